This is an optimization exercise on Yosys and OpenROAD, whose aim is small area, not a production implementation. RTL that was checked went through simulation tests only; none was proved equivalent to the original. Order is by start time. A run may have started before the one above it ended, and the first run may already hold edits. Not every run is shown, and edits may drop behaviour that the tests do not exercise. No functional check of the RTL was part of runs 2 to 5. Power and IR drop assume default switching activity.

--- config.mk ---
export PLATFORM = sky130hd
export DESIGN_NAME = Little_star_music_main
export DESIGN_NICKNAME = Little_star_music_main
export VERILOG_FILES = /design/flow/design.v
export SDC_FILE = /design/flow/constraint.sdc
export NUM_CORES = 4
export LEC_CHECK = 0
export CAP_MARGIN = 20
export CORE_MARGIN = 2
export CORE_UTILIZATION = 40
export SLEW_MARGIN = 20
--- constraint.sdc ---
create_clock -name core_clock -period 10.0 [get_ports {clk}]
set_input_delay 2.0000 -clock core_clock [delete_from_list [all_inputs] [get_ports {clk}]]
set_output_delay 2.0000 -clock core_clock [all_outputs]
set_load 0.01 [all_outputs]
--- design.v ---
`timescale 1ns / 1ps
module Div_n_Frequency_main(
    input  clk,
    input  rst,
    output reg  o_clk
    );
    reg[27:0] counter;
    parameter DIVISOR = 28'd20000000; 
    always @(posedge clk) begin
    if (rst) begin
        counter <= 28'd0;
        o_clk <= 1'b0;
    end
    else begin
    counter <= counter + 28'd1;
     if(counter==(DIVISOR-1))
        counter <= 28'd0;
    o_clk <= (counter<DIVISOR/2)?1'b1:1'b0;
    end
    end
endmodule
`timescale 1ns / 1ps
module Div_n_Frequency_C4 ( 
    input  clk,
    input  rst,
    output reg  o_clk
    );
    reg[27:0] counter;
    parameter DIVISOR = 28'd382225;
    always @(posedge clk) begin
    if (rst) begin
        counter <= 28'd0;
        o_clk <= 1'b0;
    end
    else begin
    counter <= counter + 28'd1;
     if(counter==(DIVISOR-1))
        counter <= 28'd0;
    o_clk <= (counter<DIVISOR/2)?1'b1:1'b0;
    end
    end
endmodule
module Div_n_Frequency_D4 ( 
    input  clk,
    input  rst,
    output reg  o_clk
    );
    reg[27:0] counter;
    parameter DIVISOR = 28'd340524;
    always @(posedge clk) begin
    if (rst) begin
        counter <= 28'd0;
        o_clk <= 1'b0;
    end
    else begin
    counter <= counter + 28'd1;
     if(counter==(DIVISOR-1))
        counter <= 28'd0;
    o_clk <= (counter<DIVISOR/2)?1'b1:1'b0;
    end
    end
endmodule
module Div_n_Frequency_E4 (
    input  clk,
    input  rst,
    output reg  o_clk
    );
    reg[27:0] counter;
    parameter DIVISOR = 28'd303372;
    always @(posedge clk) begin
    if (rst) begin
        counter <= 28'd0;
        o_clk <= 1'b0;
    end
    else begin
    counter <= counter + 28'd1;
     if(counter==(DIVISOR-1))
        counter <= 28'd0;
    o_clk <= (counter<DIVISOR/2)?1'b1:1'b0;
    end
    end
endmodule
module Div_n_Frequency_F4 (
    input  clk,
    input  rst,
    output reg  o_clk
    );
    reg[27:0] counter;
    parameter DIVISOR = 28'd286345;
    always @(posedge clk) begin
    if (rst) begin
        counter <= 28'd0;
        o_clk <= 1'b0;
    end
    else begin
    counter <= counter + 28'd1;
     if(counter==(DIVISOR-1))
        counter <= 28'd0;
    o_clk <= (counter<DIVISOR/2)?1'b1:1'b0;
    end
    end
endmodule
module Div_n_Frequency_G4 (
    input  clk,
    input  rst,
    output reg  o_clk
    );
    reg[27:0] counter;
    parameter DIVISOR = 28'd255106;
    always @(posedge clk) begin
    if (rst) begin
        counter <= 28'd0;
        o_clk <= 1'b0;
    end
    else begin
    counter <= counter + 28'd1;
     if(counter==(DIVISOR-1))
        counter <= 28'd0;
    o_clk <= (counter<DIVISOR/2)?1'b1:1'b0;
    end
    end
endmodule
module Div_n_Frequency_A4 (
    input  clk,
    input  rst,
    output reg  o_clk
    );
    reg[27:0] counter;
    parameter DIVISOR = 28'd227272;
    always @(posedge clk) begin
    if (rst) begin
        counter <= 28'd0;
        o_clk <= 1'b0;
    end
    else begin
    counter <= counter + 28'd1;
     if(counter==(DIVISOR-1))
        counter <= 28'd0;
    o_clk <= (counter<DIVISOR/2)?1'b1:1'b0;
    end
    end
endmodule
module Div_n_Frequency_B4 (
    input  clk,
    input  rst,
    output reg  o_clk
    );
    reg[27:0] counter;
    parameter DIVISOR = 28'd202475;
    always @(posedge clk) begin
    if (rst) begin
        counter <= 28'd0;
        o_clk <= 1'b0;
    end
    else begin
    counter <= counter + 28'd1;
     if(counter==(DIVISOR-1))
        counter <= 28'd0;
    o_clk <= (counter<DIVISOR/2)?1'b1:1'b0;
    end
    end
endmodule
module Div_n_Frequency_C5 (
    input  clk,
    input  rst,
    output reg  o_clk
    );
    reg[27:0] counter;
    parameter DIVISOR = 28'd191112;
    always @(posedge clk) begin
    if (rst) begin
        counter <= 28'd0;
        o_clk <= 1'b0;
    end
    else begin
    counter <= counter + 28'd1;
     if(counter==(DIVISOR-1))
        counter <= 28'd0;
    o_clk <= (counter<DIVISOR/2)?1'b1:1'b0;
    end
    end
endmodule
`timescale 1ns / 1ps
module Div_n_Frequency_play(
    input  clk,
    input  rst,
    output reg  o_clk
    );
    reg[27:0] counter;
    parameter DIVISOR = 28'd16;
    always @(posedge clk) begin
    if (rst) begin
        counter <= 28'd0;
        o_clk <= 1'b0;
    end
    else begin
    counter <= counter + 28'd1;
     if(counter==(DIVISOR-1))
        counter <= 28'd0;
    o_clk <= (counter<DIVISOR/2)?1'b1:1'b0;
    end
    end
endmodule
`timescale 1ns / 1ps
module Little_star_music_main(
    input clk ,
    input rst ,
    output reg music_play
    );
    wire main_clk ;
    wire play_clk ;
    wire [8:1] music_code ;
    reg main_clk_q ;
    reg play_clk_q ;
    wire main_tick = main_clk & ~main_clk_q ;
    wire play_tick = play_clk & ~play_clk_q ;
    reg [2:0] count_stop ;  
    reg [5:0] count_music_index ;  
    reg [3:0] music_arr_q ;  
    reg [3:0] get_code ;
    always @(*) begin
        case (count_music_index)
            6'd41 : music_arr_q = 4'd1 ; 6'd40 : music_arr_q = 4'd1 ; 6'd39 : music_arr_q = 4'd5 ; 6'd38 : music_arr_q = 4'd5 ;
            6'd37 : music_arr_q = 4'd6 ; 6'd36 : music_arr_q = 4'd6 ; 6'd35 : music_arr_q = 4'd5 ;
            6'd34 : music_arr_q = 4'd4 ; 6'd33 : music_arr_q = 4'd4 ; 6'd32 : music_arr_q = 4'd3 ; 6'd31 : music_arr_q = 4'd3 ;
            6'd30 : music_arr_q = 4'd2 ; 6'd29 : music_arr_q = 4'd2 ; 6'd28 : music_arr_q = 4'd1 ;
            6'd27 : music_arr_q = 4'd5 ; 6'd26 : music_arr_q = 4'd5 ; 6'd25 : music_arr_q = 4'd4 ; 6'd24 : music_arr_q = 4'd4 ;
            6'd23 : music_arr_q = 4'd3 ; 6'd22 : music_arr_q = 4'd3 ; 6'd21 : music_arr_q = 4'd2 ;
            6'd20 : music_arr_q = 4'd5 ; 6'd19 : music_arr_q = 4'd5 ; 6'd18 : music_arr_q = 4'd4 ; 6'd17 : music_arr_q = 4'd4 ;
            6'd16 : music_arr_q = 4'd3 ; 6'd15 : music_arr_q = 4'd3 ; 6'd14 : music_arr_q = 4'd2 ;
            6'd13 : music_arr_q = 4'd1 ; 6'd12 : music_arr_q = 4'd1 ; 6'd11 : music_arr_q = 4'd5 ; 6'd10 : music_arr_q = 4'd5 ;
            6'd9  : music_arr_q = 4'd6 ; 6'd8  : music_arr_q = 4'd6 ; 6'd7  : music_arr_q = 4'd5 ;
            6'd6  : music_arr_q = 4'd4 ; 6'd5  : music_arr_q = 4'd4 ; 6'd4  : music_arr_q = 4'd3 ; 6'd3  : music_arr_q = 4'd3 ;
            6'd2  : music_arr_q = 4'd2 ; 6'd1  : music_arr_q = 4'd2 ; 6'd0  : music_arr_q = 4'd1 ;
            default : music_arr_q = 4'd0 ;
        endcase
    end
    Div_n_Frequency_main #(.DIVISOR(28'd250000)) MAIN_clk(.clk(clk),.rst(rst),.o_clk(main_clk));
    Div_n_Frequency_play PLAY_clk(.clk(clk),.rst(rst),.o_clk(play_clk));
    Div_n_Frequency_C4 C4( .clk(clk), .rst(rst), .o_clk(music_code[1]));
    Div_n_Frequency_D4 D4( .clk(clk), .rst(rst), .o_clk(music_code[2]));
    Div_n_Frequency_E4 E4( .clk(clk), .rst(rst), .o_clk(music_code[3]));
    Div_n_Frequency_F4 F4( .clk(clk), .rst(rst), .o_clk(music_code[4]));
    Div_n_Frequency_G4 G4( .clk(clk), .rst(rst), .o_clk(music_code[5]));
    Div_n_Frequency_A4 A4( .clk(clk), .rst(rst), .o_clk(music_code[6]));
    Div_n_Frequency_B4 B4( .clk(clk), .rst(rst), .o_clk(music_code[7]));
    Div_n_Frequency_C5 C5( .clk(clk), .rst(rst), .o_clk(music_code[8]));
    always @(posedge clk) begin
        if (rst) begin
            main_clk_q <= 1'b0 ;
            play_clk_q <= 1'b0 ;
        end
        else begin
            main_clk_q <= main_clk ;
            play_clk_q <= play_clk ;
        end
    end
    always @(posedge clk) begin
        if (rst) begin
            count_stop <= 3'd0 ;
            count_music_index <= 6'd41 ;
            get_code <= 4'd15 ;
        end
        else if (main_tick) begin
            count_stop <= count_stop + 1'd1 ;
            if (count_stop == 1 ) begin
                count_stop <= 3'd0 ;
                get_code <= 4'd15;
            end
            else begin
                count_music_index <= count_music_index - 1'd1 ;
                if (count_music_index == 0 )begin
                    get_code <= music_arr_q ;
                    count_music_index <= 6'd41 ;
                end
                else get_code <= music_arr_q ;
            end
        end
    end
    always @(posedge clk) begin
        if (rst) begin
            music_play <= 1'b0 ;
        end
        else if (play_tick) begin
            case(get_code)
                4'd15 : music_play <= 1'b0 ;
                4'd1 : music_play <= music_code[1] ;
                4'd2 : music_play <= music_code[2] ;
                4'd3 : music_play <= music_code[3] ;
                4'd4 : music_play <= music_code[4] ;
                4'd5 : music_play <= music_code[5] ;
                4'd6 : music_play <= music_code[6] ;
                4'd7 : music_play <= music_code[7] ;
                4'd8 : music_play <= music_code[8] ;
                default : music_play <= 1'b0 ;
            endcase
        end
    end
endmodule
--- run.sh ---
#!/bin/bash
# synth_recipe.tcl (not shown) runs the flow's synth.tcl, then flattens the netlist and writes it again
# the make line also repeats each setting of config.mk as NAME=value (left out here)
make -C /OpenROAD-flow-scripts/flow DESIGN_CONFIG=/design/flow/config.mk WORK_HOME=/design/flow/orfs CLKGATE_MAP_FILE= SYNTH_SCRIPT=/design/flow/synth_recipe.tcl finish
==> metrics.md, run 1 <==
| Metric | Value |
|---|---|
| FF-to-FF Start | MAIN_clk.o_clk$_SDFF_PP0_ |
| Clock latency on the worst-skew pair | 0.52 ns |
| Die H | 192 µm |
| Final Hold Vio Count | 0 |
| Final GP Congestion | 0.815 |
| R2r setup slk | 7.02 ns |
| CP endpoint kind | flop |
| Max-cap violations | 0 |
| Vias post-DR | 10941 |
| Final clock skew | 0.0278 ns |
| Post-DRT Antenna Nets | 0 |
| Hold slack | 0.431 ns |
| Most frequent cells in the layout | 353 x nor2_1, 309 x dfxtp_1, 135 x xor2_1 |
| Synthesized area per cell | 8.47 µm² |
| Critical path arrival | 4.75 ns |
| Final Max Slew Viols | 0 |
| DP HPWL | 17.8 mm |
| Largest net degree at the start of global routing | 34 |
| Final worst-path cycle share | 0.432 |
| Antenna cells | 0 |
| Tmin final | 4.32 ns |
| Post-layout power | 2.61 mW |
| WP data required | 10.42 ns |
| Yosys reg bits | 309 |
| Worst Max-Slew Pin Slew | 0.991 ns |
| Wire per inst | 12.5 µm |
| Fmax | 0.231 GHz |
| Nets@finish | 1696 |
| Most common cell after layout, fill and taps aside | nor2_1 |
| H-tree depth | 2 |
| First-pass GRT wire length | 47.8 mm |
| Reg2reg path depth | 8 |
| Hold-fix buffers at CTS | 0 |
| Post-cts gate resize count | 0 |
| Post-CTS Setup Inserts | 0 |
| Setup Crit Path Kind | in -> reg |
| Min-delay src | music_arr_q[2]$_DFF_P_ |
| Sum Neg Setup Slack | 0 ns |
| Ports | 3 |
| Antenna violations before repair | 0 |
| Port Buffers | 2 |
| RSZ-0062 raised after global routing | no |
| Clk buf depth | 3 |
| Clock Tree Root | clkbuf_16 |
| Endpoint of the worst hold path | get_code[2]$_SDFFE_PP1N_ |
| Synthesis-to-finish area growth | 10.8% |
| Register area share after synthesis | 0.436 |
| PD cells | 166 nW/µm² |
| Vias per inst | 5.09 |
| Fillers | 3405 |
| Synth async-reset ratio | 0 |
| Leakage power | 5.57 nW |
| Drt first pass iters | 5 |
| Reg2reg end | music_arr_q[2]$_DFF_P_ |
| Mapped cell area | 14200 µm² |
| Syn_nets | 1699 |
| # DRC | 0 |
| Final setup vio count | 0 |
| Die area | 37000 µm² |
| Clock sink count | 309 |
| Worst Hold Depth | 2 |
| Worst Path Max Fanout | 33 |
| Die Width | 192 µm |
| Initial DRC count | 461 |
| Vias in the first global route | 10317 |
| Synth Flop Type | dfxtp_1 |
| VDD IR max | 0.000104 V |
| Post-Route WL | 26.9 mm |
| Layout cell share with drive strength beyond 1 | 0.0478 |
| Status | no timing/DRC/antenna violations |
| Post-DP Area | 14600 µm² |
| Startpoint Class | primary input |
| GRT overflow | 0 |
| Mapped Cells | 1674 |
| EDFF count, synth | 0 |
| Fin area | 15700 µm² |
| Yosys warns | 11 |
| Inserted Clock Buffers | 34 |
| Core Box Area | 34700 µm² |
| Hold Crit Class | reg -> reg |
| Rel. slew slack | 0.339 |
| Yosys cell types | 77 |
| CTS tree | done |
| CTS clock-pin slew for the worst setup and hold paths | 0.06 ns |
| Fin util | 0.453 |
| Initial core utilization | 0.408 |
| Gr usage total | 0.149 |
| Row count | 68 |
## stage by stage
step,std cells,setup slack [ns]
final,2148,5.68
after global routing,2148,5.45
after CTS,2148,5.78
after detailed placement,2090,5.26
after global placement,2090,5.33
after floorplan,1674,6.45
## cell type report
class | instances | area (µm²) | share of cell area
inverters | 53 | 199 | 0.0127
repair buffers | 5 | 37.5 | 0.00239
clock buffers | 47 | 981 | 0.0624
flip-flops and latches | 309 | 6190 | 0.394
clock inverters | 11 | 136 | 0.00868
well taps | 455 | 569 | 0.0362
multi-input cells | 1268 | 7610 | 0.484
## logic make-up (layout without fill, tap and decap cells)
group,Yosys count,after routing,share of synthesized area
xor+xnor,251,251,0.155
simple gates,883,883,0.305
flops,309,309,0.436
compound gates,108,108,0.0521
mux,3,3,0.00300
fa+ha+maj,23,23,0.0203
buf+inv,97,116,0.0280
## registers in the layout, summed over array words and instances (netlist names), 3 cells and up
register	flops
MAIN_clk.counter	28
count_music_index	6
C4.counter	28
G4.counter	28
D4.counter	28
PLAY_clk.counter	28
F4.counter	28
music_arr_q	3
E4.counter	28
count_stop	3
get_code	4
C5.counter	28
A4.counter	28
B4.counter	28
## synthesized netlist by cell type (3+ instances only)
master,count,share of area
nor2b_1,8,0.0035
nand4b_1,5,0.0031
a211oi_1,3,0.0016
o21ai_0,28,0.0099
nand3_1,122,0.043
o22ai_1,4,0.0018
xor2_1,135,0.083
nor4bb_1,4,0.0028
nor4b_1,9,0.0056
buf_2,10,0.0035
a31oi_1,4,0.0018
nand2b_1,4,0.0018
nor4_1,43,0.019
or2_2,6,0.0026
a41o_1,3,0.0021
ha_1,23,0.020
buf_1,3,0.00079
or4_1,7,0.0037
dfxtp_1,309,0.44
and4_1,17,0.011
nor3_1,39,0.014
nand4_1,57,0.025
and3_1,46,0.020
nand2_1,115,0.030
a21o_1,3,0.0016
xnor2_1,116,0.072
inv_1,51,0.014
or3_1,17,0.0075
and2_1,11,0.0049
clkbuf_1,27,0.0071
nor3_2,3,0.0021
nor2_1,353,0.093
o31ai_1,4,0.0021
a21oi_1,30,0.011
nand3b_1,3,0.0016
## report_power, final
part	internal, mW	total [mW]	switching, mW
Clock	0.762	1.25	0.492
Sequential	1.25	1.27	0.0183
Combinational	0.0333	0.0899	0.0565
Total	2.05	2.61	0.567
## metal layers
| layer | part of all wire | routed length, µm | track usage | vias up |
|---|---|---|---|---|
| met5 | 0 | 0 | 0 | - |
| li1 | - | - | - | 5713 |
| met4 | 0.019 | 505 | 0.0382 | 0 |
| met3 | 0.029 | 788 | 0.0256 | 44 |
| met1 | 0.50 | 13500 | 0.205 | 5077 |
| met2 | 0.45 | 12100 | 0.243 | 107 |
## worst max-delay path by stage
stage / slack (ns) / depth (start not counted) / endpoint / start
2_1_floorplan: 6.45 / 7 / music_arr_q[1]$_DFF_P_ / rst
3_3_place_gp: 5.33 / 8 / music_arr_q[1]$_DFF_P_ / rst
3_5_place_dp: 5.26 / 9 / music_arr_q[2]$_DFF_P_ / rst
5_1_grt: 5.45 / 9 / music_arr_q[2]$_DFF_P_ / rst
4_1_cts: 5.78 / 9 / music_arr_q[2]$_DFF_P_ / rst
6_report: 5.68 / 9 / music_arr_q[2]$_DFF_P_ / rst
## critical path: stages
cell and delay, ns:
buf_2 0.08, buf_4 0.39, clkinv_1 0.62, a32oi_1 0.77, ha_1 0.28, inv_1 0.07
a211oi_1 0.26, a21oi_1 0.07, o22ai_1 0.18
==> run 2: changes to the inputs <==
==> design.v (replaced) <==
module Little_star_music_main(
    input clk ,
    input rst ,
    output reg music_play
    );
    reg rst_q ;
    always @(posedge clk) rst_q <= rst ;
    wire rr = rst | rst_q ;
    reg [17:0] y_C4 ;
    reg p_C4 ;
    wire [17:0] x_C4 = y_C4 ^ 18'h24ccc ;
    wire [17:0] sh_C4 = {~y_C4[16], y_C4[15], ~y_C4[14], ~y_C4[13], y_C4[12], ~y_C4[11], y_C4[10], ~y_C4[9], y_C4[8], ~y_C4[7], y_C4[6], ~y_C4[5], y_C4[4], ~y_C4[3], y_C4[2], ~y_C4[1], y_C4[0], x_C4[17] ^ x_C4[10]} ;
    wire rt_C4 = rr | (((x_C4 ^ 18'h155dd) & 18'h3dbff) == 18'h0) ;
    always @(posedge clk) begin
        p_C4 <= ~rst & (p_C4 ^ rt_C4) ;
        if (rt_C4) y_C4 <= (sh_C4 & 18'h12aaa) | ((p_C4 ? 18'h27333 : 18'h23333) & 18'h2d555) ;
        else y_C4 <= sh_C4 ;
    end
    reg [17:0] y_D4 ;
    reg p_D4 ;
    wire [17:0] x_D4 = y_D4 ^ 18'h332cc ;
    wire [17:0] sh_D4 = {y_D4[16], ~y_D4[15], y_D4[14], ~y_D4[13], y_D4[12], ~y_D4[11], y_D4[10], ~y_D4[9], ~y_D4[8], ~y_D4[7], y_D4[6], ~y_D4[5], y_D4[4], ~y_D4[3], y_D4[2], ~y_D4[1], y_D4[0], x_D4[17] ^ x_D4[10]} ;
    wire rt_D4 = rr | (((x_D4 ^ 18'h762) & 18'h1bff7) == 18'h0) ;
    always @(posedge clk) begin
        p_D4 <= ~rst & (p_D4 ^ rt_D4) ;
        if (rt_D4) y_D4 <= (sh_D4 & 18'h2a8aa) | ((p_D4 ? 18'h33f0c : 18'h33f0c) & 18'h15755) ;
        else y_D4 <= sh_D4 ;
    end
    reg [17:0] y_E4 ;
    reg p_E4 ;
    wire [17:0] x_E4 = y_E4 ^ 18'h2666c ;
    wire [17:0] sh_E4 = {~y_E4[16], y_E4[15], ~y_E4[14], y_E4[13], ~y_E4[12], y_E4[11], ~y_E4[10], y_E4[9], ~y_E4[8], y_E4[7], ~y_E4[6], y_E4[5], ~y_E4[4], ~y_E4[3], y_E4[2], ~y_E4[1], y_E4[0], x_E4[17] ^ x_E4[10]} ;
    wire rt_E4 = rr | (((x_E4 ^ 18'h22f16) & 18'h3ef7b) == 18'h0) ;
    always @(posedge clk) begin
        p_E4 <= ~rst & (p_E4 ^ rt_E4) ;
        if (rt_E4) y_E4 <= (sh_E4 & 18'h1554a) | ((p_E4 ? 18'h21870 : 18'h21870) & 18'h2aab5) ;
        else y_E4 <= sh_E4 ;
    end
    reg [17:0] y_F4 ;
    reg p_F4 ;
    wire [17:0] x_F4 = y_F4 ^ 18'hc92c ;
    wire [17:0] sh_F4 = {y_F4[16], ~y_F4[15], y_F4[14], ~y_F4[13], y_F4[12], ~y_F4[11], ~y_F4[10], y_F4[9], ~y_F4[8], ~y_F4[7], y_F4[6], ~y_F4[5], ~y_F4[4], ~y_F4[3], y_F4[2], ~y_F4[1], y_F4[0], x_F4[17] ^ x_F4[6]} ;
    wire rt_F4 = rr | (((x_F4 ^ 18'h22ac5) & 18'h3afdf) == 18'h0) ;
    always @(posedge clk) begin
        p_F4 <= ~rst & (p_F4 ^ rt_F4) ;
        if (rt_F4) y_F4 <= (sh_F4 & 18'h2a48a) | ((p_F4 ? 18'hced3 : 18'hc6d3) & 18'h15b75) ;
        else y_F4 <= sh_F4 ;
    end
    reg [16:0] y_G4 ;
    reg p_G4 ;
    wire [16:0] x_G4 = y_G4 ^ 17'h6664 ;
    wire [16:0] sh_G4 = {y_G4[15], ~y_G4[14], y_G4[13], ~y_G4[12], y_G4[11], ~y_G4[10], y_G4[9], ~y_G4[8], y_G4[7], ~y_G4[6], y_G4[5], ~y_G4[4], y_G4[3], ~y_G4[2], ~y_G4[1], y_G4[0], x_G4[16] ^ x_G4[2]} ;
    wire rt_G4 = rr | (((x_G4 ^ 17'h187b7) & 17'h1dfef) == 17'h0) ;
    always @(posedge clk) begin
        p_G4 <= ~rst & (p_G4 ^ rt_G4) ;
        if (rt_G4) y_G4 <= (sh_G4 & 17'h15552) | ((p_G4 ? 17'h1e187 : 17'h1e187) & 17'haaad) ;
        else y_G4 <= sh_G4 ;
    end
    reg [16:0] y_A4 ;
    reg p_A4 ;
    wire [16:0] x_A4 = y_A4 ^ 17'h6ccc ;
    wire [16:0] sh_A4 = {y_A4[15], ~y_A4[14], y_A4[13], ~y_A4[12], ~y_A4[11], y_A4[10], ~y_A4[9], y_A4[8], ~y_A4[7], y_A4[6], ~y_A4[5], y_A4[4], ~y_A4[3], y_A4[2], ~y_A4[1], y_A4[0], x_A4[16] ^ x_A4[5]} ;
    wire rt_A4 = rr | (((x_A4 ^ 17'h119b8) & 17'h17eff) == 17'h0) ;
    always @(posedge clk) begin
        p_A4 <= ~rst & (p_A4 ^ rt_A4) ;
        if (rt_A4) y_A4 <= (sh_A4 & 17'h14aaa) | ((p_A4 ? 17'h6ffc : 17'h6ffc) & 17'hb555) ;
        else y_A4 <= sh_A4 ;
    end
    reg [17:0] y_s ;
    wire [17:0] x_s = y_s ^ 18'h2aaaa ;
    wire term_s = ((x_s ^ 18'hb07) & 18'h3dfff) == 18'h0 ;
    reg rest ;
    reg [5:0] idx ;
    always @(posedge clk) begin
        if (rst) begin
            y_s <= 18'h2bf29 ;
            rest <= 1'b1 ;
            idx <= 6'd0 ;
        end
        else if (term_s) begin
            y_s <= 18'h3bb39 ;
            rest <= ~rest ;
            if (!rest) idx <= (idx == 6'd41) ? 6'd0 : idx + 6'd1 ;
        end
        else y_s <= {~y_s[16:0], x_s[17] ^ x_s[10]} ;
    end
    reg tone ;
    always @(*) begin
        case (idx)
            6'd0 : tone = p_C4 ;
            6'd1 : tone = p_C4 ;
            6'd2 : tone = p_G4 ;
            6'd3 : tone = p_G4 ;
            6'd4 : tone = p_A4 ;
            6'd5 : tone = p_A4 ;
            6'd6 : tone = p_G4 ;
            6'd7 : tone = p_F4 ;
            6'd8 : tone = p_F4 ;
            6'd9 : tone = p_E4 ;
            6'd10 : tone = p_E4 ;
            6'd11 : tone = p_D4 ;
            6'd12 : tone = p_D4 ;
            6'd13 : tone = p_C4 ;
            6'd14 : tone = p_G4 ;
            6'd15 : tone = p_G4 ;
            6'd16 : tone = p_F4 ;
            6'd17 : tone = p_F4 ;
            6'd18 : tone = p_E4 ;
            6'd19 : tone = p_E4 ;
            6'd20 : tone = p_D4 ;
            6'd21 : tone = p_G4 ;
            6'd22 : tone = p_G4 ;
            6'd23 : tone = p_F4 ;
            6'd24 : tone = p_F4 ;
            6'd25 : tone = p_E4 ;
            6'd26 : tone = p_E4 ;
            6'd27 : tone = p_D4 ;
            6'd28 : tone = p_C4 ;
            6'd29 : tone = p_C4 ;
            6'd30 : tone = p_G4 ;
            6'd31 : tone = p_G4 ;
            6'd32 : tone = p_A4 ;
            6'd33 : tone = p_A4 ;
            6'd34 : tone = p_G4 ;
            6'd35 : tone = p_F4 ;
            6'd36 : tone = p_F4 ;
            6'd37 : tone = p_E4 ;
            6'd38 : tone = p_E4 ;
            6'd39 : tone = p_D4 ;
            6'd40 : tone = p_D4 ;
            6'd41 : tone = p_C4 ;
            default : tone = 1'b0 ;
        endcase
    end
    reg [3:0] ph ;
    always @(posedge clk) begin
        if (rst) ph <= 4'd0 ;
        else ph <= ph + 4'd1 ;
        if (rst) music_play <= 1'b0 ;
        else if (ph == 4'd1) music_play <= ~rest & tone ;
    end
endmodule
==> run 2 against run 1 <==
  * Cell count decreased by 74%
  * Combinational power decreased by 64%
  * Critical path depth decreased by 3
  * Global-route usage decreased by 1.4 points
  * Routed wire length decreased by 73%
  * Worst setup slack improved by 0.70 ns
  * Sequential power decreased by 52%
  * Largest cell class is now registers
  * Synthesized cell count decreased by 76%
  * Flip-flop and latch count decreased by 166
  * Largest power group is now clock
  * Worst hold slack got worse by 0.10 ns
  * First-iteration DRC count decreased by 74%
==> metrics.md, run 2 <==
| Metric | Value |
|---|---|
| Port Buffers | 2 |
| Share of the synthesized area in the top cell type | 0.653 |
| Yosys top cell by area | dfxtp_1 |
| Fmax | 0.276 GHz |
| First-pass GRT wire length | 12.2 mm |
| Startpoint Class | primary input |
| Yosys reg bits | 143 |
| Most frequent cells in the layout | 143 x dfxtp_1, 59 x nor2_1, 52 x nand2_1 |
| Clock power share | 0.500 |
| Post-Route WL | 7.19 mm |
| Yosys warns | 1 |
| RSZ-0062 raised after global routing | no |
| Clock Tree Root | clkbuf_8 |
| Gr usage total | 0.136 |
| Mapped Cells | 404 |
| Syn_nets | 412 |
| Fin area | 5160 µm² |
| Worst Path Max Fanout | 32 |
| Register area share after synthesis | 0.653 |
| PD cells | 247 nW/µm² |
| Synthesis-to-finish area growth | 17.6% |
| Tmin final | 3.63 ns |
| Die H | 109 µm |
| # DRC | 0 |
| Final Max Slew Viols | 0 |
| DP HPWL | 4.73 mm |
| VDD IR max | 0.000104 V |
| Vias post-DR | 2769 |
| Initial core utilization | 0.408 |
| Post-DRT Antenna Nets | 0 |
| Inserted Clock Buffers | 17 |
| Top post-synthesis cells by count | 143 x dfxtp_1, 59 x nor2_1, 52 x nand2_1 |
| Critical path arrival | 4.05 ns |
| Max-cap violations | 0 |
| Synth async-reset ratio | 0 |
| Pre-CTS WS | 5.84 ns |
| CP endpoint kind | flop |
| Hold-fix buffers at CTS | 0 |
| Nets@finish | 424 |
| Clk buf depth | 2 |
| Switching power | 0.261 mW |
| WP data required | 10.42 ns |
| Vias in the first global route | 2666 |
| Post-CTS Setup Inserts | 0 |
| CTS clock-pin slew for the worst setup and hold paths | 0.06 ns |
| Power share of the combinational group | 0.025 |
| Switching share of power | 0.205 |
| Final GP Congestion | 0.760 |
| Antenna cells | 0 |
| Synth area leaders | dfxtp_1 65%, nor2_1 5.1%, nand2_1 4.5%, nand4b_1 2.2%, xnor2_1 2.0% |
| Hold slack | 0.327 ns |
| Setup Crit Path Kind | in -> reg |
| Worst Max-Slew Pin Slew | 0.826 ns |
| Fillers | 991 |
| Clock latency on the worst-skew pair | 0.50 ns |
| Sum Neg Setup Slack | 0 ns |
| Post-DP Area | 4550 µm² |
| Wire per inst | 12.6 µm |
| Row count | 38 |
| Reg2reg path depth | 5 |
| H-tree depth | 4 |
| Post-cts gate resize count | 0 |
| CTS tree | done |
| Most common cell after layout, fill and taps aside | dfxtp_1 |
| Vias per inst | 4.87 |
| Die area | 11800 µm² |
| Sequential Power Share | 0.475 |
| Yosys cell types | 54 |
| Initial DRC count | 119 |
| Clock sink count | 143 |
| Drt first pass iters | 4 |
| Layout cell share with drive strength beyond 1 | 0.0932 |
| Core Box Area | 10700 µm² |
| Antenna violations before repair | 0 |
| Final Hold Vio Count | 0 |
| Leakage power | 1.93 nW |
| Mapped cell area | 4380 µm² |
| Largest net degree at the start of global routing | 33 |
| Synthesized area per cell | 10.9 µm² |
| EDFF count, synth | 0 |
| Reg area | 2860 µm² |
| Worst Slack Setup Final | 6.37 ns |
| Final worst-path cycle share | 0.363 |
| Ports | 3 |
| Synth Flop Type | dfxtp_1 |
| Multi-input gate area | 1450 µm² |
| Worst Hold Depth | 0 |
| GRT overflow | 0 |
| Pint | 1.01 mW |
| Status | no timing/DRC/antenna violations |
| Die Width | 109 µm |
| Rel. slew slack | 0.447 |
| Top-count cell post-synth | dfxtp_1 |
| Final setup vio count | 0 |
| Final clock skew | 0.00833 ns |
| Hold Crit Class | reg -> reg |
## run 2: cells by family after synthesis
logic type | Yosys count | synth area share
AND/OR/NAND/NOR | 182 | 0.218
AO/OA/AOI/OAI | 38 | 0.0608
buffers and inverters | 18 | 0.0160
flip-flops | 143 | 0.653
XOR/XNOR | 14 | 0.0280
multiplexers | 3 | 0.00713
adder cells (fa/ha/maj) | 6 | 0.0171
## run 2: final timing paths
path	start	slack (ns)	end
min reg2reg	y_E4[2]$_SDFF_PN0_	0.33	y_E4[3]$_DFF_P_
max reg2reg	y_s[12]$_SDFF_PP1_	8.04	idx[2]$_SDFFE_PP0P_
min	y_E4[2]$_SDFF_PN0_	0.33	y_E4[3]$_DFF_P_
max	rst	6.37	p_F4$_DFF_P_
## run 2: layout make-up
class	count	area share
repair buffers	3	0.00534
inverters	8	0.00582
multi-input cells	243	0.281
flip-flops and latches	143	0.555
well taps	140	0.0340
clock inverters	13	0.0364
clock buffers	19	0.0818
## run 2: worst max-delay path, stage by stage
cell             delay [ns]
clkdlybuf4s50_1        0.40
buf_4                  0.23
nor2_1                 0.66
o31ai_1                0.38
nand2_1                0.17
nor3b_1                0.19
## run 2: power by group through the flow
stage / combinational, mW / sequential [mW] / clock [mW]
finish: 0.0322 / 0.605 / 0.636
global route: 0.0374 / 0.607 / 0.677
CTS: 0.0327 / 0.605 / 0.649
detailed placement: 0.0323 / 0.617 / 0
global placement: 0.0316 / 0.617 / 0
floorplan: 0.0260 / 0.613 / 0
## run 2: routing by layer
metal	track usage	vias up	share of wire	routed length, µm
met5	0	-	0	0
met4	0.0778	0	0.018	127
li1	-	1424	-	-
met2	0.200	35	0.44	3140
met3	0.0466	12	0.027	196
met1	0.173	1298	0.52	3730
## run 2: through the flow
stage / util / cells / power (mW)
floorplan: - / 404 / 0.639
global placement: 0.423 / 537 / 0.648
detailed placement: 0.423 / 537 / 0.649
CTS: 0.480 / 569 / 1.29
global route: 0.480 / 569 / 1.32
finish: 0.480 / 569 / 1.27
==> run 3: changes to the inputs <==
--- a/config.mk
+++ b/config.mk
@@ -10,2 +10,5 @@
 export CORE_UTILIZATION = 40
+export CTS_BUF_LIST = sky130_fd_sc_hd__clkbuf_4
+export CTS_CLUSTER_DIAMETER = 100
+export CTS_CLUSTER_SIZE = 40
 export SLEW_MARGIN = 20
==> run 3 against run 2 <==
  * Worst hold slack better by 0.013 ns
  * Still clean
  * Global-route usage down 0.47 points
  * Utilization down 2.6 points
  * Sequential share of layout area up 3.2 points
  * Largest cell class unchanged
  * Flip-flop and latch count unchanged
  * Clock skew up 0.0083 ns
  * Sequential power about the same
  * Power down 18%
  * Non-clock buffer count unchanged
  * Clock-buffer cell count unchanged
  * Synthesized cell count unchanged
  * Critical endpoint unchanged
==> metrics.md, run 3 <==
| Metric | Value |
|---|---|
| Status | no timing/DRC/antenna violations |
| Yosys reg bits | 143 |
| Synth area leaders | dfxtp_1 65%, nor2_1 5.1%, nand2_1 4.5%, nand4b_1 2.2%, xnor2_1 2.0% |
| Vias post-DR | 2768 |
| Fmax | 0.277 GHz |
| Crit path from | rst |
| Fillers | 1018 |
| Synthesized area per cell | 10.9 µm² |
| Fin util | 0.454 |
| Die H | 109 µm |
| Met1 usage | 0.166 |
| Gr usage total | 0.131 |
| Post-CTS Setup Inserts | 0 |
| Most common cell after layout, fill and taps aside | dfxtp_1 |
| Syn_nets | 412 |
| # DRC | 0 |
| Vias in the first global route | 2615 |
| Largest net degree at the start of global routing | 33 |
| CTS tree | done |
| EDFF count, synth | 0 |
| Clk buf depth | 2 |
| Setup Crit Path Kind | in -> reg |
| Synth Flop Type | dfxtp_1 |
| Top post-synthesis cells by count | 143 x dfxtp_1, 59 x nor2_1, 52 x nand2_1 |
| Min-delay src | y_F4[12]$_SDFF_PN0_ |
| DP HPWL | 4.73 mm |
| Critical path arrival | 4.04 ns |
| Hold slack | 0.340 ns |
| Startpoint Class | primary input |
| Worst Hold Depth | 0 |
| Mapped cell area | 4380 µm² |
| WP data required | 10.43 ns |
| Row count | 38 |
| Clock Tree Root | clkbuf_4 |
| Layout cell share with drive strength beyond 1 | 0.0979 |
| Endpoint of the worst hold path | y_F4[13]$_DFF_P_ |
| Die Width | 109 µm |
| Mapped Cells | 404 |
| Ports | 3 |
| Top-count cell post-synth | dfxtp_1 |
| Core Box Area | 10700 µm² |
| Die area | 11800 µm² |
| Clock sink count | 143 |
| Max-cap violations | 0 |
| FF-to-FF Start | y_s[12]$_SDFF_PP1_ |
| Inserted Clock Buffers | 17 |
| Leakage power | 1.81 nW |
| Post-DRT Antenna Nets | 0 |
| Yosys top cell by area | dfxtp_1 |
| Vias per inst | 4.86 |
| Final clock skew | 0.0166 ns |
| Clock latency on the worst-skew pair | 0.51 ns |
| Nets@finish | 424 |
| Worst Path Max Fanout | 32 |
| Final setup vio count | 0 |
| Slowest cell on crit path | nor2_1 |
| Initial core utilization | 0.408 |
| Port Buffers | 2 |
| Initial DRC count | 146 |
| Post-Route WL | 6.93 mm |
| Drt first pass iters | 4 |
| Most frequent cells in the layout | 143 x dfxtp_1, 59 x nor2_1, 52 x nand2_1 |
| Fin area | 4880 µm² |
| CTS clock-pin slew for the worst setup and hold paths | 0.11 ns |
| Final GP Congestion | 0.760 |
| Post-DP Area | 4550 µm² |
| Wire per inst | 12.2 µm |
| Antenna violations before repair | 0 |
| Sum Neg Setup Slack | 0 ns |
| Register area share after synthesis | 0.653 |
| Final Hold Vio Count | 0 |
| R2r setup slk | 8.03 ns |
| Critical path cell sequence | clkdlybuf4s50_1 -> buf_4 -> nor2_1 -> o31ai_1 -> nand2_1 -> nor3b_1 |
| GRT overflow | 0 |
| Rel. slew slack | 0.449 |
| GR Util met3 | 0.0556 |
| Dpl cells | 537 |
| Post-cts gate resize count | 0 |
| CP endpoint kind | flop |
| Hold Crit Class | reg -> reg |
| Yosys warns | 1 |
| Yosys cell types | 54 |
| Antenna cells | 0 |
| Synthesis-to-finish area growth | 11.2% |
| Non-Filler Instances | 569 |
| Reg2reg end | idx[2]$_SDFFE_PP0P_ |
| Final Max Slew Viols | 0 |
| VDD IR max | 0.0000741 V |
| H-tree depth | 4 |
| Max incr delay on CP | 0.66 ns |
| M2 GR Usage | 0.194 |
| First-pass GRT wire length | 11.8 mm |
| Final worst-path cycle share | 0.361 |
| Synth async-reset ratio | 0 |
| Hold-fix buffers at CTS | 0 |
| Gr busiest metal | met2 |
| Share of the synthesized area in the top cell type | 0.653 |
| RSZ-0062 raised after global routing | no |
| PD cells | 213 nW/µm² |
| Tmin final | 3.61 ns |
| Reg2reg path depth | 5 |
| Worst Max-Slew Pin Slew | 0.824 ns |
[run 3: per-stage QoR]
stage          power [mW]  setup WS, ns
5_1_grt              1.08          6.25
2_1_floorplan       0.639          7.04
3_5_place_dp        0.649          5.84
6_report             1.04          6.39
3_3_place_gp        0.648          5.97
4_1_cts              1.05          6.39
[run 3: cells by family (layout without fill, tap and decap cells)]
group,Yosys count,count (layout),synth area share
AO/OA/AOI/OAI,38,38,0.0608
XOR/XNOR,14,14,0.0280
adder cells (fa/ha/maj),6,6,0.0171
buffers and inverters,18,43,0.0160
flip-flops,143,143,0.653
multiplexers,3,3,0.00713
AND/OR/NAND/NOR,182,182,0.218
[run 3: final cells by class]
cell class | instances | area (µm²) | area share
Inverter | 8 | 30.0 | 0.00616
Clock buffer | 19 | 143 | 0.0292
Tap cell | 140 | 175 | 0.0359
Timing Repair Buffer | 3 | 27.5 | 0.00564
Sequential cell | 143 | 2860 | 0.587
Multi-Input combinational cell | 243 | 1450 | 0.298
Clock inverter | 13 | 188 | 0.0385
[run 3: where the power goes]
group	internal (mW)	leakage [nW]	switching, mW
Combinational	0.0147	0.467	0.0173
Clock	0.205	0.170	0.198
Sequential	0.591	1.17	0.0131
[run 3: worst max-delay path, delay by kind of cell]
family | cells | cell delay, ns
AOI/OAI and AO/OA | 1 | 0.38
buffers and inverters | 2 | 0.63
and+or+nand+nor | 3 | 1.02
[run 3: how the worst max path moves through the flow]
| stage | slack (ns) | end | depth (start not counted) |
|---|---|---|---|
| floorplan | 7.04 | p_G4$_DFF_P_ | 4 |
| global placement | 5.97 | p_F4$_DFF_P_ | 6 |
| detailed placement | 5.84 | p_F4$_DFF_P_ | 6 |
| CTS | 6.39 | p_F4$_DFF_P_ | 6 |
| global route | 6.25 | p_F4$_DFF_P_ | 6 |
| finish | 6.39 | p_F4$_DFF_P_ | 6 |
[run 3: routing by layer]
metal | vias up | share of wire
met4 | 0 | 0.015
met1 | 1294 | 0.52
met3 | 8 | 0.037
li1 | 1429 | -
met2 | 37 | 0.43
met5 | - | 0
==> run 4: changes to the inputs <==
==> flow/run.sh (new file) <==
#!/bin/bash
# Own layout flow: the standard flow, with clock tree synthesis told not
# to add dummy loads and to use small clock buffers. Each tool's output goes to
# the ORFS logs under orfs/logs; the make output goes to standard.log.
set -euo pipefail
export CTS_ARGS="-sink_clustering_enable -repair_clock_nets -dont_use_dummy_load -sink_clustering_size 20 -sink_clustering_max_diameter 100 -buf_list {sky130_fd_sc_hd__clkbuf_4 sky130_fd_sc_hd__clkbuf_8}"
bash standard.sh > standard.log 2>&1
==> standard.sh (new file) <==
#!/bin/bash
# synth_recipe.tcl (not shown) runs the flow's synth.tcl, then flattens the netlist and writes it again
# the make line also repeats each setting of config.mk as NAME=value (left out here)
make -C /OpenROAD-flow-scripts/flow DESIGN_CONFIG=/design/flow/config.mk WORK_HOME=/design/flow/orfs CLKGATE_MAP_FILE= SYNTH_SCRIPT=/design/flow/synth_recipe.tcl "${@:-finish}"
--- a/config.mk
+++ b/config.mk
@@ -10,5 +10,2 @@
 export CORE_UTILIZATION = 40
-export CTS_BUF_LIST = sky130_fd_sc_hd__clkbuf_4
-export CTS_CLUSTER_DIAMETER = 100
-export CTS_CLUSTER_SIZE = 40
 export SLEW_MARGIN = 20
removed: run.sh
==> run 4 against run 3 <==
  * Largest power group unchanged
  * Clock skew rose by 0.0058 ns
  * Combinational power barely moved
  * Critical endpoint unchanged
  * Synthesized cell count unchanged
  * Final area is 2.0% lower
==> metrics.md, run 4 <==
| Metric | Value |
|---|---|
| Port Buffers | 2 |
| Initial core utilization | 0.408 |
| H-tree depth | 4 |
| Post-DRT Antenna Nets | 0 |
| Row count | 38 |
| VDD IR max | 0.0000789 V |
| Clock sink count | 143 |
| Critical path capture point | p_F4$_DFF_P_ |
| # DRC | 0 |
| Synthesized area per cell | 10.9 µm² |
| Register area share after synthesis | 0.653 |
| CTS tree | done |
| Share of the synthesized area in the top cell type | 0.653 |
| PD cells | 200 nW/µm² |
| Nets@finish | 424 |
| GRT overflow | 0 |
| Reg area | 2860 µm² |
| Yosys reg bits | 143 |
| Clk buf depth | 2 |
| Wire per inst | 12.5 µm |
| Met3 WL | 246 µm |
| Clock latency on the worst-skew pair | 0.42 ns |
| Critical path arrival | 4.06 ns |
| Setup Crit Path Kind | in -> reg |
| Hold-fix buffers at CTS | 0 |
| Die H | 109 µm |
| Final Hold Vio Count | 0 |
| Rel. slew slack | 0.437 |
| Max incr delay on CP | 0.67 ns |
| Ports | 3 |
| Metal-1 WL | 3.58 mm |
| First-pass GRT wire length | 11.8 mm |
| Yosys top cell by area | dfxtp_1 |
| Leakage power | 1.76 nW |
| Metal2 WL | 2.96 mm |
| Antenna cells | 0 |
| CTS clock-pin slew for the worst setup and hold paths | 0.08 ns |
| Vias in the first global route | 2624 |
| Yosys warns | 1 |
| Post-Route WL | 6.91 mm |
| Core Box Area | 10700 µm² |
| Most common cell after layout, fill and taps aside | dfxtp_1 |
| Final GP Congestion | 0.760 |
| Crit path from | rst |
| R2r setup slk | 8.04 ns |
| Critical path cell sequence | clkdlybuf4s50_1 -> buf_4 -> nor2_1 -> o31ai_1 -> nand2_1 -> nor3b_1 |
| Vias post-DR | 2731 |
| Worst Path Max Fanout | 32 |
| Synth Flop Type | dfxtp_1 |
| Mapped cell area | 4380 µm² |
| Layout cell share with drive strength beyond 1 | 0.0652 |
| Reg2reg end | idx[2]$_SDFFE_PP0P_ |
| Fillers | 1022 |
| Initial DRC count | 100 |
| Inserted Clock Buffers | 17 |
| CP endpoint kind | flop |
| Tmin final | 3.75 ns |
| RSZ-0062 raised after global routing | no |
| Gr usage total | 0.131 |
| Yosys cell types | 54 |
| Syn_nets | 412 |
| Hold slack | 0.317 ns |
| DP HPWL | 4.73 mm |
| Synth area leaders | dfxtp_1 65%, nor2_1 5.1%, nand2_1 4.5%, nand4b_1 2.2%, xnor2_1 2.0% |
| WP data required | 10.32 ns |
| Antenna violations before repair | 0 |
| Vias per inst | 4.93 |
| Top post-synthesis cells by count | 143 x dfxtp_1, 59 x nor2_1, 52 x nand2_1 |
| Worst Max-Slew Pin Slew | 0.841 ns |
| Final Max Slew Viols | 0 |
| Clock Tree Root | clkbuf_8 |
| Largest net degree at the start of global routing | 33 |
| Mapped Cells | 404 |
| Max-cap violations | 0 |
| Slowest cell on crit path | nor2_1 |
| Synth async-reset ratio | 0 |
| Die Width | 109 µm |
| Highest Signal Layer | met4 |
| Reg2reg path depth | 5 |
| Synthesis-to-finish area growth | 9.05% |
| Final worst-path cycle share | 0.375 |
| Fmax | 0.267 GHz |
| Multi-input gate area | 1450 µm² |
| Top-count cell post-synth | dfxtp_1 |
| Post-CTS Setup Inserts | 0 |
| Die area | 11800 µm² |
| Status | no timing/DRC/antenna violations |
| Final setup vio count | 0 |
| Sum Neg Setup Slack | 0 ns |
| Startpoint Class | primary input |
| Post-cts gate resize count | 0 |
| EDFF count, synth | 0 |
| FF-to-FF Start | y_s[14]$_SDFF_PP0_ |
| Final clock skew | 0.0223 ns |
| Most frequent cells in the layout | 143 x dfxtp_1, 59 x nor2_1, 52 x nand2_1 |
| Hold Crit Class | reg -> reg |
| Drt first pass iters | 4 |
run 4: worst max-delay path: cells and delay by family:
family	cells	cell delay, ns
AO/OA/AOI/OAI	1	0.39
AND/OR/NAND/NOR	3	1.03
buffers and inverters	2	0.63
run 4: worst min-delay path by stage:
stage / startpoint / endpoint / slack [ns] / depth (start not counted)
2_1_floorplan: y_A4[15]$_SDFF_PN0_ / y_A4[16]$_DFF_P_ / 0.31 / 0
4_1_cts: y_F4[14]$_SDFF_PN1_ / y_F4[15]$_DFF_P_ / 0.32 / 0
3_3_place_gp: y_E4[7]$_SDFF_PN0_ / y_E4[8]$_DFF_P_ / 0.31 / 0
3_5_place_dp: y_E4[2]$_SDFF_PN0_ / y_E4[3]$_DFF_P_ / 0.31 / 0
5_1_grt: y_F4[14]$_SDFF_PN1_ / y_F4[15]$_DFF_P_ / 0.33 / 0
6_report: y_F4[14]$_SDFF_PN1_ / y_F4[15]$_DFF_P_ / 0.32 / 0
run 4: layout make-up:
class | count | area share
well taps | 140 | 0.0366
flip-flops and latches | 143 | 0.599
multi-input cells | 243 | 0.304
inverters | 8 | 0.00628
repair buffers | 3 | 0.00576
clock buffers | 17 | 0.0489
run 4: per-stage QoR:
stage	std cells	util	worst slack (ns)	instance area [µm²]	power, mW
2_1_floorplan	404	-	7.04	4380	0.639
6_report	554	0.445	6.25	4780	0.954
3_3_place_gp	537	0.423	5.97	4550	0.648
3_5_place_dp	537	0.423	5.84	4550	0.649
5_1_grt	554	0.445	6.12	4780	0.998
4_1_cts	554	0.445	6.27	4780	0.967
run 4: kinds of logic (layout without fill, tap and decap cells):
family          after synthesis  count (layout)  synth area share
xor+xnor                     14              14            0.0280
buf+inv                      18              28            0.0160
fa+ha+maj                     6               6            0.0171
simple gates                182             182             0.218
flops                       143             143             0.653
compound gates               38              38            0.0608
mux                           3               3           0.00713
run 4: power by group:
part           switching, mW  internal [mW]
registers             0.0132          0.591
logic                 0.0172         0.0147
clock network          0.168          0.150
run 4: per-layer routing:
| metal | up-vias | track usage |
|---|---|---|
| li1 | 1403 | - |
| met1 | 1273 | 0.165 |
| met2 | 45 | 0.193 |
| met3 | 10 | 0.0484 |
| met4 | 0 | 0.0714 |
| met5 | - | 0 |
==> run 5: changes to the inputs <==
==> flow/run.sh (replaced) <==
#!/bin/bash
# Own layout flow: the standard flow, with clock tree synthesis told not
# to add dummy loads and to use small clock buffers. Each tool's output goes to
# the ORFS logs under orfs/logs; the make output goes to standard.log.
set -euo pipefail
export CTS_ARGS="-sink_clustering_enable -repair_clock_nets -dont_use_dummy_load -sink_clustering_size 30 -sink_clustering_max_diameter 150 -buf_list {sky130_fd_sc_hd__clkbuf_2 sky130_fd_sc_hd__clkbuf_4}"
bash standard.sh > standard.log 2>&1
==> run 5 against run 4 <==
  * First-iteration DRC count increased by 17%
  * Sequential share of layout area increased by 1.4 points
  * Worst setup slack gained 0.089 ns
  * Synthesized cell count unchanged
  * Global-route usage about the same
  * Combinational power is essentially flat
  * Maximum frequency increased by 2.4%
  * Largest power group unchanged
==> metrics.md, run 5 <==
| Metric | Value |
|---|---|
| Yosys warns | 1 |
| Vias post-DR | 2718 |
| Layout cell share with drive strength beyond 1 | 0.0652 |
| Final clock skew | 0.0326 ns |
| Mux cell area share after synthesis | 0.00713 |
| Final Hold Vio Count | 0 |
| Pre-CTS WS | 5.84 ns |
| Synth area leaders | dfxtp_1 65%, nor2_1 5.1%, nand2_1 4.5%, nand4b_1 2.2%, xnor2_1 2.0% |
| PD cells | 186 nW/µm² |
| Antenna violations before repair | 0 |
| CP endpoint kind | flop |
| Nets@finish | 424 |
| Synth Flop Type | dfxtp_1 |
| Clk buf depth | 2 |
| Top post-synthesis cells by count | 143 x dfxtp_1, 59 x nor2_1, 52 x nand2_1 |
| Most frequent cells in the layout | 143 x dfxtp_1, 59 x nor2_1, 52 x nand2_1 |
| Die Width | 109 µm |
| Metal-1 WL | 3.58 mm |
| Hold slack | 0.319 ns |
| Status | no timing/DRC/antenna violations |
| Sequential Power Share | 0.694 |
| Simple-gate share of the synthesized area | 0.218 |
| Yosys top cell by area | dfxtp_1 |
| Worst Path Max Fanout | 32 |
| Max incr delay on CP | 0.66 ns |
| Adder-Cell Fraction of Synth Area | 0.0171 |
| Post-Route WL | 6.87 mm |
| Gr usage total | 0.130 |
| Mapped cell area | 4380 µm² |
| Worst Slack Setup Final | 6.34 ns |
| Met3 WL | 249 µm |
| VDD IR max | 0.0000592 V |
| Synth Area in XOR/XNOR | 0.0280 |
| Top-count cell post-synth | dfxtp_1 |
| Synth Area in Compound Gates | 0.0608 |
| GRT overflow | 0 |
| Final Max Slew Viols | 0 |
| Fin util | 0.435 |
| Yosys cell types | 54 |
| Highest Signal Layer | met4 |
| Critical path arrival | 4.04 ns |
| Most common cell after layout, fill and taps aside | dfxtp_1 |
| EDFF count, synth | 0 |
| Die H | 109 µm |
| Clock power share | 0.269 |
| Vias in the first global route | 2621 |
| Share of the synthesized area in the top cell type | 0.653 |
| Metal2 WL | 2.93 mm |
| Drt first pass iters | 4 |
| Initial DRC count | 117 |
| Inserted Clock Buffers | 17 |
| Synthesis-to-finish area growth | 6.62% |
| Antenna cells | 0 |
| Mapped Cells | 404 |
| Clock sink count | 143 |
| Clock Tree Root | clkbuf_4 |
| Tmin final | 3.66 ns |
| Sum Neg Setup Slack | 0 ns |
| DP HPWL | 4.73 mm |
| Ports | 3 |
| Vias per inst | 4.91 |
| Synthesized area per cell | 10.9 µm² |
| Fmax | 0.273 GHz |
| Row count | 38 |
| WP data required | 10.38 ns |
| Pint | 0.683 mW |
| Clock latency on the worst-skew pair | 0.50 ns |
| Initial core utilization | 0.408 |
| H-tree depth | 4 |
| Max-cap violations | 0 |
| Critical path cell sequence | clkdlybuf4s50_1 -> buf_4 -> nor2_1 -> o31ai_1 -> nand2_1 -> nor3b_1 |
| Switching share of power | 0.215 |
| Wire per inst | 12.4 µm |
| Syn_nets | 412 |
| Final setup vio count | 0 |
| Leakage power | 1.72 nW |
| Hold Crit Class | reg -> reg |
| Cell family with most CP delay | simple AND/OR/NAND/NOR gates |
| Switching power | 0.187 mW |
| First-pass GRT wire length | 11.8 mm |
| Largest family of logic cells by synthesized area | simple AND/OR/NAND/NOR gates |
| Final GP Congestion | 0.760 |
| CTS tree | done |
| Port Buffers | 2 |
| Slowest cell on crit path | nor2_1 |
| Synth async-reset ratio | 0 |
| RSZ-0062 raised after global routing | no |
| Yosys reg bits | 143 |
| Final worst-path cycle share | 0.366 |
| Post-CTS Setup Inserts | 0 |
| Largest net degree at the start of global routing | 33 |
| CP Buf/Inv Count | 2 |
| CTS clock-pin slew for the worst setup and hold paths | 0.11 ns |
| Register area share after synthesis | 0.653 |
| Power share of the combinational group | 0.037 |
| Core Box Area | 10700 µm² |
| Hold-fix buffers at CTS | 0 |
| Post-DRT Antenna Nets | 0 |
| Rel. slew slack | 0.450 |
| Startpoint Class | primary input |
| Post-cts gate resize count | 0 |
| Die area | 11800 µm² |
| Setup Crit Path Kind | in -> reg |
| Worst Max-Slew Pin Slew | 0.822 ns |
| # DRC | 0 |
## run 5: path summary, 6_finish.rpt
check	from	end	slack, ns	cells past startpoint
worst min-delay path	y_F4[14]$_SDFF_PN1_	y_F4[15]$_DFF_P_	0.32	0
worst max-delay path	rst	p_F4$_DFF_P_	6.34	6
worst max register to register	y_s[14]$_SDFF_PP0_	idx[3]$_SDFFE_PP0P_	8.01	5
worst min register to register	y_F4[14]$_SDFF_PN1_	y_F4[15]$_DFF_P_	0.32	0
## run 5: worst register-to-register path, delay by kind of cell (launching register included)
family / cells / cell delay [ns]
AOI/OAI and AO/OA: 1 / 0.15
DFF: 1 / 0.34
and+or+nand+nor: 4 / 1.42
## run 5: per-stage QoR
step | instance area [µm²] | total power [mW] | std cells
2_1_floorplan | 4380 | 0.639 | 404
3_3_place_gp | 4550 | 0.648 | 537
3_5_place_dp | 4550 | 0.649 | 537
4_1_cts | 4670 | 0.883 | 554
5_1_grt | 4670 | 0.916 | 554
6_report | 4670 | 0.870 | 554
## run 5: cells by family after synthesis
group	after synthesis
buffers and inverters	18
xor gates and xnor gates	14
adders and majority gates	6
and+or+nand+nor	182
muxes	3
DFF	143
AOI/OAI and AO/OA	38
## run 5: final cells by class
| class | instances | area (µm²) |
|---|---|---|
| fillers | 1033 | 6070 |
| clock buffers | 17 | 128 |
| multi-input cells | 243 | 1450 |
| flip-flops and latches | 143 | 2860 |
| repair buffers | 3 | 27.5 |
| inverters | 8 | 30.0 |
| well taps | 140 | 175 |
## run 5: power groups by stage
stage	Clock, mW	Combinational, mW	Sequential [mW]
after CTS	0.246	0.0324	0.604
after detailed placement	0	0.0323	0.617
final	0.234	0.0320	0.604
after global placement	0	0.0316	0.617
after global routing	0.272	0.0372	0.607
after floorplan	0	0.0260	0.613
## run 5: per-layer routing
layer | track usage | vias up
li1 | - | 1412
met1 | 0.165 | 1272
met2 | 0.192 | 26
met3 | 0.0556 | 8
met4 | 0.0604 | 0
met5 | 0 | -
==> run 6: changes to the inputs <==
==> design.v (replaced) <==
module Little_star_music_main(
    input clk ,
    input rst ,
    output reg music_play
    );
    reg [3:0] ph ;
    always @(posedge clk) begin
        if (rst) ph <= 4'd0 ;
        else ph <= {ph[3] ^ (ph[2] & ph[1] & ph[0]), ph[2] ^ (ph[1] & ph[0]), ph[1] ^ ph[0], ~ph[0]} ;
    end
    reg rst_q ;
    always @(posedge clk) rst_q <= rst ;
    wire rr = rst | rst_q ;
    reg [17:0] y_C4 ;
    reg p_C4 ;
    wire [17:0] x_C4 = y_C4 ^ 18'h24ccc ;
    wire [17:0] sh_C4 = {~y_C4[16], y_C4[15], ~y_C4[14], ~y_C4[13], y_C4[12], ~y_C4[11], y_C4[10], ~y_C4[9], y_C4[8], ~y_C4[7], y_C4[6], ~y_C4[5], y_C4[4], ~y_C4[3], y_C4[2], ~y_C4[1], y_C4[0], x_C4[17] ^ x_C4[10]} ;
    wire end_C4 = ((x_C4 ^ 18'h155dd) & 18'h3dbff) == 18'h0 ;
    wire rt_C4 = rr | end_C4 ;
    always @(posedge clk) begin
        p_C4 <= ~rst & (p_C4 ^ (rt_C4)) ;
        if (rt_C4) y_C4 <= (sh_C4 & 18'h12aaa) | ((p_C4 ? 18'h27333 : 18'h23333) & 18'h2d555) ;
        else y_C4 <= sh_C4 ;
    end
    reg [16:0] y_D4 ;
    reg p_D4 ;
    wire [16:0] x_D4 = y_D4 ^ 17'h6664 ;
    wire [16:0] sh_D4 = {y_D4[15], ~y_D4[14], y_D4[13], ~y_D4[12], y_D4[11], ~y_D4[10], y_D4[9], ~y_D4[8], y_D4[7], ~y_D4[6], y_D4[5], ~y_D4[4], y_D4[3], ~y_D4[2], ~y_D4[1], y_D4[0], x_D4[16] ^ x_D4[2]} ;
    wire end_D4 = ((x_D4 ^ 17'h801c) & 17'h1df7b) == 17'h0 ;
    wire rt_D4 = rr | end_D4 ;
    always @(posedge clk) begin
        p_D4 <= ~rst & (p_D4 ^ (rr | (end_D4 & (ph[0:0] == 1'd0)))) ;
        if (rt_D4) y_D4 <= (sh_D4 & 17'h15552) | (17'h1e67c & 17'haaad) ;
        else y_D4 <= sh_D4 ;
    end
    reg [16:0] y_E4 ;
    reg p_E4 ;
    wire [16:0] x_E4 = y_E4 ^ 17'h666c ;
    wire [16:0] sh_E4 = {y_E4[15], ~y_E4[14], y_E4[13], ~y_E4[12], y_E4[11], ~y_E4[10], y_E4[9], ~y_E4[8], y_E4[7], ~y_E4[6], y_E4[5], ~y_E4[4], ~y_E4[3], y_E4[2], ~y_E4[1], y_E4[0], x_E4[16] ^ x_E4[5]} ;
    wire end_E4 = ((x_E4 ^ 17'hf547) & 17'h1bbfd) == 17'h0 ;
    wire rt_E4 = rr | end_E4 ;
    always @(posedge clk) begin
        p_E4 <= ~rst & (p_E4 ^ (rr | (end_E4 & (ph[0:0] == 1'd0)))) ;
        if (rt_E4) y_E4 <= (sh_E4 & 17'h1554a) | (17'h18673 & 17'haab5) ;
        else y_E4 <= sh_E4 ;
    end
    reg [17:0] y_F4 ;
    reg p_F4 ;
    wire [17:0] x_F4 = y_F4 ^ 18'hcc92 ;
    wire [17:0] sh_F4 = {y_F4[16], ~y_F4[15], y_F4[14], ~y_F4[13], y_F4[12], ~y_F4[11], y_F4[10], ~y_F4[9], y_F4[8], ~y_F4[7], ~y_F4[6], y_F4[5], ~y_F4[4], ~y_F4[3], y_F4[2], ~y_F4[1], ~y_F4[0], x_F4[17] ^ x_F4[6]} ;
    wire end_F4 = ((x_F4 ^ 18'h22ac) & 18'h3febe) == 18'h0 ;
    wire rt_F4 = rr | end_F4 ;
    always @(posedge clk) begin
        p_F4 <= ~rst & (p_F4 ^ (rt_F4)) ;
        if (rt_F4) y_F4 <= (sh_F4 & 18'h2aa48) | ((p_F4 ? 18'hcced : 18'hcc6d) & 18'h155b7) ;
        else y_F4 <= sh_F4 ;
    end
    reg [16:0] y_G4 ;
    reg p_G4 ;
    wire [16:0] x_G4 = y_G4 ^ 17'h6664 ;
    wire [16:0] sh_G4 = {y_G4[15], ~y_G4[14], y_G4[13], ~y_G4[12], y_G4[11], ~y_G4[10], y_G4[9], ~y_G4[8], y_G4[7], ~y_G4[6], y_G4[5], ~y_G4[4], y_G4[3], ~y_G4[2], ~y_G4[1], y_G4[0], x_G4[16] ^ x_G4[2]} ;
    wire end_G4 = ((x_G4 ^ 17'h187b7) & 17'h1dfef) == 17'h0 ;
    wire rt_G4 = rr | end_G4 ;
    always @(posedge clk) begin
        p_G4 <= ~rst & (p_G4 ^ (rt_G4)) ;
        if (rt_G4) y_G4 <= (sh_G4 & 17'h15552) | (17'h1e187 & 17'haaad) ;
        else y_G4 <= sh_G4 ;
    end
    reg [14:0] y_A4 ;
    reg p_A4 ;
    wire [14:0] x_A4 = y_A4 ^ 15'h4ccc ;
    wire [14:0] sh_A4 = {~y_A4[13], y_A4[12], ~y_A4[11], y_A4[10], ~y_A4[9], y_A4[8], ~y_A4[7], y_A4[6], ~y_A4[5], y_A4[4], ~y_A4[3], y_A4[2], ~y_A4[1], y_A4[0], x_A4[14] ^ x_A4[0]} ;
    wire end_A4 = ((x_A4 ^ 15'h6848) & 15'h77ef) == 15'h0 ;
    wire rt_A4 = rr | end_A4 ;
    always @(posedge clk) begin
        p_A4 <= ~rst & (p_A4 ^ (rr | (end_A4 & (ph[1:0] == 2'd0)))) ;
        if (rt_A4) y_A4 <= (sh_A4 & 15'h2aaa) | (15'hc0c & 15'h5555) ;
        else y_A4 <= sh_A4 ;
    end
    reg [13:0] y_s ;
    wire [13:0] x_s = y_s ^ 14'h2aaa ;
    wire end_s = ((x_s ^ 14'hbe4) & 14'h3dff) == 14'h0 ;
    wire ph1 = (ph == 4'd1) ;
    wire term_s = end_s & ph1 ;
    always @(posedge clk) begin
        if (rst) y_s <= 14'hf58 ;
        else if (end_s) y_s <= 14'h2f18 ;
        else y_s <= {~y_s[12:0], x_s[13] ^ x_s[12] ^ x_s[11] ^ x_s[1]} ;
    end
    reg [1:0] u ;
    reg [1:0] r ;
    reg [1:0] ty ;
    reg e ;
    wire r3 = (r == 2'd1) ;
    wire last = r3 ? u[0] : (u[1] & u[0]) ;
    always @(posedge clk) begin
        if (rst) begin
            u <= 2'b01 ; r <= 2'd1 ; ty <= 2'd1 ; e <= 1'b1 ;
        end
        else if (term_s) begin
            u <= (r3 & u[0]) ? 2'b00 : {u[1] ^ u[0], ~u[0]} ;
            if (last) begin
                case (r)
                    2'd0 : r <= 2'd1 ; 2'd1 : r <= 2'd3 ; 2'd2 : r <= 2'd0 ; 2'd3 : r <= 2'd2 ;
                endcase
                if (r3) begin
                    case ({ty, e})
                        {2'd0, 1'b0} : ty <= 2'd1 ;
                        {2'd0, 1'b1} : ty <= 2'd1 ;
                        {2'd1, 1'b0} : ty <= 2'd2 ;
                        {2'd1, 1'b1} : begin ty <= 2'd0 ; e <= 1'b0 ; end
                        {2'd2, 1'b0} : e <= 1'b1 ;
                        {2'd2, 1'b1} : ty <= 2'd0 ;
                        default : begin ty <= 2'd0 ; e <= 1'b0 ; end
                    endcase
                end
            end
        end
    end
    reg tone ;
    always @(*) begin
        case ({ty, r})
            4'd3 : tone = p_C4 ;
            4'd2 : tone = p_G4 ;
            4'd0 : tone = p_A4 ;
            4'd1 : tone = p_G4 ;
            4'd7 : tone = p_F4 ;
            4'd6 : tone = p_E4 ;
            4'd4 : tone = p_D4 ;
            4'd5 : tone = p_C4 ;
            4'd11 : tone = p_G4 ;
            4'd10 : tone = p_F4 ;
            4'd8 : tone = p_E4 ;
            4'd9 : tone = p_D4 ;
            default : tone = 1'b0 ;
        endcase
    end
    wire snd = ~u[0] & tone ;
    always @(posedge clk) begin
        if (rst) music_play <= 1'b0 ;
        else if (ph1) music_play <= snd ;
    end
endmodule
==> flow/run.sh (replaced) <==
#!/bin/bash
# Own layout flow: the standard flow (standard.sh) with ORFS's clock tree
# synthesis told to add no dummy loads, to use clkbuf_4 for the tree and a
# clkbuf_8 at the root. The make output goes to standard.log here; each
# tool's full output stays in ORFS's own logs under orfs/logs.
set -euo pipefail
export CTS_ARGS="-sink_clustering_enable -repair_clock_nets -dont_use_dummy_load -root_buf sky130_fd_sc_hd__clkbuf_8 -buf_list {sky130_fd_sc_hd__clkbuf_4}"
bash standard.sh > standard.log 2>&1
==> run 6 against run 5 <==
  * Combinational power increased by 6%
  * Power decreased by 3.6%
  * Final area decreased by 8.9%
  * Flip-flop and latch count decreased by 8
  * Synthesized cell count decreased by 13%
  * Worst setup slack got worse by 0.12 ns
  * Register-to-register slack got worse by 0.21 ns
  * Routed wire length decreased by 13%
  * Global-route usage decreased by 0.72 points
  * Clock-buffer cell count unchanged
  * Via count decreased by 16%
==> metrics.md, run 6 <==
| Metric | Value |
|---|---|
| Reg2reg path depth | 5 |
| Die H | 104 µm |
| Yosys reg bits | 135 |
| Final worst-path cycle share | 0.378 |
| Hold Crit Class | reg -> reg |
| Dpl cells | 477 |
| Clock sink count | 135 |
| Clk buf depth | 2 |
| GRT overflow | 0 |
| Antenna violations before repair | 0 |
| Max-cap violations | 0 |
| Port Buffers | 2 |
| Sum Neg Setup Slack | 0 ns |
| Yosys warns | 1 |
| Clock Tree Root | clkbuf_8 |
| Share of the synthesized area in the top cell type | 0.681 |
| Worst Path Max Fanout | 33 |
| Vias post-DR | 2294 |
| Register area share after synthesis | 0.681 |
| Non-Filler Instances | 494 |
| Drt first pass iters | 4 |
| Final clock skew | 0.0412 ns |
| Ports | 3 |
| Synth Flop Type | dfxtp_1 |
| Synth async-reset ratio | 0 |
| Final GP Congestion | 0.737 |
| PD cells | 197 nW/µm² |
| Hold-fix buffers at CTS | 0 |
| Hold slack | 0.306 ns |
| Die area | 10700 µm² |
| Row count | 36 |
| Post-CTS Setup Inserts | 0 |
| Most frequent cells in the layout | 135 x dfxtp_1, 43 x nor2_1, 41 x nand2_1 |
| Synth area leaders | dfxtp_1 68%, nor2_1 4.1%, nand2_1 3.9%, xnor2_1 2.2%, ha_1 1.3% |
| Critical path arrival | 4.03 ns |
| DP HPWL | 3.94 mm |
| Antenna cells | 0 |
| Final setup vio count | 0 |
| Clock latency on the worst-skew pair | 0.40 ns |
| Top-count cell post-synth | dfxtp_1 |
| Fmax | 0.265 GHz |
| Post-cts gate resize count | 0 |
| Final Max Slew Viols | 0 |
| VDD IR max | 0.0000876 V |
| Synthesized area per cell | 11.3 µm² |
| Yosys top cell by area | dfxtp_1 |
| Layout cell share with drive strength beyond 1 | 0.0748 |
| Yosys cell types | 45 |
| Most common cell after layout, fill and taps aside | dfxtp_1 |
| Core Box Area | 9680 µm² |
| CTS tree | done |
| Mapped cell area | 3970 µm² |
| Reg2reg end | r[0]$_SDFFE_PP1P_ |
| Top post-synthesis cells by count | 135 x dfxtp_1, 43 x nor2_1, 41 x nand2_1 |
| Die Width | 104 µm |
| Inserted Clock Buffers | 17 |
| Post-DRT Antenna Nets | 0 |
| Synthesis-to-finish area growth | 7.28% |
| EDFF count, synth | 0 |
| Post-Route WL | 5.95 mm |
| Largest net degree at the start of global routing | 34 |
| Endpoint of the worst hold path | y_E4[12]$_DFF_P_ |
| Min-delay src | y_E4[11]$_SDFF_PP0_ |
| First-pass GRT wire length | 10.5 mm |
| FF-to-FF Start | y_s[5]$_SDFF_PP0_ |
| RSZ-0062 raised after global routing | no |
| Wire per inst | 12.0 µm |
| Leakage power | 1.62 nW |
| Vias per inst | 4.64 |
| CP endpoint kind | flop |
| Initial core utilization | 0.410 |
| Largest registers | y_C4 (18), y_F4 (18) |
| Gr usage total | 0.123 |
| Syn_nets | 357 |
| Final Hold Vio Count | 0 |
| Initial DRC count | 79 |
| Status | no timing/DRC/antenna violations |
| Mapped Cells | 351 |
| R2r setup slk | 7.80 ns |
| Worst Hold Depth | 0 |
| Nets@finish | 369 |
| Startpoint Class | primary input |
| # DRC | 0 |
| Worst Max-Slew Pin Slew | 0.772 ns |
| H-tree depth | 4 |
| Rel. slew slack | 0.484 |
| Setup Crit Path Kind | in -> reg |
| Tmin final | 3.78 ns |
| WP data required | 10.25 ns |
| Vias in the first global route | 2278 |
| CTS clock-pin slew for the worst setup and hold paths | 0.11 ns |
run 6: cell count changes after synthesis, moves of 3 or more:
cell / before / now
nor2_1: 59 / 43
nand2_1: 52 / 41
dfxtp_1: 143 / 135
nand4b_1: 11 / 5
inv_1: 8 / 5
or4_1: 3 / 0
run 6: logic make-up after synthesis:
family                     count (synthesis)  share of synthesized area
and+or+nand+nor                          149                      0.204
adders and majority gates                  4                     0.0126
DFF                                      135                      0.681
xor gates and xnor gates                  15                     0.0331
AOI/OAI and AO/OA                         30                     0.0476
buffers and inverters                     15                     0.0145
muxes                                      3                    0.00819
run 6: per-layer routing:
metal  part of all wire  track usage
met1               0.54        0.161
met2               0.41        0.176
met3              0.033       0.0434
met4              0.016       0.0695
met5                  0            0
run 6: area by class of cell:
type | instances | area [µm²]
clock buffers | 17 | 134
fillers | 935 | 5420
inverters | 5 | 18.8
multi-input cells | 201 | 1210
flip-flops and latches | 135 | 2700
well taps | 133 | 166
repair buffers | 3 | 27.5
run 6: worst max path at each step:
stage / endpoint / slack (ns) / cells after the start / from
final: p_A4$_DFF_P_ / 6.22 / 6 / rst
after global routing: p_A4$_DFF_P_ / 6.05 / 6 / rst
after CTS: p_A4$_DFF_P_ / 6.24 / 6 / rst
after detailed placement: p_A4$_DFF_P_ / 5.85 / 6 / rst
after global placement: p_A4$_DFF_P_ / 5.92 / 6 / rst
after floorplan: p_E4$_DFF_P_ / 6.84 / 5 / rst
run 6: report_power, final:
part	total (mW)	switching [mW]	internal [mW]
Clock	0.236	0.152	0.0834
Combinational	0.0338	0.0179	0.0159
Sequential	0.569	0.0122	0.557
run 6: worst max-delay path, cell delays in order:
cell and delay, ns:
clkdlybuf4s50_1 0.40, buf_4 0.24, nor2_1 0.64, nand2_1 0.24
o21ai_0 0.15, mux2_2 0.35
run 6: through the flow:
stage / setup WS (ns) / utilization / total power, mW / area (µm²)
6_report: 6.22 / 0.440 / 0.839 / 4260
5_1_grt: 6.05 / 0.440 / 0.877 / 4260
4_1_cts: 6.24 / 0.440 / 0.850 / 4260
3_5_place_dp: 5.85 / 0.426 / 0.616 / 4130
3_3_place_gp: 5.92 / 0.426 / 0.615 / 4130
2_1_floorplan: 6.84 / - / 0.606 / 3970
==> run 7: changes to the inputs <==
--- a/design.v
+++ b/design.v
@@ -23,24 +23,2 @@
         else y_C4 <= sh_C4 ;
-    end
-    reg [16:0] y_D4 ;
-    reg p_D4 ;
-    wire [16:0] x_D4 = y_D4 ^ 17'h6664 ;
-    wire [16:0] sh_D4 = {y_D4[15], ~y_D4[14], y_D4[13], ~y_D4[12], y_D4[11], ~y_D4[10], y_D4[9], ~y_D4[8], y_D4[7], ~y_D4[6], y_D4[5], ~y_D4[4], y_D4[3], ~y_D4[2], ~y_D4[1], y_D4[0], x_D4[16] ^ x_D4[2]} ;
-    wire end_D4 = ((x_D4 ^ 17'h801c) & 17'h1df7b) == 17'h0 ;
-    wire rt_D4 = rr | end_D4 ;
-    always @(posedge clk) begin
-        p_D4 <= ~rst & (p_D4 ^ (rr | (end_D4 & (ph[0:0] == 1'd0)))) ;
-        if (rt_D4) y_D4 <= (sh_D4 & 17'h15552) | (17'h1e67c & 17'haaad) ;
-        else y_D4 <= sh_D4 ;
-    end
-    reg [16:0] y_E4 ;
-    reg p_E4 ;
-    wire [16:0] x_E4 = y_E4 ^ 17'h666c ;
-    wire [16:0] sh_E4 = {y_E4[15], ~y_E4[14], y_E4[13], ~y_E4[12], y_E4[11], ~y_E4[10], y_E4[9], ~y_E4[8], y_E4[7], ~y_E4[6], y_E4[5], ~y_E4[4], ~y_E4[3], y_E4[2], ~y_E4[1], y_E4[0], x_E4[16] ^ x_E4[5]} ;
-    wire end_E4 = ((x_E4 ^ 17'hf547) & 17'h1bbfd) == 17'h0 ;
-    wire rt_E4 = rr | end_E4 ;
-    always @(posedge clk) begin
-        p_E4 <= ~rst & (p_E4 ^ (rr | (end_E4 & (ph[0:0] == 1'd0)))) ;
-        if (rt_E4) y_E4 <= (sh_E4 & 17'h1554a) | (17'h18673 & 17'haab5) ;
-        else y_E4 <= sh_E4 ;
     end
@@ -78,2 +56,37 @@
         else y_A4 <= sh_A4 ;
+    end
+    reg [4:0] y_Q27 ;
+    wire [4:0] x_Q27 = y_Q27 ^ 5'hc ;
+    wire [4:0] sh_Q27 = {~y_Q27[3], y_Q27[2], ~y_Q27[1], y_Q27[0], x_Q27[4] ^ x_Q27[2]} ;
+    wire end_Q27 = ((x_Q27 ^ 5'h1a) & 5'hf) == 5'h0 ;
+    always @(posedge clk) begin
+        if (rr | end_Q27) y_Q27 <= (sh_Q27 & 5'ha) | (5'h1c & 5'h15) ;
+        else y_Q27 <= sh_Q27 ;
+    end
+    reg [1:0] q3 ;
+    always @(posedge clk) begin
+        if (rr) q3 <= 2'd0 ;
+        else if (end_Q27) q3 <= {q3[0], ~(q3[1] | q3[0])} ;
+    end
+    reg [10:0] y_D4s ;
+    wire [10:0] x_D4s = y_D4s ^ 11'h66c ;
+    wire [10:0] sh_D4s = {y_D4s[9], ~y_D4s[8], y_D4s[7], ~y_D4s[6], y_D4s[5], ~y_D4s[4], ~y_D4s[3], y_D4s[2], ~y_D4s[1], y_D4s[0], x_D4s[10] ^ x_D4s[8]} ;
+    wire end_D4s = ((x_D4s ^ 11'h4d0) & 11'h6f3) == 11'h0 ;
+    always @(posedge clk) begin
+        if (rr | end_D4s) y_D4s <= (sh_D4s & 11'h54a) | (11'h7fc & 11'h2b5) ;
+        else y_D4s <= sh_D4s ;
+    end
+    reg [11:0] y_E4s ;
+    wire [11:0] x_E4s = y_E4s ^ 12'hccc ;
+    wire [11:0] sh_E4s = {y_E4s[10], ~y_E4s[9], y_E4s[8], ~y_E4s[7], y_E4s[6], ~y_E4s[5], y_E4s[4], ~y_E4s[3], y_E4s[2], ~y_E4s[1], y_E4s[0], x_E4s[11] ^ x_E4s[10]} ;
+    wire end_E4s = ((x_E4s ^ 12'ha37) & 12'h7fe) == 12'h0 ;
+    always @(posedge clk) begin
+        if (rr | end_E4s) y_E4s <= (sh_E4s & 12'haaa) | (12'hcf3 & 12'h555) ;
+        else y_E4s <= sh_E4s ;
+    end
+    reg p_D4 ;
+    reg p_E4 ;
+    always @(posedge clk) begin
+        p_D4 <= ~rst & (p_D4 ^ (rr | (end_D4s & end_Q27 & q3[1] & ~ph[0]))) ;
+        p_E4 <= ~rst & (p_E4 ^ (rr | (end_E4s & end_Q27 & ~ph[0]))) ;
     end
==> flow/run.sh (replaced) <==
#!/bin/bash
# Own layout flow: the standard flow (standard.sh) with two changes.
# 1. Synthesis runs flow/synth.tcl: the standard flow's synthesis script, but ABC maps the
#    logic with the area-oriented script flow/area.abc.
# 2. Clock tree synthesis adds no dummy loads and uses clkbuf_4 buffers with a
#    clkbuf_8 at the root.
# The make output goes to standard.log here; each tool's full output stays in
# ORFS's own logs under orfs/logs.
set -euo pipefail
export AREA_ABC_SCRIPT="$PWD/flow/area.abc"
export CTS_ARGS="-sink_clustering_enable -repair_clock_nets -dont_use_dummy_load -root_buf sky130_fd_sc_hd__clkbuf_8 -buf_list {sky130_fd_sc_hd__clkbuf_4}"
bash standard.sh finish SYNTH_SCRIPT="$PWD/flow/synth.tcl" > standard.log 2>&1
==> flow/area.abc (new file) <==
strash
&get -n
&st
&dch
&nf -R 1000 -p -F 10 -A 10 -C 32
&put
==> flow/synth.tcl (new file) <==
# The standard flow's synthesis script (synth_recipe.tcl) with one change: Yosys's abc
# command gets the area-oriented ABC script flow/area.abc in place of ORFS's
# delay-oriented one. Registers are mapped before ABC runs, so they are the
# same as in the standard synthesis.
proc synth {args} { yosys synth -nofsm -noshare {*}$args }
proc abc {args} {
  set i [lsearch -exact $args -script]
  if {$i >= 0} { lset args [expr {$i + 1}] $::env(AREA_ABC_SCRIPT) }
  yosys abc {*}$args
}
source $::env(SCRIPTS_DIR)/synth.tcl
# left out here: clear keep_hierarchy, flatten, clean up, hide names made inside functions, write 1_2_yosys.v
==> run 7 against run 6 <==
  * Synthesized cell count fell by 4.8%
  * Clock power decreased by 4%
  * Clock skew down 0.011 ns
  * Worst setup slack better by 0.12 ns
  * Cell count shrank 5.7%
  * Maximum frequency grew 3.2%
  * Utilization is 0.33 points higher
  * Die area is 5.4% lower
==> metrics.md, run 7 <==
| Metric | Value |
|---|---|
| Hold Crit Class | reg -> reg |
| Mux cell area share after synthesis | 0.00534 |
| Antenna cells | 0 |
| Fmax | 0.273 GHz |
| Final clock skew | 0.0301 ns |
| Startpoint Class | primary input |
| Leakage power | 1.57 nW |
| Initial core utilization | 0.410 |
| Largest registers | y_C4 (18), y_F4 (18), y_G4 (17) |
| CTS tree | done |
| Yosys cell types | 33 |
| VDD IR max | 0.000105 V |
| CP endpoint kind | flop |
| Post-DRT Antenna Nets | 0 |
| Status | no timing/DRC/antenna violations |
| Mapped cell area | 3750 µm² |
| Antenna violations before repair | 0 |
| Vias per inst | 4.80 |
| GRT overflow | 0 |
| Register area share after synthesis | 0.700 |
| # DRC | 0 |
| Synth Flop Type | dfxtp_1 |
| Initial DRC count | 76 |
| Setup Crit Path Kind | in -> reg |
| WP data required | 10.30 ns |
| Simple-gate share of the synthesized area | 0.193 |
| Post-Route WL | 5.35 mm |
| Vias in the first global route | 2138 |
| Reg2reg end | r[1]$_SDFFE_PP0P_ |
| Post-cts gate resize count | 0 |
| Clock Tree Root | clkbuf_8 |
| Most frequent cells in the layout | 131 x dfxtp_1, 51 x nor2_1, 39 x nand2_1 |
| Adder-Cell Fraction of Synth Area | 0.0134 |
| Inserted Clock Buffers | 17 |
| Die H | 101 µm |
| Top-count cell post-synth | dfxtp_1 |
| Tmin final | 3.66 ns |
| Endpoint of the worst hold path | y_A4[5]$_DFF_P_ |
| Rel. slew slack | 0.449 |
| CTS clock-pin slew for the worst setup and hold paths | 0.09 ns |
| Largest family of logic cells by synthesized area | simple AND/OR/NAND/NOR gates |
| Vias post-DR | 2235 |
| Synth area leaders | dfxtp_1 70%, nor2_1 5.1%, nand2_1 3.9%, xnor2_1 1.9%, xor2_1 1.9% |
| Sum Neg Setup Slack | 0 ns |
| Die area | 10200 µm² |
| First-pass GRT wire length | 9.39 mm |
| PD cells | 199 nW/µm² |
| R2r setup slk | 7.10 ns |
| RSZ-0062 raised after global routing | no |
| Synth Area in Compound Gates | 0.0477 |
| Layout cell share with drive strength beyond 1 | 0.0535 |
| DP HPWL | 3.63 mm |
| Synthesized area per cell | 11.2 µm² |
| Yosys reg bits | 131 |
| Most common cell after layout, fill and taps aside | dfxtp_1 |
| Final Hold Vio Count | 0 |
| Final worst-path cycle share | 0.366 |
| Top post-synthesis cells by count | 131 x dfxtp_1, 51 x nor2_1, 39 x nand2_1 |
| H-tree depth | 4 |
| Reg2reg path depth | 8 |
| Post-CTS Setup Inserts | 0 |
| Synth async-reset ratio | 0 |
| Min-delay src | y_A4[4]$_SDFF_PP0_ |
| Gr usage total | 0.121 |
| Die Width | 101 µm |
| Yosys warns | 1 |
| Ports | 3 |
| Mapped Cells | 334 |
| Share of the synthesized area in the top cell type | 0.700 |
| FF-to-FF Start | y_s[5]$_SDFF_PP0_ |
| Synthesis-to-finish area growth | 8.21% |
| Clock sink count | 131 |
| Final setup vio count | 0 |
| Worst Max-Slew Pin Slew | 0.823 ns |
| Clock latency on the worst-skew pair | 0.39 ns |
| Drt first pass iters | 4 |
| Row count | 35 |
| Worst Hold Depth | 0 |
| Nets@finish | 363 |
| Yosys top cell by area | dfxtp_1 |
| Fin util | 0.443 |
| Worst Path Max Fanout | 26 |
| EDFF count, synth | 0 |
| Max-cap violations | 0 |
| Synth Area in XOR/XNOR | 0.0374 |
| Largest net degree at the start of global routing | 27 |
| Core Box Area | 9150 µm² |
| Port Buffers | 2 |
| Critical path arrival | 3.96 ns |
| Final Max Slew Viols | 0 |
| Final GP Congestion | 0.732 |
| Wire per inst | 11.5 µm |
| Syn_nets | 340 |
| Hold-fix buffers at CTS | 0 |
| Clk buf depth | 2 |
## run 7: cells by family (layout without fill, tap and decap cells)
logic type,count (synthesis),after routing
AND/OR/NAND/NOR,148,148
flip-flops,131,131
AO/OA/AOI/OAI,29,29
XOR/XNOR,16,16
adder cells (fa/ha/maj),4,4
buffers and inverters,4,25
multiplexers,2,2
## run 7: layer usage
metal  track usage  vias up  wire, µm
li1              -     1174         -
met1         0.152     1033      2740
met2         0.176       20      2350
met3        0.0541        8       190
met4        0.0632        0        66
met5             0        -         0
## run 7: worst max path at each step
| stage | cells after the start | from | to | slack (ns) |
|---|---|---|---|---|
| floorplan | 5 | rst | p_A4$_DFF_P_ | 6.73 |
| global placement | 6 | rst | p_C4$_DFF_P_ | 6.10 |
| detailed placement | 6 | rst | p_C4$_DFF_P_ | 5.94 |
| CTS | 6 | rst | p_C4$_DFF_P_ | 6.36 |
| global route | 6 | rst | p_C4$_DFF_P_ | 6.13 |
| finish | 6 | rst | p_C4$_DFF_P_ | 6.34 |
## run 7: per-stage QoR
stage	hold slack [ns]	worst slack, ns	power, mW	instance area (µm²)	instances
6_report	0.324	6.34	0.808	4060	466
3_3_place_gp	0.311	6.10	0.594	3920	449
2_1_floorplan	0.310	6.73	0.584	3750	334
4_1_cts	0.327	6.36	0.820	4060	466
3_5_place_dp	0.315	5.94	0.595	3920	449
5_1_grt	0.330	6.13	0.848	4060	466
## run 7: layout make-up
class | count | area, µm²
well taps | 111 | 139
fillers | 860 | 5100
flip-flops and latches | 131 | 2620
multi-input cells | 199 | 1110
clock buffers | 17 | 134
inverters | 4 | 15.0
repair buffers | 4 | 35.0
## run 7: critical path, cell delays in order
cell	delay, ns
clkdlybuf4s50_1	0.39
buf_4	0.22
nor2_1	0.65
nand2_1	0.33
nand2_1	0.16
nor3b_1	0.19
## run 7: where the power goes
group          switching, mW  internal (mW)
combinational         0.0151         0.0132
sequential            0.0122          0.542
clock                  0.142         0.0834

[separate check: timing with driven ports]
No port has a modelled driver above. Below, the same layouts with a new extraction and two added sets of constraints.
Step 1, drivers: a clkbuf_16 drives clk and a buf_2 each remaining input, both assumed.
Step 2 also shifts input and output timing later by t, the mid clock arrival at the registers, as if the neighbouring blocks saw the same clock.
Slacks: ideal / step 1 / step 2; pairs: ideal / step 1.
run | t (ns) | setup slack, ns | hold slack, ns | worst setup path at the end | cell pins on the clock port's net
run 1 | 0.558 | 5.675 / 5.705 / 5.147 | 0.431 / 0.431 / 0.431 | input to register | 1
run 2 | 0.536 | 6.370 / 6.382 / 5.846 | 0.327 / 0.327 / 0.327 | input to register | 1
run 3 | 0.536 | 6.386 / 6.394 / 5.858 | 0.340 / 0.340 / 0.340 | input to register | 1
run 4 | 0.440 | 6.253 / 6.262 / 5.822 | 0.317 / 0.317 / 0.317 | input to register | 1
run 5 | 0.512 | 6.342 / 6.351 / 5.839 | 0.319 / 0.319 / 0.319 | input to register | 1
run 6 | 0.413 | 6.221 / 6.229 / 5.815 | 0.306 / 0.306 / 0.306 | input to register | 1
run 7 | 0.407 | 6.339 / 6.348 / 5.940 | 0.324 / 0.324 / 0.324 | input to register | 1
After both steps every run listed still meets setup and hold.
